This is an optimization exercise on Yosys and OpenROAD, whose aim is small area, not a production implementation.
At most, simulation tests tie the RTL to the original design; equivalence was not proved.
Runs are listed by start time; runs that overlapped did not see each other's results, and the first one shown may already differ from the original design.
Not every run is shown, and edits may drop behaviour that the tests do not exercise.
Only the layout flow was run in runs 4 and 5; the RTL was not checked for function there.
Power and IR drop assume default switching activity. The flow treats the clock pin as an ideal source, which a real chip does not have.

**run.sh**
```bash
#!/bin/bash
# synth_recipe.tcl (not shown) runs the flow's synth.tcl, then flattens the netlist and writes it again
# the make line also repeats each setting of config.mk as NAME=value (left out here)
make -C /OpenROAD-flow-scripts/flow DESIGN_CONFIG=/design/flow/config.mk WORK_HOME=/design/flow/orfs CLKGATE_MAP_FILE= SYNTH_SCRIPT=/design/flow/synth_recipe.tcl finish
```
**config.mk**
```make
export PLATFORM = sky130hd
export DESIGN_NAME = dotProduct
export DESIGN_NICKNAME = dotProduct
export VERILOG_FILES = /design/flow/design.v
export SDC_FILE = /design/flow/constraint.sdc
export NUM_CORES = 4
export LEC_CHECK = 0
export CAP_MARGIN = 20
export CORE_MARGIN = 2
export CORE_UTILIZATION = 40
export PLACE_DENSITY = 0.6
export SLEW_MARGIN = 20
```
**constraint.sdc**
```tcl
create_clock -name core_clock -period 10.0 [get_ports {clk}]
set_input_delay 2.0000 -clock core_clock [delete_from_list [all_inputs] [get_ports {clk}]]
set_output_delay 2.0000 -clock core_clock [all_outputs]
set_load 0.01 [all_outputs]
```
**design.v**
```verilog
module multiplier
		#(parameter Data_Width = 8)
		(in_data0, in_data1, out_data);
		input [Data_Width-1:0] in_data0, in_data1;
		output [Data_Width*2-1:0] out_data;
		assign out_data = in_data0 * in_data1;
endmodule
module PEGroup
			#(
			parameter Data_Width = 8,
			parameter Para_Deg = 4)
			(clk, reset, load_old_output, data0, data1, result, old_output);
			input clk, reset, load_old_output;
			input [Para_Deg * Data_Width - 1:0] data0, data1;
			input [Para_Deg * Data_Width * 2 - 1:0] old_output;
			output [Para_Deg * Data_Width * 2 - 1:0] result;
			wire [Data_Width * 2 - 1:0] mul_result [0:Para_Deg-1];
			reg [Data_Width * 2 - 1:0] tmp_result [0:Para_Deg-1];
			genvar PE_index;
			generate
				for(PE_index = 0; PE_index < Para_Deg; PE_index = PE_index + 1) begin: PEs
					multiplier #(.Data_Width(Data_Width)) mul(.in_data0(data0[Data_Width * (PE_index+1) - 1:Data_Width * PE_index]), 
					.in_data1(data1[Data_Width * (PE_index+1) - 1:Data_Width * PE_index]), .out_data(mul_result[PE_index]));
				end
			endgenerate
			integer acc_index;
			always@(posedge clk) begin
				if(reset) begin
					for(acc_index = 0; acc_index < Para_Deg; acc_index = acc_index + 1) begin: clearRegs
						tmp_result[acc_index] <= 0;
					end					
				end
				else if(load_old_output)begin
					for(acc_index = 0; acc_index < Para_Deg; acc_index = acc_index + 1) begin: accumulateWithOutput
						tmp_result[acc_index] <= old_output[2 * Data_Width * acc_index +:2 * Data_Width] + mul_result[acc_index];
					end
				end
				else begin	
					for(acc_index = 0; acc_index < Para_Deg; acc_index = acc_index + 1) begin: accumulate
						tmp_result[acc_index] <= mul_result[acc_index];
					end
				end
			end
			genvar out_index;
				generate
				for(out_index = 0; out_index < Para_Deg; out_index = out_index + 1) begin: output_connection
					assign result[Data_Width * 2 * out_index +:2 * Data_Width] = tmp_result[out_index];
				end
			endgenerate
endmodule
module Dual_SRAM
		#(
		parameter Data_Width = 8,
		parameter Addr_Width = 4,
		parameter Ram_Depth = 1 << Addr_Width,
		parameter Para_Deg = 2)
		(clk, Mem_Clear, Chip_Select, En_Write, En_Read, Addr_Write, Addr_Read, Write_Data, Read_Data);
			input clk, Mem_Clear, Chip_Select, En_Write, En_Read;
			input [Addr_Width-1:0] Addr_Write, Addr_Read;
			input [Para_Deg * Data_Width-1:0] Write_Data;
			output [Para_Deg * Data_Width-1:0] Read_Data;
			reg [Para_Deg * Data_Width-1:0] Read_Data;
			reg [Data_Width-1:0] Mem_Data [0:Ram_Depth-1];
			integer Mem_Index;
			integer Write_Index;
			always@(posedge clk) begin
				if(Mem_Clear) begin
					for(Mem_Index = 0; Mem_Index < Ram_Depth;Mem_Index = Mem_Index + 1) begin: ClearMemory
						Mem_Data[Mem_Index] <= 0;
					end
				end
				else if(Chip_Select && En_Write) begin
					for(Write_Index = 0; Write_Index < Para_Deg; Write_Index = Write_Index + 1) begin: WriteParallel
						Mem_Data[Addr_Write + Write_Index] <= Write_Data[Write_Index * Data_Width +: Data_Width];
					end
				end
				else begin
					for(Mem_Index = 0; Mem_Index < Ram_Depth;Mem_Index = Mem_Index + 1) begin: MemoryNoWrite
						Mem_Data[Mem_Index] <= Mem_Data[Mem_Index];
					end					
				end
			end
			integer Read_Index;
			always@(posedge clk) begin
				if(!Mem_Clear && Chip_Select && En_Read) begin
					for(Read_Index = 0; Read_Index < Para_Deg; Read_Index = Read_Index + 1) begin: ReadParallel
						Read_Data[Read_Index * Data_Width +: Data_Width] <= Mem_Data[Addr_Read + Read_Index];
					end
				end
				else begin
					Read_Data <= 0;
				end
			end
endmodule
module MEMController
		#(	
			parameter Addr_Width = 4,
			parameter Ram_Depth = 1 << Addr_Width,
			parameter Nums_SRAM_In = 2,
			parameter Nums_SRAM_Out = 1,
			parameter Nums_SRAM = Nums_SRAM_In + Nums_SRAM_Out,
			parameter Nums_Data_in_bits = 4,
			parameter Nums_Data = 1 << Nums_Data_in_bits,
			parameter Nums_Pipeline_Stages = 4,
			parameter Pipeline_Tail = Nums_Pipeline_Stages - 1,
			parameter Total_Computation_Steps = Nums_Data + Pipeline_Tail,
			parameter Para_Deg = 1
		)
		(clk, Mem_reset, Comp_reset, Mem_Index_reset, load_from_file, Computing, write_to_file, loading_signal, computing_signal, write_to_file_signal,
		Mem_Clear, En_Chip_Select, En_Write, En_Read, Addr_Read, Addr_Write, 
		test, mem_index_test);
		input clk, Mem_reset, Comp_reset, Mem_Index_reset, load_from_file, Computing, write_to_file;
		output reg [Nums_SRAM - 1:0] Mem_Clear, En_Chip_Select, En_Write, En_Read;
		output reg [Nums_SRAM * Addr_Width - 1:0] Addr_Read , Addr_Write;
		reg [Nums_Data_in_bits:0] computation_step_counter;
		output reg loading_signal, computing_signal, write_to_file_signal;
		output [Nums_Data_in_bits:0] test;
		reg [Addr_Width:0] mem_index_counter;  
		output [Addr_Width:0] mem_index_test;
		assign mem_index_test = mem_index_counter;
		assign test = computation_step_counter;
		integer Ram_Index;
		integer Addr_Index;
		always@(posedge clk) begin
			for(Ram_Index = 0; Ram_Index < Nums_SRAM; Ram_Index = Ram_Index + 1) begin: MemReset
				Mem_Clear[Ram_Index] <= Mem_reset;
			end
		end
		always@(posedge clk) begin
			if(load_from_file) begin
				loading_signal <= 1;
			end
			else if (loading_signal)  begin
				if (mem_index_counter < Ram_Depth) begin
					loading_signal <= loading_signal;
				end
				else begin
					loading_signal <= 0;
				end
			end
			else begin
				loading_signal <= 0;
			end
			if(Computing) begin
				computing_signal <= 1;
			end
			else if (computing_signal) begin
				if (computation_step_counter < Total_Computation_Steps) begin
					computing_signal <= computing_signal;
				end
				else begin
					computing_signal <= 0;
				end
			end
			else begin
				computing_signal <= computing_signal;
			end
			if (write_to_file) begin
				write_to_file_signal <= 1;	
			end
			else if (write_to_file_signal) begin
				if(mem_index_counter < Ram_Depth + 1) begin
					write_to_file_signal <= write_to_file_signal;
				end
				else begin
					write_to_file_signal <= 0;
				end
			end
			else begin
				write_to_file_signal <= write_to_file_signal;
			end
		end
		always@(posedge clk) begin
			if(Mem_Index_reset) begin
				mem_index_counter <= 0;
			end
			else if(loading_signal) begin
				if (mem_index_counter < Ram_Depth) begin
					mem_index_counter <= mem_index_counter + Para_Deg; 
				end
				else begin
					mem_index_counter <= mem_index_counter;
				end
			end
			else if(write_to_file_signal) begin
				if (mem_index_counter < Ram_Depth + 1) begin
					mem_index_counter <= mem_index_counter + Para_Deg;
				end
				else begin
					mem_index_counter <= mem_index_counter;
				end
			end
			else begin
				mem_index_counter <= mem_index_counter;
			end			
		end
		always@(posedge clk) begin
			if(Comp_reset) begin
				computation_step_counter <= 0;
			end
			else if(computing_signal) begin
				if (computation_step_counter < Total_Computation_Steps) begin
					computation_step_counter <= computation_step_counter + Para_Deg;
				end
				else begin
					computation_step_counter <= computation_step_counter;
				end
			end
		end
		always @(posedge clk) begin
			if(loading_signal) begin
				if (mem_index_counter < Ram_Depth) begin
					for(Ram_Index = 0; Ram_Index < Nums_SRAM; Ram_Index = Ram_Index + 1) begin: MemSetLoadingSignals
						En_Chip_Select[Ram_Index] <= 1;
						En_Read[Ram_Index] <= 1;
						En_Write[Ram_Index] <= 1;
						Addr_Write[Ram_Index * Addr_Width +: Addr_Width] <= mem_index_counter;
						Addr_Read[Ram_Index * Addr_Width +: Addr_Width] <= mem_index_counter - 2;
					end
				end
				else begin
					for(Ram_Index = 0; Ram_Index < Nums_SRAM; Ram_Index = Ram_Index + 1) begin: MemSetNotLoadingSignals
						En_Chip_Select[Ram_Index] <= 0;
						En_Read[Ram_Index] <= 0;
						En_Write[Ram_Index] <= 0;
						Addr_Write[Ram_Index * Addr_Width +: Addr_Width] <= 0;
						Addr_Read[Ram_Index * Addr_Width +: Addr_Width] <= 0;
					end
				end				
			end
			else if(write_to_file_signal) begin
				if (mem_index_counter < Ram_Depth + 1) begin
					for(Ram_Index = Nums_SRAM_In; Ram_Index < Nums_SRAM; Ram_Index = Ram_Index + 1) begin: MemSetWritingSignals
						En_Chip_Select[Ram_Index] <= 1;
						En_Read[Ram_Index] <= 1;
						En_Write[Ram_Index] <= 0;
						Addr_Write[Ram_Index * Addr_Width +: Addr_Width] <= 0;
						Addr_Read[Ram_Index * Addr_Width +: Addr_Width] <= mem_index_counter;
					end
				end
				else begin
					for(Ram_Index = Nums_SRAM_In; Ram_Index < Nums_SRAM; Ram_Index = Ram_Index + 1) begin: MemSetNotWritingSignals
						En_Chip_Select[Ram_Index] <= 0;
						En_Read[Ram_Index] <= 0;
						En_Write[Ram_Index] <= 0;
						Addr_Write[Ram_Index * Addr_Width +: Addr_Width] <= 0;
						Addr_Read[Ram_Index * Addr_Width +: Addr_Width] <= 0;
					end
				end				
			end
			else if(computing_signal) begin
				if(computation_step_counter < Total_Computation_Steps) begin
					for(Ram_Index = 0; Ram_Index < Nums_SRAM; Ram_Index = Ram_Index + 1) begin: MemSetComputingSignalsAllSRAM
						En_Chip_Select[Ram_Index] <= 1;
						if(computation_step_counter < Total_Computation_Steps - Pipeline_Tail) begin
							En_Read[Ram_Index] <= 1;
							Addr_Read[Ram_Index * Addr_Width +: Addr_Width] <= computation_step_counter;
						end
						else begin
							En_Read <= 0;
							Addr_Read <= 0;
						end
					end
					for(Ram_Index = 0; Ram_Index < Nums_SRAM_In; Ram_Index = Ram_Index + 1) begin: MemSetComputingSignalsInputSRAM
						En_Write[Ram_Index] <= 0;
						Addr_Write[Ram_Index * Addr_Width +: Addr_Width] <= 0;
					end
					for(Ram_Index = Nums_SRAM_In; Ram_Index < Nums_SRAM; Ram_Index = Ram_Index + 1) begin: MemSetComputingSignalsOutputSRAM
						if(computation_step_counter > 1 && computation_step_counter < Total_Computation_Steps - 1) begin
							En_Write[Ram_Index] <= 1;
							Addr_Write[Ram_Index * Addr_Width +: Addr_Width] <= computation_step_counter - 2;
						end
						else begin
							En_Write[Ram_Index] <= 0;
							Addr_Write[Ram_Index * Addr_Width +: Addr_Width] <= 0;						
						end
					end				
				end
				else begin
					En_Chip_Select <= 0;
					En_Read <= 0;
					En_Write <= 0;
					Addr_Read <= 0;
					Addr_Write <= 0;
				end
			end
			else begin
				En_Chip_Select <= 0;
				En_Read <= 0;
				En_Write <= 0;
				Addr_Read <= 0;
				Addr_Write <= 0;
			end
		end
endmodule
module dotProduct
		#(
			parameter Addr_Width = 5,
			parameter Ram_Depth = 1 << Addr_Width,
			parameter Nums_SRAM_In = 2,
			parameter Nums_SRAM_Out = 1,
			parameter Nums_SRAM = Nums_SRAM_In + Nums_SRAM_Out,
			parameter Nums_Data_in_bits = 5,
			parameter Nums_Data = 1 << Nums_Data_in_bits,
			parameter Nums_Pipeline_Stages = 4,
			parameter Pipeline_Tail = Nums_Pipeline_Stages - 1,
			parameter Total_Computation_Steps = Nums_Data + Pipeline_Tail,
			parameter Para_Deg = 1,
			parameter Data_Width_In = 8,
			parameter Data_Width_Out = 16
		)
		(clk, Mem_reset, Comp_reset, Mem_Index_reset, Computing,
		PE_reset, load_old_output, load_from_file, write_to_file,
		input_data_from_file, output_data_from_file, output_data_to_file,
		result, state);
		input clk, Mem_reset, Comp_reset, Mem_Index_reset, Computing;
		input PE_reset, load_old_output, load_from_file, write_to_file;
		input [Nums_SRAM_In * Para_Deg * Data_Width_In - 1:0] input_data_from_file;
		input [Nums_SRAM_Out * Para_Deg * Data_Width_Out - 1:0] output_data_from_file;
		output [Nums_SRAM_Out * Para_Deg * Data_Width_Out - 1:0] output_data_to_file;
		output [Para_Deg * Data_Width_Out - 1:0] result;
		output [Nums_Data_in_bits:0] state;
		wire [Nums_SRAM - 1:0] memclear, cs, en_w, en_r;
		wire [Nums_SRAM * Addr_Width - 1:0] read_addr, write_addr;
		wire [Para_Deg * Data_Width_In - 1:0] data_in [0:Nums_SRAM_In-1];
		wire [Para_Deg * Data_Width_Out - 1:0] old_output;
		wire [Para_Deg * Data_Width_Out - 1:0] data_out [0:Nums_SRAM_Out-1];
		wire [Para_Deg * Data_Width_In - 1:0] write_in_data [0:Nums_SRAM_In-1];
		wire [Para_Deg * Data_Width_Out - 1:0] write_out_data [0:Nums_SRAM_Out-1];
		wire loading_signal, computing_signal, write_to_file_signal;
		MEMController #(.Addr_Width(Addr_Width), .Ram_Depth(Ram_Depth), .Nums_SRAM_In(Nums_SRAM_In), .Nums_SRAM_Out(Nums_SRAM_Out), .Nums_SRAM(Nums_SRAM),
		.Nums_Data_in_bits(Nums_Data_in_bits), .Nums_Data(Nums_Data), .Nums_Pipeline_Stages(Nums_Pipeline_Stages), .Pipeline_Tail(Pipeline_Tail),
		.Total_Computation_Steps(Total_Computation_Steps), .Para_Deg(Para_Deg))
		memcontroller (.clk(clk), .Mem_reset(Mem_reset), .Comp_reset(Comp_reset), .Mem_Index_reset(Mem_Index_reset), 
		.load_from_file(load_from_file), .Computing(Computing), .write_to_file(write_to_file), 
		.loading_signal(loading_signal), .computing_signal(computing_signal), .write_to_file_signal(write_to_file_signal),
		.Mem_Clear(memclear), .En_Chip_Select(cs), .En_Write(en_w), .En_Read(en_r), .Addr_Read(read_addr), .Addr_Write(write_addr),
		 .test(state), .mem_index_test());
		genvar SRAM_Index;
		genvar offset_Index;
		generate
			for(SRAM_Index = 0; SRAM_Index < Nums_SRAM_In; SRAM_Index = SRAM_Index + 1) begin: SRAMsINs
				Dual_SRAM #(.Data_Width(Data_Width_In), .Addr_Width(Addr_Width), .Ram_Depth(Ram_Depth), .Para_Deg(Para_Deg))
				srams_inputs (.clk(clk), .Mem_Clear(memclear[SRAM_Index]), .Chip_Select(cs[SRAM_Index]), .En_Write(en_w[SRAM_Index]),
				.En_Read(en_r[SRAM_Index]), .Addr_Write(write_addr[Addr_Width * SRAM_Index +: Addr_Width]), 
				.Addr_Read(read_addr[Addr_Width * SRAM_Index +: Addr_Width]), .Write_Data(write_in_data[SRAM_Index]), .Read_Data(data_in[SRAM_Index]));
				assign write_in_data[SRAM_Index] = loading_signal ? input_data_from_file[SRAM_Index * Para_Deg * Data_Width_In +: Para_Deg * Data_Width_In] : 0;
			end
			for(SRAM_Index = Nums_SRAM_In; SRAM_Index < Nums_SRAM; SRAM_Index = SRAM_Index + 1) begin: SRAMsOuts
				Dual_SRAM #(.Data_Width(Data_Width_Out), .Addr_Width(Addr_Width), .Ram_Depth(Ram_Depth), .Para_Deg(Para_Deg))
				srams_outputs (.clk(clk), .Mem_Clear(memclear[SRAM_Index]), .Chip_Select(cs[SRAM_Index]), .En_Write(en_w[SRAM_Index]), 
				.En_Read(en_r[SRAM_Index]), .Addr_Write(write_addr[Addr_Width * SRAM_Index +: Addr_Width]), 
				.Addr_Read(read_addr[Addr_Width * SRAM_Index +: Addr_Width]), .Write_Data(write_out_data[SRAM_Index-Nums_SRAM_In]), .Read_Data(old_output));
				assign write_out_data[SRAM_Index-Nums_SRAM_In] = loading_signal ? 
						output_data_from_file[(SRAM_Index-Nums_SRAM_In) * Para_Deg * Data_Width_Out +: Para_Deg * Data_Width_Out] : data_out[SRAM_Index-Nums_SRAM_In];
			end
		endgenerate
		assign output_data_to_file = old_output;
		PEGroup #(.Data_Width(Data_Width_In), .Para_Deg(Para_Deg))
		pegroups (.clk(clk), .reset(PE_reset), .load_old_output(load_old_output), .data0(data_in[0]), .data1(data_in[1]), .result(data_out[0]), .old_output(old_output));
		genvar result_index;
		generate
			for(SRAM_Index = 0; SRAM_Index < Nums_SRAM_Out; SRAM_Index = SRAM_Index + 1) begin : resultOutParallel
				for(result_index = 0; result_index < Para_Deg; result_index = result_index + 1) begin: resultParallel
					assign result[result_index * Data_Width_Out +: Data_Width_Out] = data_out[SRAM_Index][result_index * Data_Width_Out +: Data_Width_Out];
				end
			end	
		endgenerate
endmodule
```
==> impl_metrics.py, run 1 <==
metrics = {
    "run_status": {
        "status": "timing/DRC/antenna clean",
    },
    "critical_path": {
        "cp-endpoint": "pegroups.tmp_result[0][15]",
        "r2r_cells": 20,
        "reg2reg_slack_ps": 3870,
        "critPathKind": "reg -> reg",
        "crit_start": "SRAMsINs[0].srams_inputs.Read_Data[2]",
        "r2r-end": "pegroups.tmp_result[0][15]",
        "critPathArrivalTime_ps": 6720,
        "cp_max_fo": 8,
        "start_kind": "flip-flop",
        "r2r-start": "SRAMsINs[0].srams_inputs.Read_Data[2]",
        "critical_path_required_ps": 10590,
        "cp-end-kind": "flip-flop",
    },
    "yosys": {
        "synth.mux.area_fraction_pct": 15.6,
        "synth_top_family_by_area": "multiplexers",
        "synth-compound-area-share_pct": 1.37,
        "synth_fa_ha_area_share_pct": 3.00,
        "synth_top_cell_by_area": "edfxtp_1",
        "synthesis.nets": 3607,
        "yosysSeqAreaShare_pct": 65.2,
        "yosysMostFrequentCell": "nor2_1",
        "avgSynthCellArea_um2": 14.5,
        "synth_xor_area_share_pct": 0.524,
        "ys_ff_latch": 1114,
        "yosys-top-cells-area": "edfxtp_1 62%, mux4_2 14%, nor2_1 8.2%",
        "synthFlopType": "edfxtp_1",
        "synth_enable_flop_cells": 1037,
        "yosys.area_share.simple_pct": 11.7,
        "synth_cells": 3468,
        "async_reset_ff_share_pct": 0,
        "yosysWarningCount": 7,
        "yosysUniqueCellTypes": 66,
        "yosys.area.top_type_share_pct": 62.1,
        "syn_area_um2": 50200,
        "yosys-top-cells-count": "1098 x nor2_1, 1037 x edfxtp_1, 320 x mux4_2",
    },
    "clock_tree": {
        "worstSkewPairLatency_ps": 730,
        "cts_tree": "done",
        "cts_buffers": 115,
        "cts_sinks": 1114,
        "clk_pin_slew_ps": 60,
        "h-tree-depth": 3,
        "cts-root-buf": "clkbuf_16",
        "ctsLongestPathBuffers": 3,
        "holdBufCountCts": 0,
        "post_cts_buffers": 0,
        "postCtsResizedCells": 0,
    },
    "run": {
        "drv_cap": 0,
    },
    "timing": {
        "finalSetupTns_ps": 0,
        "max_freq_ghz": 0.163,
        "tightest_slew_ps": 1170,
        "setup_viol": 0,
        "relSlewSlack_pct": 22.0,
        "min_period_over_period_pct": 61.3,
        "skew_ps": 53.8,
        "hold_viol": 0,
        "final_max_slew_viol_count": 0,
        "finalCriticalPeriod_ps": 6130,
        "rsz0062_at_grt": "false",
    },
    "floorplanning": {
        "initial_core_util_pct": 40.4,
        "coreArea_um2": 124000,
        "ios": 79,
        "dieHeight_um": 358,
        "rows": 129,
        "die_w_um": 358,
        "dieArea_um2": 128000,
    },
    "routing": {
        "drc": 0,
        "via_count": 28837,
        "first_pass_iters": 5,
        "drtIter0Drc": 2828,
        "wl_per_cell_um": 25.9,
        "wl_mm": 134,
        "vias_per_cell": 5.56,
        "ant_nets": 0,
    },
    "global_routing": {
        "grt_usage_pct": 20.9,
        "grt_pass1_wl_mm": 196,
        "antenna_found_initial": 6,
        "grt_max_degree": 129,
        "grt_overflow": 0,
        "grt_pass1_vias": 28488,
    },
    "cells_and_area": {
        "final_cell_area_um2": 56100,
        "nNetsFinal": 3589,
        "stdcell_count": 5184,
        "syn_to_final_growth_pct": 11.9,
        "diodes": 0,
        "final_core_utilization_pct": 45.2,
        "layout-drive-gt1-share_pct": 16.2,
    },
    "power": {
        "leakage_nw": 20.3,
        "p_per_area_nw_per_um2": 195,
        "vdd_drop_max_mv": 0.140,
    },
    "placement": {
        "place_congestion": 0.811,
        "dpl_cell_area_um2": 52500,
        "dpl.hpwl_mm": 82.0,
        "io_buffers": 78,
        "dp_cells": 4970,
    },
    "min_path": {
        "hp-class": "reg -> reg",
    },
}
-- through the flow --
step | hold slack (ps) | setup WS (ps) | power, mW
final | 574 | 3870 | 11.0
after detailed placement | 563 | 3910 | 6.97
after floorplan | 496 | 4380 | 6.39
after global routing | 638 | 3560 | 11.3
after CTS | 573 | 3890 | 11.0
after global placement | 562 | 3960 | 6.96
-- worst min-delay path by stage --
stage | start | to | cells after the start
2_1_floorplan | memcontroller.mem_index_counter[1] | memcontroller.mem_index_counter[1] | 2
3_3_place_gp | memcontroller.mem_index_counter[1] | memcontroller.mem_index_counter[1] | 2
3_5_place_dp | memcontroller.mem_index_counter[0] | memcontroller.mem_index_counter[5] | 2
4_1_cts | memcontroller.mem_index_counter[0] | memcontroller.mem_index_counter[5] | 2
5_1_grt | memcontroller.mem_index_counter[0] | memcontroller.mem_index_counter[5] | 2
6_report | memcontroller.mem_index_counter[0] | memcontroller.mem_index_counter[5] | 2
-- per-layer routing --
| metal | global-route usage, % | vias up | routed length [µm] |
|---|---|---|---|
| met3 | 3.00 | 170 | 9800 |
| met1 | 30.0 | 14985 | 56400 |
| met4 | 5.62 | 4 | 3480 |
| met2 | 33.6 | 1115 | 64400 |
| li1 | - | 12563 | - |
| met5 | 0 | - | 33 |
-- sequential cells by signal, summed over array words and instances (netlist names), 6 cells and up --
signal                                  flops
SRAMsOuts.srams_outputs.Read_Data          16
memcontroller.Addr_Read                    10
SRAMsINs.srams_inputs.Read_Data            16
memcontroller.computation_step_counter      6
memcontroller.mem_index_counter             6
memcontroller.Addr_Write                   10
pegroups.tmp_result                        16
SRAMsINs.srams_inputs.Mem_Data            512
SRAMsOuts.srams_outputs.Mem_Data          512
-- layout by cell type (no fill, tap or decap), types with 4 or more instances in the layout --
master           count
a21oi_1             21
fa_1                37
clkbuf_1            30
clkinv_1            27
o211ai_1             5
a21o_1              13
xor2_1              10
mux2i_1             42
buf_4               50
mux4_2             320
nand2_1            113
bufinv_16            4
edfxtp_1          1037
and2_1              59
nand2b_1            73
clkbuf_8             5
xnor2_1             20
nor3_1              16
dfxtp_1             71
nor3b_1              8
nand2_2              8
and3_1               4
clkdlybuf4s50_1     78
nor2_1            1098
nand3_1              8
o21ai_0             20
mux2i_4             16
o21bai_1             5
clkinv_2            24
clkbuf_16          115
a211oi_1             7
nor2b_1              4
inv_1               60
ha_1                61
-- critical path, stage by stage (launching register included) --
cell	delay, ps
dfxtp_1	480
and2_1	200
fa_1	460
fa_1	530
fa_1	540
inv_1	50
fa_1	530
inv_1	40
ha_1	330
o21a_1	220
o21a_1	170
a21oi_1	330
o21ba_2	220
xor2_1	190
inv_1	90
ha_1	340
nand4_1	140
o211ai_1	350
mux2i_1	120
or4_1	540
mux2i_1	130
-- report_power, final --
part	internal [mW]	switching, mW
registers	5.31	0.152
clock network	2.26	1.83
logic	0.583	0.814
-- cell type report --
type                            instances  area (µm²)
Multi-Input combinational cell       2027       16300
Clock buffer                          150        3060
Tap cell                             1637        2050
Sequential cell                      1114       32700
Inverter                               61         229
Fill cell                           10843       68000
Clock inverter                         64         497
Timing Repair Buffer                  131        1220
-- cells by family (layout without fill, tap and decap cells) --
group           count (synthesis)  in the layout
buf+inv                       327            406
mux                           379            379
xor+xnor                       30             30
flops                        1114           1114
simple gates                 1420           1420
fa+ha+maj                      98             98
compound gates                100            100
==> run 2, diff against run 1 <==
==> design.v (replaced) <==
module multiplier
		#(parameter Data_Width = 8)
		(in_data0, in_data1, out_data);
		input [Data_Width-1:0] in_data0, in_data1;
		output [Data_Width*2-1:0] out_data;
		assign out_data = in_data0 * in_data1;
endmodule
module dotProduct
		(clk, Mem_reset, Comp_reset, Mem_Index_reset, Computing,
		PE_reset, load_old_output, load_from_file, write_to_file,
		input_data_from_file, output_data_from_file, output_data_to_file,
		result, state);
		input clk, Mem_reset, Comp_reset, Mem_Index_reset, Computing;
		input PE_reset, load_old_output, load_from_file, write_to_file;
		input [15:0] input_data_from_file;
		input [15:0] output_data_from_file;
		output [15:0] output_data_to_file;
		output [15:0] result;
		output [5:0] state;
		reg clr, ls, cs, ws;
		reg [5:0] mic, csc;
		wire mic_lt32 = ~mic[5];
		wire mic_lt33 = ~mic[5] | (mic[4:0] == 5'd0);
		wire csc_lt32 = ~csc[5];
		wire csc_lt35 = ~csc[5] | (csc[4:0] < 5'd3);
		always @(posedge clk) begin
			clr <= Mem_reset;
			ls <= load_from_file | (ls & mic_lt32);
			cs <= Computing | (cs & csc_lt35);
			ws <= write_to_file | (ws & mic_lt33);
			if (Mem_Index_reset)
				mic <= 6'd0;
			else if (ls ? mic_lt32 : (ws & mic_lt33))
				mic <= mic + 6'd1;
			if (Comp_reset)
				csc <= 6'd0;
			else if (cs & csc_lt35)
				csc <= csc + 6'd1;
		end
		assign state = csc;
		reg en_r_ab, en_w_ab, en_r_o, en_w_o;
		reg [4:0] ar_ab, ar_o, aw_o;
		always @(posedge clk) begin
			if (ls) begin
				en_r_ab <= mic_lt32;
				en_w_ab <= mic_lt32;
				ar_ab <= mic[4:0] - 5'd2;
				en_r_o <= mic_lt32;
				en_w_o <= mic_lt32;
				ar_o <= mic[4:0] - 5'd2;
				aw_o <= mic[4:0];
			end else if (ws) begin
				en_r_o <= mic_lt33;
				en_w_o <= 1'b0;
				ar_o <= mic[4:0];
			end else if (cs) begin
				en_r_ab <= csc_lt32 & csc_lt35;
				en_w_ab <= 1'b0;
				ar_ab <= csc[4:0];
				en_r_o <= csc_lt32 & csc_lt35;
				en_w_o <= csc_lt35 & (csc[5:1] != 5'd0) & (csc != 6'd34);
				ar_o <= csc[4:0];
				aw_o <= csc[4:0] - 5'd2;
			end else begin
				en_r_ab <= 1'b0;
				en_w_ab <= 1'b0;
				en_r_o <= 1'b0;
				en_w_o <= 1'b0;
			end
		end
		reg rd_ab, rd_o;
		reg [4:0] ard_ab, ard_o;
		always @(posedge clk) begin
			rd_ab <= en_r_ab;
			rd_o <= en_r_o;
			ard_ab <= ar_ab;
			ard_o <= ar_o;
		end
		wire [4:0] aw_ab = ar_ab + 5'd2;
		wire [15:0] wd_ab = clr ? 16'd0 : input_data_from_file;
		wire [15:0] wd_o = clr ? 16'd0 : (ls ? output_data_from_file : result);
		reg [15:0] mem_ab [0:31];
		reg [15:0] mem_o [0:31];
		genvar i;
		generate
			for (i = 0; i < 32; i = i + 1) begin : row
				always @(posedge clk) begin
					if (clr | (en_w_ab & (aw_ab == i)))
						mem_ab[i] <= wd_ab;
					if (clr | (en_w_o & (aw_o == i)))
						mem_o[i] <= wd_o;
				end
			end
		endgenerate
		reg [15:0] q_ab, q_o;
		integer k;
		always @* begin
			q_ab = 16'd0;
			q_o = 16'd0;
			for (k = 0; k < 32; k = k + 1) begin
				q_ab = q_ab | (mem_ab[k] & {16{rd_ab & (ard_ab == k)}});
				q_o = q_o | (mem_o[k] & {16{rd_o & (ard_o == k)}});
			end
		end
		assign output_data_to_file = q_o;
		wire [15:0] prod;
		multiplier #(.Data_Width(8)) mul (.in_data0(q_ab[7:0]), .in_data1(q_ab[15:8]), .out_data(prod));
		reg [15:0] acc;
		always @(posedge clk) begin
			if (PE_reset)
				acc <= 16'd0;
			else if (load_old_output)
				acc <= q_o + prod;
			else
				acc <= prod;
		end
		assign result = acc;
endmodule
==> impl_metrics.py, run 2 <==
metrics = {
    "timing": {
        "min_period_over_period_pct": 79.7,
        "max_freq_ghz": 0.125,
        "relSlewSlack_pct": 17.5,
        "setup_ws_ps": 2030,
        "hold_viol": 0,
        "setup_viol": 0,
        "finalSetupTns_ps": 0,
        "tightest_slew_ps": 1230,
        "finalCriticalPeriod_ps": 7970,
        "rsz0062_at_grt": "false",
        "final_max_slew_viol_count": 0,
        "skew_ps": 38.2,
    },
    "yosys": {
        "avgSynthCellArea_um2": 16.1,
        "async_reset_ff_share_pct": 0,
        "yosysMostFrequentCell": "edfxtp_1",
        "synth_top_cell_by_area": "edfxtp_1",
        "yosys-top-cells-area": "edfxtp_1 73%, a22oi_1 7.1%, dfxtp_1 2.1%",
        "synth_enable_flop_cells": 1040,
        "yosysUniqueCellTypes": 63,
        "ys_ff_latch": 1086,
        "synthesis.nets": 2808,
        "syn_area_um2": 43000,
        "synthFlopType": "edfxtp_1",
        "synth_cells": 2668,
        "yosysSeqAreaShare_pct": 74.8,
        "yosys-top-cells-count": "1040 x edfxtp_1, 408 x a22oi_1, 143 x nor2_1",
        "yosysWarningCount": 3,
        "yosys.area.top_type_share_pct": 72.6,
    },
    "clock_tree": {
        "cts_buffers": 106,
        "post_cts_buffers": 0,
        "cts-root-buf": "clkbuf_16",
        "postCtsResizedCells": 0,
        "h-tree-depth": 3,
        "holdBufCountCts": 0,
        "clk_pin_slew_ps": 60,
        "ctsLongestPathBuffers": 3,
        "worstSkewPairLatency_ps": 700,
        "cts_sinks": 1086,
        "cts_tree": "done",
    },
    "global_routing": {
        "grt_usage_pct": 24.9,
        "grt_pass1_wl_mm": 195,
        "grt_pass1_vias": 26315,
        "grt_max_degree": 83,
        "antenna_found_initial": 1,
        "grt_overflow": 0,
    },
    "floorplanning": {
        "coreArea_um2": 107000,
        "dieArea_um2": 110000,
        "rows": 120,
        "initial_core_util_pct": 40.2,
        "die_w_um": 332,
        "ios": 79,
        "dieHeight_um": 332,
    },
    "cells_and_area": {
        "stdcell_count": 4342,
        "nNetsFinal": 2997,
        "seqCellArea_um2": 32200,
        "layout-drive-gt1-share_pct": 11.6,
        "final_common_cell": "edfxtp_1",
        "final_cell_mix": "1040 x edfxtp_1, 408 x a22oi_1, 112 x nor2_1, 110 x buf_4, 108 x clkbuf_16",
        "syn_to_final_growth_pct": 15.5,
        "final_core_utilization_pct": 46.5,
        "num-fill-cells": 9098,
        "final_cell_area_um2": 49700,
        "multiInputGateArea_um2": 10600,
        "largest_registers": "mem_ab (512), mem_o (512), acc (16)",
        "diodes": 0,
    },
    "critical_path": {
        "start_kind": "flip-flop",
        "cp-end-kind": "flip-flop",
        "cp_max_fo": 8,
        "critPathArrivalTime_ps": 8560,
        "critical_path_required_ps": 10590,
        "critPathKind": "reg -> reg",
        "crit_top_cell": "fa_1",
        "cpMaxStageDelayCell": "nor2_1",
        "slowest_delay_ps": 790,
    },
    "power": {
        "p_switching_mw": 4.01,
        "vdd_drop_max_mv": 0.235,
        "p_per_area_nw_per_um2": 259,
        "combPwrFrac_pct": 27.2,
        "seq_power_share_pct": 43.2,
        "p_clk_share_pct": 29.6,
        "p_sw_share_pct": 31.1,
        "p_int_mw": 8.85,
        "leakage_nw": 17.8,
    },
    "placement": {
        "dpl_cell_area_um2": 46300,
        "dpl.hpwl_mm": 83.3,
        "place_congestion": 0.875,
        "pre_cts_ws_ps": 2050,
        "io_buffers": 78,
        "dp_cells": 4152,
    },
    "routing": {
        "drtIter0Drc": 4093,
        "wl_mm": 139,
        "ant_nets": 0,
        "via_count": 26939,
        "first_pass_iters": 6,
        "drc": 0,
        "wl_per_cell_um": 32.1,
        "vias_per_cell": 6.20,
    },
    "run": {
        "drv_cap": 0,
    },
    "run_status": {
        "status": "timing/DRC/antenna clean",
    },
    "min_path": {
        "hp-class": "reg -> reg",
    },
}
[run 2: cell types whose count changed in the layout (fill, tap and decap cells not counted), moves of 60 or more]
| cell | before | now |
|---|---|---|
| nand4_1 | 3 | 97 |
| a22oi_1 | 0 | 408 |
| nor2_1 | 1098 | 112 |
| nand3_1 | 8 | 71 |
| buf_4 | 50 | 110 |
| mux4_2 | 320 | 0 |
[run 2: cell families after synthesis]
group	count (synthesis)	share of synthesized area, %
muxes	27	0.632
AOI/OAI and AO/OA	642	11.4
and+or+nand+nor	605	7.40
xor gates and xnor gates	35	0.713
adders and majority gates	99	3.53
buffers and inverters	174	1.57
DFF	1086	74.8
[run 2: worst paths after layout]
| check | startpoint | endpoint | slack [ps] | cells past startpoint |
|---|---|---|---|---|
| worst max-delay path | ard_ab[3] | acc[15] | 2030 | 27 |
| worst min-delay path | en_r_o | rd_o | 330 | 0 |
| worst max register to register | ard_ab[3] | acc[15] | 2030 | 27 |
| worst min register to register | en_r_o | rd_o | 330 | 0 |
[run 2: power by group through the flow]
stage                     clock network (mW)  logic (mW)  registers, mW
after floorplan                            0        2.33           5.60
after global placement                     0        3.44           5.64
after detailed placement                   0        3.45           5.65
after CTS                               3.83        3.49           5.56
after global routing                    4.00        3.86           5.59
final                                   3.81        3.49           5.56
[run 2: critical path, delay by kind of cell, from the launching register on]
family                   cells  cell delay (ps)
AO/OA/AOI/OAI                6             1110
XOR/XNOR                     1              200
adder cells (fa/ha/maj)      6             2600
buffers and inverters        4              540
flip-flops                   1              370
multiplexers                 2              620
AND/OR/NAND/NOR              8             2400
[run 2: layer usage]
metal,wire length (µm),global-route usage (%),up-vias
met2,65200,40.1,1745
met4,5340,8.79,0
li1,-,-,11123
met1,52200,33.1,13732
met5,0,0,-
met3,16700,5.93,339
[run 2: cell type report]
cell class	instances	area share, %
Inverter	64	0.484
Timing Repair Buffer	191	3.31
Clock inverter	53	0.882
Multi-Input combinational cell	1408	21.4
Clock buffer	137	5.66
Tap cell	1403	3.53
Sequential cell	1086	64.8
[run 2: through the flow]
step	hold WS (ps)	total power, mW
2_1_floorplan	310	7.93
3_5_place_dp	323	9.10
3_3_place_gp	326	9.08
5_1_grt	361	13.4
4_1_cts	333	12.9
6_report	332	12.9
==> run 3, diff against run 2 <==
--- a/config.mk
+++ b/config.mk
@@ -7,6 +7,7 @@
 export LEC_CHECK = 0
 export CAP_MARGIN = 20
 export CORE_MARGIN = 2
-export CORE_UTILIZATION = 40
-export PLACE_DENSITY = 0.6
+export CORE_UTILIZATION = 55
+export CTS_BUF_LIST = sky130_fd_sc_hd__clkbuf_4 sky130_fd_sc_hd__clkbuf_8
+export PLACE_DENSITY = 0.7
 export SLEW_MARGIN = 20
==> impl_metrics.py, run 3 <==
metrics = {
    "run_status": {
        "status": "timing/DRC/antenna clean",
    },
    "yosys": {
        "yosysWarningCount": 3,
        "synth_xor_area_share_pct": 0.713,
        "synth_fa_ha_area_share_pct": 3.53,
        "synthFlopType": "edfxtp_1",
        "synthesis.nets": 2808,
        "yosysUniqueCellTypes": 63,
        "yosysSeqAreaShare_pct": 74.8,
        "syn_area_um2": 43000,
        "yosys-top-cells-count": "1040 x edfxtp_1, 408 x a22oi_1, 143 x nor2_1",
        "ys_ff_latch": 1086,
        "yosys.area_share.simple_pct": 7.40,
        "async_reset_ff_share_pct": 0,
        "synth_enable_flop_cells": 1040,
        "avgSynthCellArea_um2": 16.1,
        "synth-compound-area-share_pct": 11.4,
        "synth_top_cell_by_area": "edfxtp_1",
        "synth_top_family_by_area": "compound AO/OA/AOI/OAI gates",
        "yosysMostFrequentCell": "edfxtp_1",
        "synth.mux.area_fraction_pct": 0.632,
        "yosys.area.top_type_share_pct": 72.6,
        "yosys-top-cells-area": "edfxtp_1 73%, a22oi_1 7.1%, dfxtp_1 2.1%",
        "synth_cells": 2668,
    },
    "clock_tree": {
        "cts_buffers": 168,
        "cts_sinks": 1086,
        "clk_pin_slew_ps": 70,
        "holdBufCountCts": 0,
        "ctsLongestPathBuffers": 3,
        "cts_tree": "done",
        "h-tree-depth": 4,
        "worstSkewPairLatency_ps": 850,
        "post_cts_buffers": 0,
        "cts-root-buf": "clkbuf_8",
        "postCtsResizedCells": 0,
    },
    "critical_path": {
        "r2r-end": "acc[15]",
        "cpMaxStageDelayCell": "nor2_1",
        "cp-endpoint": "acc[15]",
        "r2r-start": "ard_ab[1]",
        "slowest_delay_ps": 810,
        "cp_max_fo": 10,
        "cp_num_buf_inv": 3,
        "r2r_cells": 26,
        "start_kind": "flip-flop",
        "crit_start": "ard_ab[1]",
        "critical_path_required_ps": 10700,
        "cp.depth": 26,
        "reg2reg_slack_ps": 1940,
        "critPathArrivalTime_ps": 8760,
        "crit_top_cell": "fa_1",
        "cp-end-kind": "flip-flop",
        "critPathKind": "reg -> reg",
        "path_delay_family": "adder cells",
    },
    "global_routing": {
        "grt_max_degree": 63,
        "grt_overflow": 0,
        "grt_pass1_wl_mm": 192,
        "grt_usage_pct": 33.6,
        "antenna_found_initial": 4,
        "grt_pass1_vias": 27183,
    },
    "cells_and_area": {
        "final_cell_mix": "1040 x edfxtp_1, 408 x a22oi_1, 170 x clkbuf_8, 126 x nor2_1, 116 x buf_4",
        "nNetsFinal": 3064,
        "syn_to_final_growth_pct": 14.9,
        "final_common_cell": "edfxtp_1",
        "largest_registers": "mem_ab (512), mem_o (512), acc (16)",
        "layout-drive-gt1-share_pct": 15.3,
    },
    "timing": {
        "finalSetupTns_ps": 0,
        "relSlewSlack_pct": 21.9,
        "setup_viol": 0,
        "final_max_slew_viol_count": 0,
        "rsz0062_at_grt": "false",
        "finalCriticalPeriod_ps": 8060,
        "max_freq_ghz": 0.124,
        "setup_ws_ps": 1940,
        "min_period_over_period_pct": 80.6,
        "hold_viol": 0,
        "tightest_slew_ps": 1170,
        "skew_ps": 61.7,
    },
    "floorplanning": {
        "dieHeight_um": 284,
        "initial_core_util_pct": 55.5,
        "ios": 79,
        "rows": 102,
        "die_w_um": 284,
        "coreArea_um2": 77500,
        "dieArea_um2": 80400,
    },
    "power": {
        "leakage_nw": 18.1,
        "vdd_drop_max_mv": 0.240,
        "p_per_area_nw_per_um2": 259,
    },
    "routing": {
        "first_pass_iters": 8,
        "wl_per_cell_um": 33.0,
        "drtIter0Drc": 4766,
        "drc": 0,
        "via_count": 27746,
        "wl_mm": 136,
        "ant_nets": 0,
        "vias_per_cell": 6.76,
    },
    "placement": {
        "place_congestion": 0.924,
        "pre_cts_ws_ps": 2130,
        "dpl.hpwl_mm": 79.8,
        "io_buffers": 78,
    },
    "run": {
        "drv_cap": 0,
    },
    "min_path": {
        "hp-class": "reg -> reg",
        "holdPathStages": 0,
    },
}
==> run 3: cell counts after synthesis <==
No cell type changed its count.
==> run 3: final cells by class <==
type                            instances  area [µm²]
Antenna cell                            1        2.50
Clock buffer                          224        2750
Clock inverter                         84         701
Fill cell                            5434       28100
Inverter                               64         240
Multi-Input combinational cell       1408       10600
Sequential cell                      1086       32200
Tap cell                             1040        1300
Timing Repair Buffer                  196        1680
==> run 3: how the worst min path moves through the flow <==
stage,from,end
detailed placement,en_r_o,rd_o
global route,en_r_o,rd_o
CTS,en_r_o,rd_o
floorplan,en_r_o,rd_o
finish,en_r_o,rd_o
global placement,en_r_o,rd_o
==> run 3: report_power, final <==
part           total, mW  leakage [nW]  switching (mW)  internal [mW]
clock               3.81          1.81            1.80           2.01
sequential          5.56          11.0           0.142           5.42
combinational       3.43          5.24            2.12           1.30
==> run 3: cells by family (layout without fill, tap and decap cells) <==
| group | after synthesis | after routing |
|---|---|---|
| AOI/OAI and AO/OA | 642 | 642 |
| xor gates and xnor gates | 35 | 35 |
| adders and majority gates | 99 | 99 |
| buffers and inverters | 174 | 568 |
| DFF | 1086 | 1086 |
| muxes | 27 | 27 |
| other | 0 | 1 |
| and+or+nand+nor | 605 | 605 |
==> run 3: through the flow <==
step | std cells | utilization (%) | hold slack [ps] | total power [mW] | instance area, µm²
CTS | 4101 | 63.6 | 336 | 12.8 | 49300
global route | 4103 | 63.8 | 344 | 13.4 | 49400
finish | 4103 | 63.8 | 336 | 12.8 | 49400
floorplan | 2668 | - | 310 | 7.93 | 43000
detailed placement | 3793 | 59.2 | 321 | 9.02 | 45800
global placement | 3792 | 59.1 | 319 | 8.94 | 45800
==> run 3: layer usage <==
layer / wire, µm / share of wire, % / track usage, %
met5: 24 / 0.018 / 0
met3: 20200 / 15 / 9.44
met4: 5570 / 4.1 / 13.2
met2: 62000 / 46 / 52.2
met1: 47800 / 35 / 45.2
==> run 4, diff against run 3 <==
--- a/design.v
+++ b/design.v
@@ -76,7 +76,6 @@
 			ard_ab <= ar_ab;
 			ard_o <= ar_o;
 		end
-		wire [4:0] aw_ab = ar_ab + 5'd2;
 		wire [15:0] wd_ab = clr ? 16'd0 : input_data_from_file;
 		wire [15:0] wd_o = clr ? 16'd0 : (ls ? output_data_from_file : result);
 		reg [15:0] mem_ab [0:31];
@@ -85,7 +84,7 @@
 		generate
 			for (i = 0; i < 32; i = i + 1) begin : row
 				always @(posedge clk) begin
-					if (clr | (en_w_ab & (aw_ab == i)))
+					if (clr | (en_w_ab & (aw_o == i)))
 						mem_ab[i] <= wd_ab;
 					if (clr | (en_w_o & (aw_o == i)))
 						mem_o[i] <= wd_o;
@@ -109,10 +108,8 @@
 		always @(posedge clk) begin
 			if (PE_reset)
 				acc <= 16'd0;
-			else if (load_old_output)
-				acc <= q_o + prod;
 			else
-				acc <= prod;
+				acc <= prod + (q_o & {16{load_old_output}});
 		end
 		assign result = acc;
 endmodule
==> config.mk (replaced) <==
export PLATFORM = sky130hd
export DESIGN_NAME = dotProduct
export DESIGN_NICKNAME = dotProduct
export VERILOG_FILES = /design/flow/design.v
export SDC_FILE = /design/flow/constraint.sdc
export NUM_CORES = 4
export LEC_CHECK = 0
export CAP_MARGIN = 0
export CORE_MARGIN = 2
export CORE_UTILIZATION = 40
export CTS_CLUSTER_DIAMETER = 150
export CTS_CLUSTER_SIZE = 30
export GPL_TIMING_DRIVEN = 0
export PLACE_DENSITY = 0.6
export SLEW_MARGIN = 0
==> impl_metrics.py, run 4 <==
metrics = {
    "run_status": {
        "status": "timing/DRC/antenna clean",
    },
    "yosys": {
        "synthesis.nets": 2691,
        "yosys-top-cells-count": "1040 x edfxtp_1, 494 x a22oi_1, 149 x nor2_1",
        "syn_area_um2": 42200,
        "synthFlopType": "edfxtp_1",
        "yosys-top-cells-area": "edfxtp_1 74%, a22oi_1 8.8%, fa_1 2.4%",
        "ys_ff_latch": 1086,
        "yosysSeqAreaShare_pct": 76.1,
        "yosys.area.top_type_share_pct": 73.9,
        "synth.mux.area_fraction_pct": 0.456,
        "avgSynthCellArea_um2": 16.5,
        "synth_xor_area_share_pct": 0.435,
        "yosysWarningCount": 3,
        "async_reset_ff_share_pct": 0,
        "yosysMostFrequentCell": "edfxtp_1",
        "yosysUniqueCellTypes": 59,
        "synth_enable_flop_cells": 1040,
        "synth_cells": 2555,
        "synth_fa_ha_area_share_pct": 3.70,
        "synth_top_cell_by_area": "edfxtp_1",
        "synth-compound-area-share_pct": 11.1,
        "synth_top_family_by_area": "compound AO/OA/AOI/OAI gates",
        "yosys.area_share.simple_pct": 6.51,
    },
    "timing": {
        "finalCriticalPeriod_ps": 7910,
        "hold_viol": 0,
        "rsz0062_at_grt": "false",
        "skew_ps": 41.7,
        "finalSetupTns_ps": 0,
        "max_freq_ghz": 0.126,
        "relSlewSlack_pct": 2.06,
        "final_max_slew_viol_count": 0,
        "min_period_over_period_pct": 79.1,
        "setup_viol": 0,
        "tightest_slew_ps": 1470,
    },
    "critical_path": {
        "reg2reg_slack_ps": 2090,
        "start_kind": "flip-flop",
        "cp-end-kind": "flip-flop",
        "r2r_cells": 23,
        "critPathArrivalTime_ps": 8470,
        "cp-endpoint": "acc[14]",
        "crit_start": "rd_ab",
        "r2r-end": "acc[14]",
        "r2r-start": "rd_ab",
        "critPathKind": "reg -> reg",
        "cp_max_fo": 10,
        "critical_path_required_ps": 10560,
    },
    "floorplanning": {
        "ios": 79,
        "rows": 119,
        "initial_core_util_pct": 40.2,
        "die_w_um": 329,
        "dieHeight_um": 329,
        "coreArea_um2": 105000,
        "dieArea_um2": 108000,
    },
    "cells_and_area": {
        "layout-drive-gt1-share_pct": 5.61,
        "nNetsFinal": 2838,
        "final_common_cell": "edfxtp_1",
        "largest_registers": "mem_ab (512), mem_o (512), acc (16)",
        "final_cell_area_um2": 46700,
        "syn_to_final_growth_pct": 10.6,
        "num-fill-cells": 9102,
        "final_cell_mix": "1040 x edfxtp_1, 494 x a22oi_1, 133 x nor2_1, 119 x nand4_1, 112 x clkbuf_1",
    },
    "clock_tree": {
        "ctsLongestPathBuffers": 3,
        "cts_tree": "done",
        "holdBufCountCts": 0,
        "cts_buffers": 42,
        "clk_pin_slew_ps": 120,
        "cts_sinks": 1086,
        "post_cts_buffers": 0,
        "postCtsResizedCells": 0,
        "worstSkewPairLatency_ps": 670,
        "cts-root-buf": "clkbuf_16",
        "h-tree-depth": 2,
    },
    "routing": {
        "ant_nets": 0,
        "drc": 0,
        "first_pass_iters": 6,
        "wl_per_cell_um": 33.3,
        "via_count": 26127,
        "vias_per_cell": 6.34,
        "wl_mm": 137,
        "drtIter0Drc": 4917,
    },
    "global_routing": {
        "grt_overflow": 0,
        "met2_usage_pct": 39.0,
        "antenna_found_initial": 2,
        "grt_pass1_wl_mm": 189,
        "grtUsageMet3_pct": 5.42,
        "grt_max_degree": 33,
        "busiest_layer": "met2",
        "grt_usage_pct": 24.8,
        "grtUsageMet1_pct": 34.8,
        "grt_pass1_vias": 24800,
    },
    "placement": {
        "io_buffers": 77,
        "dpl.hpwl_mm": 83.0,
        "place_congestion": 0.869,
        "dpl_cell_area_um2": 45500,
    },
    "power": {
        "p_total_mw": 9.90,
        "vdd_drop_max_mv": 0.205,
        "p_per_area_nw_per_um2": 212,
        "leakage_nw": 16.0,
    },
    "run": {
        "drv_cap": 0,
    },
    "min_path": {
        "hp-class": "reg -> reg",
    },
}
[run 4: cell types whose count changed after synthesis, sizes merged, moves of 21 or more]
cell and delta:
nand4 +22, a221oi -36, a22o -40, nand3 -63, a22oi +86, inv +21
[run 4: power by group]
group | switching (mW) | leakage, nW | internal (mW) | total, mW
Sequential | 0.108 | 11.0 | 5.35 | 5.46
Clock | 1.36 | 0.573 | 0.811 | 2.17
Combinational | 1.44 | 4.45 | 0.826 | 2.27
[run 4: final cells by class]
cell class | instances | area, µm² | area share, %
clock buffer | 65 | 1140 | 2.43
antenna | 1 | 2.50 | 0.00536
sequential | 1086 | 32200 | 68.8
tap | 1391 | 1740 | 3.72
inverter | 85 | 319 | 0.683
timing repair buffer | 103 | 1250 | 2.68
buffer | 103 | 400 | 0.857
multi-input combinational | 1281 | 9660 | 20.7
clock inverter | 5 | 58.8 | 0.126
[run 4: worst min-delay path by stage]
stage / from / to / depth (start not counted)
floorplan: en_r_o / rd_o / 0
global placement: en_r_o / rd_o / 0
detailed placement: ar_ab[2] / ard_ab[2] / 0
CTS: en_r_o / rd_o / 0
global route: en_r_o / rd_o / 0
finish: en_r_o / rd_o / 0
[run 4: cells by family (layout without fill, tap and decap cells)]
kind of cell               count (synthesis)  in the layout
adders and majority gates                 95             95
other                                      0              1
buffers and inverters                    188            361
muxes                                     19             19
xor gates and xnor gates                  21             21
AOI/OAI and AO/OA                        627            627
DFF                                     1086           1086
and+or+nand+nor                          519            519
[run 4: worst max-delay path: stages (launching register included)]
cell and delay (ps):
dfxtp_1 490, nand4bb_1 230, nor2_1 960, clkbuf_1 1070
a22oi_1 190, nand4_1 170, nor2_1 60, nand3_1 470
nand2_1 160, fa_1 450, fa_1 540, inv_1 40
ha_1 260, inv_1 50, fa_1 540, inv_1 60
ha_1 260, a21o_1 150, a21o_1 200, a2111oi_0 410
nor3_1 160, a2111o_1 390, o311ai_0 120, mux2_2 390
[run 4: stage by stage]
step | hold WS (ps) | setup slack [ps] | cells | utilization (%)
floorplan | 310 | 3760 | 2555 | -
detailed placement | 329 | 2260 | 4047 | 43.3
global route | 357 | 1760 | 4119 | 44.5
CTS | 354 | 2240 | 4117 | 44.5
finish | 351 | 2090 | 4120 | 44.5
global placement | 317 | 2320 | 4023 | 42.6
[run 4: routing by layer]
metal	vias up	routed length, µm
met5	-	9
met4	2	4610
met3	270	16900
met2	1890	62600
met1	13471	53000
li1	10494	-
==> run 5, diff against run 4 <==
--- a/config.mk
+++ b/config.mk
@@ -7,9 +7,8 @@
 export LEC_CHECK = 0
 export CAP_MARGIN = 0
 export CORE_MARGIN = 2
-export CORE_UTILIZATION = 40
+export CORE_UTILIZATION = 60
 export CTS_CLUSTER_DIAMETER = 150
 export CTS_CLUSTER_SIZE = 30
-export GPL_TIMING_DRIVEN = 0
-export PLACE_DENSITY = 0.6
+export PLACE_DENSITY = 0.75
 export SLEW_MARGIN = 0
==> impl_metrics.py, run 5 <==
metrics = {
    "run_status": {
        "status": "timing/DRC/antenna clean",
    },
    "clock_tree": {
        "ctsLongestPathBuffers": 3,
        "cts_sinks": 1086,
        "holdBufCountCts": 0,
        "h-tree-depth": 2,
        "cts_tree": "done",
        "cts-root-buf": "clkbuf_16",
        "worstSkewPairLatency_ps": 650,
        "clk_pin_slew_ps": 120,
        "postCtsResizedCells": 0,
        "post_cts_buffers": 0,
        "cts_buffers": 42,
    },
    "yosys": {
        "avgSynthCellArea_um2": 16.5,
        "synth-compound-area-share_pct": 11.1,
        "yosys.area.top_type_share_pct": 73.9,
        "yosys-top-cells-count": "1040 x edfxtp_1, 494 x a22oi_1, 149 x nor2_1",
        "async_reset_ff_share_pct": 0,
        "synth_top_cell_by_area": "edfxtp_1",
        "yosysUniqueCellTypes": 59,
        "synthesis.nets": 2691,
        "yosysWarningCount": 3,
        "yosys.area_share.simple_pct": 6.51,
        "yosys-top-cells-area": "edfxtp_1 74%, a22oi_1 8.8%, fa_1 2.4%",
        "ys_ff_latch": 1086,
        "syn_area_um2": 42200,
        "synth_top_family_by_area": "compound AO/OA/AOI/OAI gates",
        "yosysMostFrequentCell": "edfxtp_1",
        "yosysSeqAreaShare_pct": 76.1,
        "synth.mux.area_fraction_pct": 0.456,
        "synth_enable_flop_cells": 1040,
        "synth_fa_ha_area_share_pct": 3.70,
        "synth_cells": 2555,
        "synthFlopType": "edfxtp_1",
        "synth_xor_area_share_pct": 0.435,
    },
    "global_routing": {
        "grt_overflow": 0,
        "grt_pass1_vias": 25526,
        "antenna_found_initial": 4,
        "grt_pass1_wl_mm": 182,
        "grt_max_degree": 83,
        "grt_usage_pct": 35.6,
    },
    "min_path": {
        "hp-class": "reg -> reg",
        "holdPathStages": 0,
        "hold_start": "ar_o[2]",
        "holdPathEnd": "ard_o[2]",
    },
    "power": {
        "leakage_nw": 16.3,
        "p_total_mw": 9.88,
        "vdd_drop_max_mv": 0.242,
        "p_per_area_nw_per_um2": 214,
    },
    "placement": {
        "io_buffers": 78,
        "dpl_cell_area_um2": 45000,
        "place_congestion": 0.969,
        "dpl.hpwl_mm": 76.9,
    },
    "timing": {
        "finalCriticalPeriod_ps": 7110,
        "finalSetupTns_ps": 0,
        "hold_viol": 0,
        "setup_viol": 0,
        "fin_hold_ws_ps": 353,
        "relSlewSlack_pct": 11.7,
        "rsz0062_at_grt": "false",
        "final_max_slew_viol_count": 0,
        "tightest_slew_ps": 1320,
        "max_freq_ghz": 0.141,
        "skew_ps": 48.8,
        "min_period_over_period_pct": 71.1,
    },
    "cells_and_area": {
        "multiInputGateArea_um2": 9560,
        "nNetsFinal": 2842,
        "layout-drive-gt1-share_pct": 8.60,
        "syn_to_final_growth_pct": 9.40,
        "seqCellArea_um2": 32200,
        "final_common_cell": "edfxtp_1",
        "largest_registers": "mem_ab (512), mem_o (512), acc (16)",
        "final_cell_mix": "1040 x edfxtp_1, 494 x a22oi_1, 134 x nor2_1, 132 x buf_4, 119 x nand4_1",
        "final_cell_area_um2": 46200,
        "num-fill-cells": 4668,
    },
    "routing": {
        "vias_per_cell": 7.18,
        "first_pass_iters": 6,
        "wl_mm": 130,
        "via_count": 26400,
        "wl_per_cell_um": 35.4,
        "drc": 0,
        "ant_nets": 0,
        "drtIter0Drc": 4870,
    },
    "floorplanning": {
        "rows": 97,
        "die_w_um": 269,
        "dieHeight_um": 269,
        "coreArea_um2": 69900,
        "dieArea_um2": 72600,
        "initial_core_util_pct": 60.4,
        "ios": 79,
    },
    "critical_path": {
        "crit_chain": "nand4bb_1 -> nor2_1 -> buf_4 -> a22oi_1 -> nand4_1 -> nor2_1 -> nand3_1 -> nand2_1 -> fa_1 -> fa_1 -> inv_1 -> ha_1 -> inv_1 -> fa_1 -> inv_1 -> ha_1 -> a21o_1 -> a21o_1 -> a2111oi_0 -> nor3_1 -> a2111o_1 -> o311ai_0 -> mux2_2",
        "cpMaxStageDelayCell": "nor2_1",
        "reg2reg_slack_ps": 2890,
        "r2r-start": "rd_ab",
        "r2r-end": "acc[14]",
        "critical_path_required_ps": 10540,
        "cp_max_fo": 10,
        "r2r_cells": 23,
        "cp-end-kind": "flip-flop",
        "slowest_delay_ps": 870,
        "critPathArrivalTime_ps": 7650,
        "start_kind": "flip-flop",
        "critPathKind": "reg -> reg",
    },
    "run": {
        "drv_cap": 0,
    },
}
[run 5: layout make-up]
type,instances,area share (%)
Tap cell,940,2.54
Inverter,85,0.690
Timing Repair Buffer,210,3.83
Clock buffer,66,2.51
Antenna cell,4,0.0217
Sequential cell,1086,69.6
Multi-Input combinational cell,1281,20.7
Clock inverter,3,0.135
[run 5: worst max-delay path, delay by kind of cell, from the launching register on]
family          cells  cell delay (ps)
compound gates      6             1420
simple gates        7             2160
flops               1              470
mux                 1              380
fa+ha+maj           5             2060
buf+inv             4              500
[run 5: worst max-delay path by stage]
stage / startpoint / end / slack, ps / cells past startpoint
2_1_floorplan: load_old_output / acc[14] / 3760 / 17
3_3_place_gp: load_old_output / acc[14] / 2860 / 15
3_5_place_dp: load_old_output / acc[14] / 2700 / 15
4_1_cts: rd_ab / acc[14] / 3020 / 23
5_1_grt: rd_ab / acc[14] / 2590 / 23
6_report: rd_ab / acc[14] / 2890 / 23
[run 5: report_power, final]
group | switching (mW) | internal [mW] | total, mW
clock network | 1.31 | 0.825 | 2.13
registers | 0.116 | 5.35 | 5.47
logic | 1.45 | 0.832 | 2.28
[run 5: layer usage]
metal,part of all wire [%],global-route usage [%],vias to the layer above
met2,44,53.2,2494
li1,-,-,10477
met1,33,48.3,12948
met3,17,11.4,479
met5,0.0085,0,-
met4,5.6,16.0,2
[run 5: per-stage QoR]
step                utilization, %  instances  setup slack, ps
detailed placement            64.3       3602             2700
global placement              64.3       3602             2860
finish                        66.1       3675             2890
global route                  66.1       3671             2590
CTS                           66.1       3671             3020
floorplan                        -       2555             3760
[run 5: cell families (layout without fill, tap and decap cells)]
family          after synthesis  count (layout)
flops                      1086            1086
fa+ha+maj                    95              95
mux                          19              19
simple gates                519             519
xor+xnor                     21              21
buf+inv                     188             364
compound gates              627             627
other cells                   0               4
==> run 6, diff against run 5 <==
--- a/design.v
+++ b/design.v
@@ -1,9 +1,199 @@
-module multiplier
-		#(parameter Data_Width = 8)
-		(in_data0, in_data1, out_data);
-		input [Data_Width-1:0] in_data0, in_data1;
-		output [Data_Width*2-1:0] out_data;
-		assign out_data = in_data0 * in_data1;
+module multiplier (pp_n, c_n, out_n);
+  input [63:0] pp_n;
+  input [15:0] c_n;
+  output [15:0] out_n;
+  wire t1, t2, t3, t4, t5, t6, t7, t8, t9, t10, t11, t12;
+  wire t13, t14, t15, t16, t17, t18, t19, t20, t21, t22, t23, t24;
+  wire t25, t26, t27, t28, t29, t30, t31, t32, t33, t34, t35, t36;
+  wire t37, t38, t39, t40, t41, t42, t43, t44, t45, t46, t47, t48;
+  wire t49, t50, t51, t52, t53, t54, t55, t56, t57, t58, t59, t60;
+  wire t61, t62, t63, t64, t65, t66, t67, t68, t69, t70, t71, t72;
+  wire t73, t74, t75, t76, t77, t78, t79, t80, t81, t82, t83, t84;
+  wire t85, t86, t87, t88, t89, t90, t91, t92, t93, t94, t95, t96;
+  wire t97, t98, t99, t100, t101, t102, t103, t104, t105, t106, t107, t108;
+  wire t109, t110, t111, t112, t113, t114, t115, t116, t117, t118, t119, t120;
+  wire t121, t122, t123, t124, t125, t126, t127, t128, t129, t130, t131, t132;
+  wire t133, t134, t135, t136, t137, t138, t139, t140, t141, t142, t143;
+  add_half_s hs2 (.a(pp_n[5]), .b(pp_n[12]), .s(t1));
+  add_half_c hc2 (.a(pp_n[5]), .b(pp_n[12]), .co(t2));
+  add_full fa4 (.a(pp_n[6]), .b(pp_n[13]), .c(pp_n[20]), .s(t3), .co(t4));
+  add_half_s hs6 (.a(pp_n[27]), .b(pp_n[34]), .s(t5));
+  add_half_c hc6 (.a(pp_n[27]), .b(pp_n[34]), .co(t6));
+  add_full fa8 (.a(pp_n[7]), .b(pp_n[14]), .c(pp_n[21]), .s(t7), .co(t8));
+  add_full fa10 (.a(pp_n[28]), .b(pp_n[35]), .c(pp_n[42]), .s(t9), .co(t10));
+  add_half_s hs12 (.a(pp_n[49]), .b(pp_n[56]), .s(t11));
+  add_half_c hc12 (.a(pp_n[49]), .b(pp_n[56]), .co(t12));
+  add_full fa14 (.a(pp_n[15]), .b(pp_n[22]), .c(pp_n[29]), .s(t13), .co(t14));
+  add_full fa16 (.a(pp_n[36]), .b(pp_n[43]), .c(pp_n[50]), .s(t15), .co(t16));
+  add_half_s hs18 (.a(pp_n[57]), .b(c_n[8]), .s(t17));
+  add_half_c hc18 (.a(pp_n[57]), .b(c_n[8]), .co(t18));
+  add_full fa20 (.a(pp_n[23]), .b(pp_n[30]), .c(pp_n[37]), .s(t19), .co(t20));
+  add_full fa22 (.a(pp_n[44]), .b(pp_n[51]), .c(pp_n[58]), .s(t21), .co(t22));
+  add_full fa24 (.a(pp_n[31]), .b(pp_n[38]), .c(pp_n[45]), .s(t23), .co(t24));
+  add_half_s hs26 (.a(pp_n[3]), .b(pp_n[10]), .s(t25));
+  add_half_c hc26 (.a(pp_n[3]), .b(pp_n[10]), .co(t26));
+  add_full fa28 (.a(pp_n[4]), .b(pp_n[11]), .c(pp_n[18]), .s(t27), .co(t28));
+  add_half_s hs30 (.a(pp_n[25]), .b(pp_n[32]), .s(t29));
+  add_half_c hc30 (.a(pp_n[25]), .b(pp_n[32]), .co(t30));
+  add_full fa32 (.a(pp_n[19]), .b(pp_n[26]), .c(pp_n[33]), .s(t31), .co(t32));
+  add_full fa34 (.a(pp_n[40]), .b(c_n[5]), .c(t1), .s(t33), .co(t34));
+  add_full fa36 (.a(pp_n[41]), .b(pp_n[48]), .c(c_n[6]), .s(t35), .co(t36));
+  add_full fa38 (.a(t3), .b(t5), .c(t2), .s(t37), .co(t38));
+  add_full fa40 (.a(c_n[7]), .b(t7), .c(t9), .s(t39), .co(t40));
+  add_full fa42 (.a(t11), .b(t4), .c(t6), .s(t41), .co(t42));
+  add_full fa44 (.a(t13), .b(t15), .c(t17), .s(t43), .co(t44));
+  add_full fa46 (.a(t8), .b(t10), .c(t12), .s(t45), .co(t46));
+  add_full fa48 (.a(c_n[9]), .b(t19), .c(t21), .s(t47), .co(t48));
+  add_full fa50 (.a(t14), .b(t16), .c(t18), .s(t49), .co(t50));
+  add_full fa52 (.a(pp_n[52]), .b(pp_n[59]), .c(c_n[10]), .s(t51), .co(t52));
+  add_full fa54 (.a(t23), .b(t20), .c(t22), .s(t53), .co(t54));
+  add_full fa56 (.a(pp_n[39]), .b(pp_n[46]), .c(pp_n[53]), .s(t55), .co(t56));
+  add_full fa58 (.a(pp_n[60]), .b(c_n[11]), .c(t24), .s(t57), .co(t58));
+  add_full fa60 (.a(pp_n[47]), .b(pp_n[54]), .c(pp_n[61]), .s(t59), .co(t60));
+  add_half_s hs62 (.a(pp_n[2]), .b(pp_n[9]), .s(t61));
+  add_half_c hc62 (.a(pp_n[2]), .b(pp_n[9]), .co(t62));
+  add_full fa64 (.a(pp_n[17]), .b(pp_n[24]), .c(c_n[3]), .s(t63), .co(t64));
+  add_full fa66 (.a(c_n[4]), .b(t27), .c(t29), .s(t65), .co(t66));
+  add_full fa68 (.a(t31), .b(t33), .c(t28), .s(t67), .co(t68));
+  add_full fa70 (.a(t35), .b(t37), .c(t32), .s(t69), .co(t70));
+  add_full fa72 (.a(t39), .b(t41), .c(t36), .s(t71), .co(t72));
+  add_full fa74 (.a(t43), .b(t45), .c(t40), .s(t73), .co(t74));
+  add_full fa76 (.a(t47), .b(t49), .c(t44), .s(t75), .co(t76));
+  add_full fa78 (.a(t51), .b(t53), .c(t48), .s(t77), .co(t78));
+  add_full fa80 (.a(t55), .b(t57), .c(t52), .s(t79), .co(t80));
+  add_full fa82 (.a(c_n[12]), .b(t59), .c(t56), .s(t81), .co(t82));
+  add_full fa84 (.a(pp_n[55]), .b(pp_n[62]), .c(c_n[13]), .s(t83), .co(t84));
+  add_half_s hs86 (.a(pp_n[1]), .b(pp_n[8]), .s(t85));
+  add_half_c hc86 (.a(pp_n[1]), .b(pp_n[8]), .co(t86));
+  add_full fa88 (.a(pp_n[16]), .b(c_n[2]), .c(t61), .s(t87), .co(t88));
+  add_full fa90 (.a(t25), .b(t63), .c(t62), .s(t89), .co(t90));
+  add_full fa92 (.a(t26), .b(t65), .c(t64), .s(t91), .co(t92));
+  add_full fa94 (.a(t30), .b(t67), .c(t66), .s(t93), .co(t94));
+  add_full fa96 (.a(t34), .b(t69), .c(t68), .s(t95), .co(t96));
+  add_full fa98 (.a(t38), .b(t71), .c(t70), .s(t97), .co(t98));
+  add_full fa100 (.a(t42), .b(t73), .c(t72), .s(t99), .co(t100));
+  add_full fa102 (.a(t46), .b(t75), .c(t74), .s(t101), .co(t102));
+  add_full fa104 (.a(t50), .b(t77), .c(t76), .s(t103), .co(t104));
+  add_full fa106 (.a(t54), .b(t79), .c(t78), .s(t105), .co(t106));
+  add_full fa108 (.a(t58), .b(t81), .c(t80), .s(t107), .co(t108));
+  add_full fa110 (.a(t60), .b(t83), .c(t82), .s(t109), .co(t110));
+  add_full fa112 (.a(pp_n[63]), .b(c_n[14]), .c(t84), .s(t111), .co(t112));
+  add_half_s hs114 (.a(pp_n[0]), .b(c_n[0]), .s(t113));
+  add_half_c hc114 (.a(pp_n[0]), .b(c_n[0]), .co(t114));
+  add_full fa116 (.a(c_n[1]), .b(t85), .c(t114), .s(t115), .co(t116));
+  add_full fa118 (.a(t87), .b(t86), .c(t116), .s(t117), .co(t118));
+  add_full fa120 (.a(t89), .b(t88), .c(t118), .s(t119), .co(t120));
+  add_full fa122 (.a(t91), .b(t90), .c(t120), .s(t121), .co(t122));
+  add_full fa124 (.a(t93), .b(t92), .c(t122), .s(t123), .co(t124));
+  add_full fa126 (.a(t95), .b(t94), .c(t124), .s(t125), .co(t126));
+  add_full fa128 (.a(t97), .b(t96), .c(t126), .s(t127), .co(t128));
+  add_full fa130 (.a(t99), .b(t98), .c(t128), .s(t129), .co(t130));
+  add_full fa132 (.a(t101), .b(t100), .c(t130), .s(t131), .co(t132));
+  add_full fa134 (.a(t103), .b(t102), .c(t132), .s(t133), .co(t134));
+  add_full fa136 (.a(t105), .b(t104), .c(t134), .s(t135), .co(t136));
+  add_full fa138 (.a(t107), .b(t106), .c(t136), .s(t137), .co(t138));
+  add_full fa140 (.a(t109), .b(t108), .c(t138), .s(t139), .co(t140));
+  add_full fa142 (.a(t111), .b(t110), .c(t140), .s(t141), .co(t142));
+  assign t143 = c_n[15] ^ t112 ^ t142;
+  assign out_n = {t143, t141, t139, t137, t135, t133, t131, t129, t127, t125, t123, t121, t119, t117, t115, t113};
+endmodule
+module add_full (a, b, c, s, co);
+  input a, b, c;
+  output s, co;
+  assign s = a ^ b ^ c;
+  assign co = (a & b) | (a & c) | (b & c);
+endmodule
+module add_half_s (a, b, s);
+  input a, b;
+  output s;
+  assign s = ~(a ^ b);
+endmodule
+module add_half_c (a, b, co);
+  input a, b;
+  output co;
+  assign co = a | b;
+endmodule
+module PEGroup (a, b, old_output, load_old_output, pp_n, c_n);
+		input [7:0] a, b;
+		input [15:0] old_output;
+		input load_old_output;
+		output [63:0] pp_n;
+		output [15:0] c_n;
+		genvar i, j;
+		generate
+			for (i = 0; i < 8; i = i + 1) begin : row
+				for (j = 0; j < 8; j = j + 1) begin : col
+					assign pp_n[8*i+j] = ~(a[i] & b[j]);
+				end
+			end
+		endgenerate
+		assign c_n = ~(old_output & {16{load_old_output}});
+endmodule
+module Dual_SRAM (sel, data, q);
+		input [31:0] sel;
+		input [32*16-1:0] data;
+		output [15:0] q;
+		genvar b, g;
+		generate
+			for (b = 0; b < 16; b = b + 1) begin : bits
+				wire [10:0] t;
+				for (g = 0; g < 10; g = g + 1) begin : grp
+					aoi222 u (.a1(data[(3*g)*16+b]), .a2(sel[3*g]), .b1(data[(3*g+1)*16+b]), .b2(sel[3*g+1]),
+						.c1(data[(3*g+2)*16+b]), .c2(sel[3*g+2]), .y(t[g]));
+				end
+				aoi22 u10 (.a1(data[30*16+b]), .a2(sel[30]), .b1(data[31*16+b]), .b2(sel[31]), .y(t[10]));
+				nand11 u11 (.t(t), .q(q[b]));
+			end
+		endgenerate
+endmodule
+module aoi222 (a1, a2, b1, b2, c1, c2, y);
+		input a1, a2, b1, b2, c1, c2;
+		output y;
+		assign y = ~((a1 & a2) | (b1 & b2) | (c1 & c2));
+endmodule
+module aoi22 (a1, a2, b1, b2, y);
+		input a1, a2, b1, b2;
+		output y;
+		assign y = ~((a1 & a2) | (b1 & b2));
+endmodule
+module nand11 (t, q);
+		input [10:0] t;
+		output q;
+		assign q = ~&t;
+endmodule
+module MEMController (aw, en_ab, en_o, clr, we_ab, we_o);
+		input [4:0] aw;
+		input en_ab, en_o, clr;
+		output [31:0] we_ab, we_o;
+		wire [3:0] hi_ab_n, hi_o_n;
+		wire [7:0] lo_n;
+		wire clr_n = ~clr;
+		genvar g, j;
+		generate
+			for (g = 0; g < 4; g = g + 1) begin : hi
+				assign hi_ab_n[g] = ~(en_ab & (aw[4:3] == g));
+				assign hi_o_n[g] = ~(en_o & (aw[4:3] == g));
+			end
+			for (j = 0; j < 8; j = j + 1) begin : lo
+				assign lo_n[j] = ~(aw[2:0] == j);
+			end
+			for (g = 0; g < 4; g = g + 1) begin : row_hi
+				for (j = 0; j < 8; j = j + 1) begin : row_lo
+					oai21 u_ab (.a1(hi_ab_n[g]), .a2(lo_n[j]), .b1(clr_n), .y(we_ab[8*g+j]));
+					oai21 u_o (.a1(hi_o_n[g]), .a2(lo_n[j]), .b1(clr_n), .y(we_o[8*g+j]));
+				end
+			end
+		endgenerate
+endmodule
+module oai21 (a1, a2, b1, y);
+		input a1, a2, b1;
+		output y;
+		assign y = ~((a1 | a2) & b1);
+endmodule
+module ao22 (a1, a2, b1, b2, y);
+		input a1, a2, b1, b2;
+		output y;
+		assign y = (a1 & a2) | (b1 & b2);
 endmodule
 module dotProduct
 		(clk, Mem_reset, Comp_reset, Mem_Index_reset, Computing,
@@ -76,40 +266,55 @@
 			ard_ab <= ar_ab;
 			ard_o <= ar_o;
 		end
+		reg [15:0] acc;
+		wire [31:0] we_ab, we_o;
+		MEMController wr_en (.aw(aw_o), .en_ab(en_w_ab), .en_o(en_w_o), .clr(clr), .we_ab(we_ab), .we_o(we_o));
 		wire [15:0] wd_ab = clr ? 16'd0 : input_data_from_file;
-		wire [15:0] wd_o = clr ? 16'd0 : (ls ? output_data_from_file : result);
+		wire [15:0] wd_o;
+		wire wd_file = ls & ~clr;
+		wire wd_acc = ~ls & ~clr;
+		genvar i;
+		generate
+			for (i = 0; i < 16; i = i + 1) begin : wdo
+				ao22 u (.a1(wd_file), .a2(output_data_from_file[i]), .b1(wd_acc), .b2(acc[i]), .y(wd_o[i]));
+			end
+		endgenerate
 		reg [15:0] mem_ab [0:31];
 		reg [15:0] mem_o [0:31];
-		genvar i;
 		generate
 			for (i = 0; i < 32; i = i + 1) begin : row
 				always @(posedge clk) begin
-					if (clr | (en_w_ab & (aw_o == i)))
+					if (we_ab[i])
 						mem_ab[i] <= wd_ab;
-					if (clr | (en_w_o & (aw_o == i)))
+					if (we_o[i])
 						mem_o[i] <= wd_o;
 				end
 			end
 		endgenerate
-		reg [15:0] q_ab, q_o;
-		integer k;
-		always @* begin
-			q_ab = 16'd0;
-			q_o = 16'd0;
-			for (k = 0; k < 32; k = k + 1) begin
-				q_ab = q_ab | (mem_ab[k] & {16{rd_ab & (ard_ab == k)}});
-				q_o = q_o | (mem_o[k] & {16{rd_o & (ard_o == k)}});
-			end
-		end
+		wire [15:0] q_ab, q_o;
+		wire [32*16-1:0] flat_ab, flat_o;
+		wire [31:0] sel_ab, sel_o;
+		generate
+			for (i = 0; i < 32; i = i + 1) begin : rsel
+				assign flat_ab[i*16 +: 16] = mem_ab[i];
+				assign flat_o[i*16 +: 16] = mem_o[i];
+				assign sel_ab[i] = rd_ab & (ard_ab == i);
+				assign sel_o[i] = rd_o & (ard_o == i);
+			end
+		endgenerate
+		Dual_SRAM rd_mux_ab (.sel(sel_ab), .data(flat_ab), .q(q_ab));
+		Dual_SRAM rd_mux_o (.sel(sel_o), .data(flat_o), .q(q_o));
 		assign output_data_to_file = q_o;
-		wire [15:0] prod;
-		multiplier #(.Data_Width(8)) mul (.in_data0(q_ab[7:0]), .in_data1(q_ab[15:8]), .out_data(prod));
-		reg [15:0] acc;
+		wire [63:0] pp_n;
+		wire [15:0] c_n, mac_n;
+		PEGroup pe (.a(q_ab[7:0]), .b(q_ab[15:8]), .old_output(q_o), .load_old_output(load_old_output),
+			.pp_n(pp_n), .c_n(c_n));
+		multiplier mul (.pp_n(pp_n), .c_n(c_n), .out_n(mac_n));
 		always @(posedge clk) begin
 			if (PE_reset)
 				acc <= 16'd0;
 			else
-				acc <= prod + (q_o & {16{load_old_output}});
+				acc <= ~mac_n;
 		end
 		assign result = acc;
 endmodule
==> flow/run.sh (new file) <==
#!/bin/bash
set -euo pipefail
bash standard.sh \
  "BUFFER_PORTS_ARGS=-buffer_cell sky130_fd_sc_hd__buf_1" \
  "CTS_ARGS=-sink_clustering_enable -repair_clock_nets -sink_clustering_size 25 -sink_clustering_max_diameter 80 -dont_use_dummy_load" \
  finish > standard_make.log 2>&1
==> standard.sh (new file) <==
#!/bin/bash
# synth_recipe.tcl (not shown) runs the flow's synth.tcl, then flattens the netlist and writes it again
# the make line also repeats each setting of config.mk as NAME=value (left out here)
make -C /OpenROAD-flow-scripts/flow DESIGN_CONFIG=/design/flow/config.mk WORK_HOME=/design/flow/orfs CLKGATE_MAP_FILE= SYNTH_SCRIPT=/design/flow/synth_recipe.tcl "${@:-finish}"
==> config.mk (replaced) <==
export PLATFORM = sky130hd
export DESIGN_NAME = dotProduct
export DESIGN_NICKNAME = dotProduct
export VERILOG_FILES = /design/flow/design.v
export SDC_FILE = /design/flow/constraint.sdc
export NUM_CORES = 4
export LEC_CHECK = 0
export CAP_MARGIN = 10
export CORE_MARGIN = 2
export CORE_UTILIZATION = 40
export CTS_CLUSTER_DIAMETER = 80
export CTS_CLUSTER_SIZE = 25
export GPL_TIMING_DRIVEN = 1
export PLACE_DENSITY = 0.75
export SLEW_MARGIN = 10
export SYNTH_HIERARCHICAL = 1
removed: run.sh
==> impl_metrics.py, run 6 <==
metrics = {
    "cells_and_area": {
        "final_cell_area_um2": 44700,
        "syn_to_final_growth_pct": 10.1,
        "final_common_cell": "edfxtp_1",
        "largest_registers": "mem_ab (512), mem_o (512), acc (16)",
        "diodes": 0,
        "layout-drive-gt1-share_pct": 11.3,
        "num-fill-cells": 8369,
        "final_cell_mix": "1040 x edfxtp_1, 320 x a222oi_1, 144 x buf_4, 96 x nand2_1, 81 x nor2_1",
        "nNetsFinal": 2466,
    },
    "yosys": {
        "synth_top_cell_by_area": "edfxtp_1",
        "yosysMostFrequentCell": "edfxtp_1",
        "synth_enable_flop_cells": 1040,
        "ys_ff_latch": 1086,
        "yosysSeqAreaShare_pct": 79.2,
        "synth_cells": 2137,
        "avgSynthCellArea_um2": 19.0,
        "yosys.area.top_type_share_pct": 76.9,
        "yosysUniqueCellTypes": 55,
        "yosys-top-cells-area": "edfxtp_1 77%, a222oi_1 7.9%, fa_1 3.1%",
        "yosys-top-cells-count": "1040 x edfxtp_1, 320 x a222oi_1, 96 x nand2_1",
        "syn_area_um2": 40600,
        "synthesis.nets": 2249,
        "synthFlopType": "edfxtp_1",
        "yosysWarningCount": 9,
        "async_reset_ff_share_pct": 0,
    },
    "routing": {
        "via_count": 23366,
        "vias_per_cell": 6.30,
        "drc": 0,
        "drtIter0Drc": 4570,
        "first_pass_iters": 14,
        "wl_mm": 105,
        "wl_per_cell_um": 28.4,
        "ant_nets": 0,
    },
    "run_status": {
        "status": "timing/DRC/antenna clean",
    },
    "placement": {
        "dpl.hpwl_mm": 68.5,
        "dpl_cell_area_um2": 43400,
        "io_buffers": 78,
        "place_congestion": 0.949,
        "pre_cts_ws_ps": 893,
    },
    "clock_tree": {
        "ctsLongestPathBuffers": 3,
        "postCtsResizedCells": 0,
        "worstSkewPairLatency_ps": 670,
        "post_cts_buffers": 0,
        "cts_sinks": 1086,
        "cts-root-buf": "clkbuf_16",
        "cts_tree": "done",
        "cts_buffers": 50,
        "h-tree-depth": 2,
        "holdBufCountCts": 0,
        "clk_pin_slew_ps": 100,
    },
    "global_routing": {
        "grt_pass1_vias": 22564,
        "grt_usage_pct": 19.8,
        "grt_overflow": 0,
        "grt_pass1_wl_mm": 151,
        "grt_max_degree": 34,
        "antenna_found_initial": 3,
    },
    "timing": {
        "setup_viol": 0,
        "rsz0062_at_grt": "false",
        "final_max_slew_viol_count": 0,
        "hold_viol": 0,
        "finalSetupTns_ps": 0,
        "min_period_over_period_pct": 91.9,
        "relSlewSlack_pct": 13.4,
        "tightest_slew_ps": 1300,
        "skew_ps": 68.1,
        "max_freq_ghz": 0.109,
        "setup_ws_ps": 814,
        "finalCriticalPeriod_ps": 9190,
    },
    "critical_path": {
        "crit_top_cell": "fa_1",
        "r2r-end": "acc[15]",
        "cpMaxStageDelayCell": "nor2_1",
        "start_kind": "flip-flop",
        "slowest_delay_ps": 890,
        "reg2reg_slack_ps": 810,
        "critPathArrivalTime_ps": 9700,
        "r2r_cells": 23,
        "critPathKind": "reg -> reg",
        "crit_chain": "nor2b_1 -> nand3_1 -> nor2_1 -> a222oi_1 -> nand4_1 -> or3_1 -> nand2_1 -> fa_1 -> fa_1 -> fa_1 -> fa_1 -> fa_1 -> fa_1 -> fa_1 -> fa_1 -> fa_1 -> fa_1 -> fa_1 -> fa_1 -> fa_1 -> fa_1 -> xor3_1 -> nor2_1",
        "cp_max_fo": 16,
        "r2r-start": "rd_ab",
        "cp-end-kind": "flip-flop",
        "critical_path_required_ps": 10510,
    },
    "floorplanning": {
        "ios": 79,
        "dieArea_um2": 104000,
        "die_w_um": 323,
        "rows": 116,
        "dieHeight_um": 323,
        "initial_core_util_pct": 40.5,
        "coreArea_um2": 100000,
    },
    "power": {
        "p_sw_share_pct": 27.8,
        "p_per_area_nw_per_um2": 215,
        "p_switching_mw": 2.67,
        "p_clk_share_pct": 22.6,
        "p_int_mw": 6.94,
        "vdd_drop_max_mv": 0.184,
        "combPwrFrac_pct": 20.1,
        "leakage_nw": 14.7,
        "seq_power_share_pct": 57.3,
    },
    "run": {
        "drv_cap": 0,
    },
    "min_path": {
        "hp-class": "reg -> reg",
        "hold_start": "en_r_o",
        "holdPathStages": 0,
        "holdPathEnd": "rd_o",
    },
}
## run 6: cell types whose count changed after synthesis, moves of 45 or more
| cell | previous run | this run |
|---|---|---|
| a22oi_1 | 494 | 0 |
| a222oi_1 | 0 | 320 |
| clkbuf_1 | 89 | 19 |
| inv_1 | 85 | 15 |
| nor2_1 | 149 | 84 |
| o21ai_1 | 0 | 64 |
| nand4_1 | 119 | 67 |
| a21o_1 | 49 | 1 |
| and2_1 | 45 | 0 |
## run 6: power by group through the flow
stage,Sequential [mW],Combinational [mW],Clock (mW)
finish,5.50,1.93,2.17
global route,5.53,2.10,2.33
CTS,5.50,1.91,2.20
detailed placement,5.61,1.91,0
global placement,5.58,1.87,0
floorplan,5.56,1.46,0
## run 6: kinds of logic (layout without fill, tap and decap cells)
| group | after synthesis | count (layout) | synth area share, % |
|---|---|---|---|
| DFF | 1086 | 1086 | 79.2 |
| AOI/OAI and AO/OA | 468 | 468 | 10.7 |
| and+or+nand+nor | 418 | 418 | 5.27 |
| muxes | 8 | 8 | 0.225 |
| adders and majority gates | 71 | 71 | 3.33 |
| xor gates and xnor gates | 14 | 14 | 0.339 |
| buffers and inverters | 72 | 287 | 0.934 |
## run 6: worst max-delay path by stage
stage                    startpoint       to  slack [ps]  cells after the start
finish                        rd_ab  acc[15]         810                     23
global route                  rd_ab  acc[15]         420                     23
floorplan                 ard_ab[1]  acc[15]        1540                     25
detailed placement            rd_ab  acc[15]         890                     24
global placement    load_old_output  acc[15]        1080                     19
CTS                           rd_ab  acc[15]         910                     24
## run 6: critical path: cells and delay by family (launching register included)
kind	cells	cell delay [ps]
AOI/OAI and AO/OA	1	290
adders and majority gates	14	6020
and+or+nand+nor	7	2150
xor gates and xnor gates	1	230
DFF	1	410
## run 6: layer usage
metal / vias up / wire length (µm) / global-route usage (%)
met3: 203 / 12800 / 3.99
met1: 11821 / 38800 / 26.5
met5: - / 0 / 0
met4: 0 / 3740 / 6.61
li1: 9652 / - / -
met2: 1690 / 50100 / 32.3
## run 6: metrics by stage
stage / hold slack [ps] / instances / util [%] / power [mW]
finish: 345 / 3709 / 44.5 / 9.61
global route: 357 / 3709 / 44.5 / 9.96
CTS: 350 / 3709 / 44.5 / 9.61
detailed placement: 328 / 3659 / 43.3 / 7.51
global placement: 320 / 3659 / 43.3 / 7.45
floorplan: 310 / 2137 / - / 7.02
## run 6: layout make-up
| cell class | instances | area, µm² | area share (%) |
|---|---|---|---|
| sequential | 1086 | 32200 | 72.0 |
| tap | 1357 | 1700 | 3.80 |
| multi-input combinational | 979 | 8150 | 18.2 |
| timing repair buffer | 222 | 1370 | 3.08 |
| inverter | 15 | 56.3 | 0.126 |
| clock buffer | 50 | 1250 | 2.80 |
## run 6: modules after synthesis (local to each module, per instance), a selection
module | area (µm²) | flops+latches | cells
dotProduct | 33700 | 1086 | 1365
PEGroup | 407 | 0 | 98
multiplier | 144 | 0 | 17
MEMController | 121 | 0 | 17
nand11 | 23.8 | 0 | 4
add_full | 20.0 | 0 | 1
aoi222 | 10.0 | 0 | 1
ao22 | 8.76 | 0 | 1
add_half_s | 8.76 | 0 | 1
add_half_c | 6.26 | 0 | 1
oai21 | 5.00 | 0 | 1
==> run 7, diff against run 6 <==
==> flow/run.sh (replaced) <==
#!/bin/bash
set -euo pipefail
bash standard.sh \
  "BUFFER_PORTS_ARGS=-buffer_cell sky130_fd_sc_hd__buf_1" \
  "CTS_ARGS=-sink_clustering_enable -repair_clock_nets -sink_clustering_size 30 -sink_clustering_max_diameter 80 -dont_use_dummy_load" \
  finish > standard_make.log 2>&1
--- a/config.mk
+++ b/config.mk
@@ -9,7 +9,7 @@
 export CORE_MARGIN = 2
 export CORE_UTILIZATION = 40
 export CTS_CLUSTER_DIAMETER = 80
-export CTS_CLUSTER_SIZE = 25
+export CTS_CLUSTER_SIZE = 30
 export GPL_TIMING_DRIVEN = 1
 export PLACE_DENSITY = 0.75
 export SLEW_MARGIN = 10
==> impl_metrics.py, run 7 <==
metrics = {
    "critical_path": {
        "start_kind": "flip-flop",
        "cp-end-kind": "flip-flop",
        "slowest_delay_ps": 920,
        "critical_path_required_ps": 10500,
        "reg2reg_slack_ps": 770,
        "path_delay_family": "adder cells",
        "crit_chain": "nor2b_1 -> nand3_1 -> nor2_1 -> a222oi_1 -> nand4_1 -> or3_1 -> nand2_1 -> xnor2_1 -> fa_1 -> fa_1 -> fa_1 -> fa_1 -> fa_1 -> fa_1 -> fa_1 -> fa_1 -> fa_1 -> fa_1 -> fa_1 -> fa_1 -> fa_1 -> fa_1 -> xor3_1 -> nor2_1",
        "cp_max_fo": 16,
        "critPathKind": "reg -> reg",
        "cpMaxStageDelayCell": "nor2_1",
        "crit_top_cell": "fa_1",
        "cp_num_buf_inv": 0,
        "critPathArrivalTime_ps": 9730,
    },
    "power": {
        "p_total_mw": 9.45,
        "vdd_drop_max_mv": 0.187,
        "p_per_area_nw_per_um2": 212,
        "leakage_nw": 14.6,
    },
    "floorplanning": {
        "ios": 79,
        "rows": 116,
        "coreArea_um2": 100000,
        "dieArea_um2": 104000,
        "die_w_um": 323,
        "initial_core_util_pct": 40.5,
        "dieHeight_um": 323,
    },
    "yosys": {
        "synthFlopType": "edfxtp_1",
        "yosysSeqAreaShare_pct": 79.2,
        "synthesis.nets": 2249,
        "synth_top_cell_by_area": "edfxtp_1",
        "ys_ff_latch": 1086,
        "yosys-top-cells-area": "edfxtp_1 77%, a222oi_1 7.9%, fa_1 3.1%",
        "synth_enable_flop_cells": 1040,
        "yosysMostFrequentCell": "edfxtp_1",
        "syn_area_um2": 40600,
        "async_reset_ff_share_pct": 0,
        "avgSynthCellArea_um2": 19.0,
        "yosysUniqueCellTypes": 55,
        "yosys.area.top_type_share_pct": 76.9,
        "yosysWarningCount": 9,
        "synth_cells": 2137,
        "yosys-top-cells-count": "1040 x edfxtp_1, 320 x a222oi_1, 96 x nand2_1",
    },
    "cells_and_area": {
        "final_cell_area_um2": 44500,
        "layout-drive-gt1-share_pct": 11.0,
        "seqCellArea_um2": 32200,
        "diodes": 0,
        "num-fill-cells": 8395,
        "final_cell_mix": "1040 x edfxtp_1, 320 x a222oi_1, 144 x buf_4, 96 x nand2_1, 81 x nor2_1",
        "largest_registers": "mem_ab (512), mem_o (512), acc (16)",
        "nNetsFinal": 2459,
        "final_common_cell": "edfxtp_1",
        "syn_to_final_growth_pct": 9.62,
        "multiInputGateArea_um2": 8150,
        "stdcell_count": 3702,
    },
    "clock_tree": {
        "cts_tree": "done",
        "postCtsResizedCells": 0,
        "cts_sinks": 1086,
        "clk_pin_slew_ps": 120,
        "cts-root-buf": "clkbuf_16",
        "post_cts_buffers": 0,
        "h-tree-depth": 2,
        "ctsLongestPathBuffers": 3,
        "worstSkewPairLatency_ps": 650,
        "holdBufCountCts": 0,
        "cts_buffers": 43,
    },
    "timing": {
        "finalSetupTns_ps": 0,
        "skew_ps": 76.3,
        "tightest_slew_ps": 1300,
        "finalCriticalPeriod_ps": 9230,
        "relSlewSlack_pct": 13.3,
        "final_max_slew_viol_count": 0,
        "hold_viol": 0,
        "min_period_over_period_pct": 92.3,
        "setup_viol": 0,
        "max_freq_ghz": 0.108,
        "rsz0062_at_grt": "false",
    },
    "routing": {
        "drtIter0Drc": 4704,
        "wl_per_cell_um": 28.4,
        "via_count": 23300,
        "ant_nets": 0,
        "first_pass_iters": 14,
        "vias_per_cell": 6.29,
        "drc": 0,
        "wl_mm": 105,
    },
    "min_path": {
        "hp-class": "reg -> reg",
    },
    "global_routing": {
        "grt_usage_pct": 19.7,
        "grt_pass1_vias": 22491,
        "grt_pass1_wl_mm": 151,
        "antenna_found_initial": 6,
        "grt_max_degree": 34,
        "grt_overflow": 0,
    },
    "placement": {
        "dpl_cell_area_um2": 43400,
        "place_congestion": 0.949,
        "io_buffers": 78,
        "dp_cells": 3659,
        "dpl.hpwl_mm": 68.5,
    },
    "run_status": {
        "status": "timing/DRC/antenna clean",
    },
    "run": {
        "drv_cap": 0,
    },
}
[run 7: cell counts after synthesis]
Identical to the previous run, type by type.
[run 7: where the power goes]
group | switching (mW) | total, mW | internal, mW | leakage, nW
clock network | 1.24 | 2.01 | 0.777 | 0.530
logic | 1.25 | 1.93 | 0.684 | 3.17
registers | 0.139 | 5.50 | 5.37 | 10.9
[run 7: path summary, 6_finish.rpt]
path              startpoint       to  cells past startpoint
setup reg to reg       rd_ab  acc[15]                     24
setup / recovery       rd_ab  acc[15]                     24
hold reg to reg       en_r_o     rd_o                      0
hold / removal        en_r_o     rd_o                      0
[run 7: worst register-to-register path: cells and delay by family (launching register included)]
family | cells | cell delay (ps)
AO/OA/AOI/OAI | 1 | 290
XOR/XNOR | 2 | 470
adder cells (fa/ha/maj) | 14 | 5760
flip-flops | 1 | 420
AND/OR/NAND/NOR | 7 | 2220
[run 7: cells by family (layout without fill, tap and decap cells)]
group / after synthesis / count (layout) / share of synthesized area [%]
fa+ha+maj: 71 / 71 / 3.33
compound gates: 468 / 468 / 10.7
xor+xnor: 14 / 14 / 0.339
simple gates: 418 / 418 / 5.27
buf+inv: 72 / 280 / 0.934
mux: 8 / 8 / 0.225
flops: 1086 / 1086 / 79.2
[run 7: Yosys stat by module (local to each module, per instance), excerpt]
module         flip-flops and latches  area, µm²
aoi222                              0       10.0
add_half_s                          0       8.76
dotProduct                       1086      33700
add_full                            0       20.0
nand11                              0       23.8
PEGroup                             0        407
MEMController                       0        121
ao22                                0       8.76
multiplier                          0        144
aoi22                               0       12.5
add_half_c                          0       6.26
oai21                               0       5.00
[run 7: final cells by class]
class                      count  share of cell area (%)
clock buffer                  43                    2.42
inverter                      15                   0.127
multi-input combinational    979                    18.3
sequential                  1086                    72.2
tap                         1357                    3.82
timing repair buffer         222                    3.09
[run 7: stage by stage]
step,hold WS [ps],setup WS [ps],util [%]
after global routing,356,390,44.4
after detailed placement,328,893,43.3
after global placement,320,1080,43.3
after CTS,349,886,44.4
after floorplan,310,1540,-
final,348,767,44.4
[run 7: layer usage]
layer  share of wire [%]  up-vias  global-route usage (%)  wire, µm
met3                  12      178                    3.52     12500
met5               0.026        -                       0        27
met1                  37    11792                    26.5     38600
met2                  48     1699                    32.4     50300
met4                 3.5        4                    6.55      3640
li1                    -     9627                       -         -
==> run 8, diff against run 7 <==
==> run.sh (new file) <==
#!/bin/bash
# synth_recipe.tcl (not shown) runs the flow's synth.tcl, then flattens the netlist and writes it again
# the make line also repeats each setting of config.mk as NAME=value (left out here)
make -C /OpenROAD-flow-scripts/flow DESIGN_CONFIG=/design/flow/config.mk WORK_HOME=/design/flow/orfs CLKGATE_MAP_FILE= SYNTH_SCRIPT=/design/flow/synth_recipe.tcl finish
--- a/config.mk
+++ b/config.mk
@@ -11,6 +11,6 @@
 export CTS_CLUSTER_DIAMETER = 80
 export CTS_CLUSTER_SIZE = 30
 export GPL_TIMING_DRIVEN = 1
-export PLACE_DENSITY = 0.75
+export PLACE_DENSITY = 0.7
 export SLEW_MARGIN = 10
 export SYNTH_HIERARCHICAL = 1
removed: flow/run.sh
removed: standard.sh
==> impl_metrics.py, run 8 <==
metrics = {
    "run_status": {
        "status": "timing/DRC/antenna clean",
    },
    "routing": {
        "drtIter0Drc": 4448,
        "vias_per_cell": 6.20,
        "ant_nets": 0,
        "drc": 0,
        "first_pass_iters": 14,
        "wl_mm": 105,
        "wl_per_cell_um": 28.2,
        "via_count": 23112,
    },
    "yosys": {
        "synthesis.nets": 2249,
        "synth_top_cell_by_area": "edfxtp_1",
        "async_reset_ff_share_pct": 0,
        "synthFlopType": "edfxtp_1",
        "avgSynthCellArea_um2": 19.0,
        "yosys-top-cells-count": "1040 x edfxtp_1, 320 x a222oi_1, 96 x nand2_1",
        "synth_cells": 2137,
        "syn_area_um2": 40600,
        "yosysWarningCount": 9,
        "yosysMostFrequentCell": "edfxtp_1",
        "yosys.area.top_type_share_pct": 76.9,
        "yosysUniqueCellTypes": 55,
        "yosysSeqAreaShare_pct": 79.2,
        "synth_enable_flop_cells": 1040,
        "yosys-top-cells-area": "edfxtp_1 77%, a222oi_1 7.9%, fa_1 3.1%",
        "ys_ff_latch": 1086,
    },
    "cells_and_area": {
        "final_core_utilization_pct": 45.1,
        "final_cell_mix": "1040 x edfxtp_1, 320 x a222oi_1, 138 x buf_4, 96 x nand2_1, 78 x clkdlybuf4s50_1",
        "num-fill-cells": 8368,
        "nNetsFinal": 2455,
        "diodes": 0,
        "layout-drive-gt1-share_pct": 11.2,
        "largest_registers": "mem_ab (512), mem_o (512), acc (16)",
        "final_common_cell": "edfxtp_1",
        "syn_to_final_growth_pct": 11.4,
    },
    "power": {
        "p_total_mw": 9.69,
        "p_per_area_nw_per_um2": 214,
        "vdd_drop_max_mv": 0.152,
        "leakage_nw": 14.9,
    },
    "floorplanning": {
        "die_w_um": 323,
        "dieArea_um2": 104000,
        "initial_core_util_pct": 40.5,
        "dieHeight_um": 323,
        "ios": 79,
        "rows": 116,
        "coreArea_um2": 100000,
    },
    "critical_path": {
        "cp-end-kind": "flip-flop",
        "critPathKind": "reg -> reg",
        "cp_num_buf_inv": 0,
        "cpMaxStageDelayCell": "nor2_1",
        "crit_top_cell": "fa_1",
        "cp_max_fo": 16,
        "start_kind": "flip-flop",
        "critical_path_required_ps": 10510,
        "path_delay_family": "adder cells",
        "critPathArrivalTime_ps": 9740,
        "slowest_delay_ps": 1010,
        "crit_chain": "nor2b_1 -> nand3b_1 -> nor2_1 -> a222oi_1 -> nand4_1 -> or3_1 -> nand2_1 -> fa_1 -> fa_1 -> fa_1 -> fa_1 -> fa_1 -> fa_1 -> fa_1 -> fa_1 -> fa_1 -> fa_1 -> fa_1 -> fa_1 -> fa_1 -> fa_1 -> xor3_1 -> nor2_1",
    },
    "timing": {
        "setup_ws_ps": 770,
        "tightest_slew_ps": 1280,
        "rsz0062_at_grt": "false",
        "finalCriticalPeriod_ps": 9230,
        "final_max_slew_viol_count": 0,
        "relSlewSlack_pct": 14.4,
        "finalSetupTns_ps": 0,
        "hold_viol": 0,
        "min_period_over_period_pct": 92.3,
        "setup_viol": 0,
        "fin_hold_ws_ps": 345,
        "max_freq_ghz": 0.108,
        "skew_ps": 34.4,
    },
    "global_routing": {
        "grt_usage_pct": 19.8,
        "antenna_found_initial": 5,
        "grt_overflow": 0,
        "grt_pass1_vias": 22696,
        "grt_pass1_wl_mm": 152,
        "grt_max_degree": 34,
    },
    "clock_tree": {
        "postCtsResizedCells": 0,
        "cts_buffers": 44,
        "cts-root-buf": "clkbuf_16",
        "cts_tree": "done",
        "worstSkewPairLatency_ps": 640,
        "post_cts_buffers": 0,
        "holdBufCountCts": 0,
        "ctsLongestPathBuffers": 3,
        "cts_sinks": 1086,
        "h-tree-depth": 2,
        "clk_pin_slew_ps": 110,
    },
    "placement": {
        "pre_cts_ws_ps": 755,
        "io_buffers": 78,
        "place_congestion": 0.931,
        "dpl.hpwl_mm": 67.5,
    },
    "run": {
        "drv_cap": 0,
    },
    "min_path": {
        "hp-class": "reg -> reg",
    },
}
[run 8: cell counts after synthesis]
Identical to the previous run, type by type.
[run 8: worst paths after layout]
check         start  endpoint  slack, ps  cells after the start
max           rd_ab   acc[15]        770                     23
min          en_r_o      rd_o        350                      0
max reg2reg   rd_ab   acc[15]        770                     23
min reg2reg  en_r_o      rd_o        350                      0
[run 8: metrics by stage]
step           std cells  area (µm²)
5_1_grt             3730       45200
3_3_place_gp        3653       43900
4_1_cts             3729       45200
6_report            3730       45200
2_1_floorplan       2137       40600
3_5_place_dp        3653       43900
[run 8: area by class of cell]
cell class / instances / area (µm²) / share of cell area, %
clock buffers: 64 / 1220 / 2.69
inverters: 15 / 56.3 / 0.124
repair buffers: 217 / 1830 / 4.04
multi-input cells: 979 / 8160 / 18.0
clock inverters: 12 / 121 / 0.268
flip-flops and latches: 1086 / 32200 / 71.1
well taps: 1357 / 1700 / 3.75
[run 8: cells by family (layout without fill, tap and decap cells)]
| logic type | count (synthesis) | count (layout) | share of synthesized area (%) |
|---|---|---|---|
| mux | 8 | 8 | 0.225 |
| fa+ha+maj | 71 | 71 | 3.33 |
| compound gates | 468 | 468 | 10.7 |
| flops | 1086 | 1086 | 79.2 |
| buf+inv | 72 | 308 | 0.934 |
| xor+xnor | 14 | 14 | 0.339 |
| simple gates | 418 | 418 | 5.27 |
[run 8: routing by layer]
layer | share of wire (%) | vias to the layer above | GRT usage [%]
met3 | 12 | 225 | 4.73
met5 | 0.012 | - | 0
met2 | 48 | 1516 | 32.5
met4 | 4.1 | 2 | 7.23
li1 | - | 9656 | -
met1 | 36 | 11713 | 25.8
[run 8: modules after synthesis (local to each module, per instance), excerpt]
| module | cell area [µm²] | cells inside | flops+latches | copies in the design |
|---|---|---|---|---|
| dotProduct | 33700 | 1365 | 1086 | 1 |
| PEGroup | 407 | 98 | 0 | 1 |
| multiplier | 144 | 17 | 0 | 1 |
| MEMController | 121 | 17 | 0 | 1 |
| nand11 | 23.8 | 4 | 0 | 32 |
| add_full | 20.0 | 1 | 0 | 62 |
| aoi22 | 12.5 | 1 | 0 | 32 |
| aoi222 | 10.0 | 1 | 0 | 320 |
| add_half_s | 8.76 | 1 | 0 | 9 |
| ao22 | 8.76 | 1 | 0 | 16 |
| add_half_c | 6.26 | 1 | 0 | 9 |
| oai21 | 5.00 | 1 | 0 | 64 |
[run 8: where the power goes]
part / internal [mW] / total, mW / switching (mW)
logic: 0.736 / 1.99 / 1.25
registers: 5.37 / 5.50 / 0.139
clock network: 0.883 / 2.20 / 1.32
[run 8: worst register-to-register path, stage by stage (launching register included)]
cell	delay, ps
dfxtp_1	420
nor2b_1	290
nand3b_1	210
nor2_1	1010
a222oi_1	260
nand4_1	300
or3_1	300
nand2_1	130
fa_1	520
fa_1	520
fa_1	470
fa_1	420
fa_1	400
fa_1	430
fa_1	410
fa_1	410
fa_1	400
fa_1	390
fa_1	390
fa_1	390
fa_1	400
fa_1	390
xor3_1	210
nor2_1	50
==> run 9, diff against run 8 <==
==> flow/run.sh (new file) <==
#!/bin/bash
set -euo pipefail
bash standard.sh \
  "BUFFER_PORTS_ARGS=-buffer_cell sky130_fd_sc_hd__buf_1" \
  "CTS_ARGS=-sink_clustering_enable -repair_clock_nets -sink_clustering_size 30 -sink_clustering_max_diameter 80 -dont_use_dummy_load" \
  finish > standard_make.log 2>&1
==> standard.sh (new file) <==
#!/bin/bash
# synth_recipe.tcl (not shown) runs the flow's synth.tcl, then flattens the netlist and writes it again
# the make line also repeats each setting of config.mk as NAME=value (left out here)
make -C /OpenROAD-flow-scripts/flow DESIGN_CONFIG=/design/flow/config.mk WORK_HOME=/design/flow/orfs CLKGATE_MAP_FILE= SYNTH_SCRIPT=/design/flow/synth_recipe.tcl "${@:-finish}"
--- a/config.mk
+++ b/config.mk
@@ -11,6 +11,6 @@
 export CTS_CLUSTER_DIAMETER = 80
 export CTS_CLUSTER_SIZE = 30
 export GPL_TIMING_DRIVEN = 1
-export PLACE_DENSITY = 0.7
+export PLACE_DENSITY = 0.8
 export SLEW_MARGIN = 10
 export SYNTH_HIERARCHICAL = 1
removed: run.sh
==> impl_metrics.py, run 9 <==
metrics = {
    "run_status": {
        "status": "timing/DRC/antenna clean",
    },
    "clock_tree": {
        "cts_tree": "done",
        "cts_buffers": 43,
        "clk_pin_slew_ps": 120,
        "worstSkewPairLatency_ps": 640,
        "postCtsResizedCells": 0,
        "holdBufCountCts": 0,
        "cts_sinks": 1086,
        "ctsLongestPathBuffers": 3,
        "post_cts_buffers": 0,
        "h-tree-depth": 2,
        "cts-root-buf": "clkbuf_16",
    },
    "min_path": {
        "hp-class": "reg -> reg",
        "hold_start": "en_r_o",
    },
    "floorplanning": {
        "die_w_um": 323,
        "rows": 116,
        "dieHeight_um": 323,
        "initial_core_util_pct": 40.5,
        "ios": 79,
        "dieArea_um2": 104000,
        "coreArea_um2": 100000,
    },
    "timing": {
        "final_max_slew_viol_count": 0,
        "max_freq_ghz": 0.108,
        "rsz0062_at_grt": "false",
        "hold_viol": 0,
        "setup_viol": 0,
        "relSlewSlack_pct": 13.6,
        "finalSetupTns_ps": 0,
        "finalCriticalPeriod_ps": 9250,
        "min_period_over_period_pct": 92.5,
        "skew_ps": 71.0,
        "fin_hold_ws_ps": 311,
        "tightest_slew_ps": 1300,
    },
    "critical_path": {
        "cp_max_fo": 16,
        "crit_chain": "nor2b_1 -> nand3b_1 -> nor2_1 -> a222oi_1 -> nand4_1 -> or3_1 -> nand2_1 -> fa_1 -> fa_1 -> fa_1 -> fa_1 -> fa_1 -> fa_1 -> fa_1 -> fa_1 -> fa_1 -> fa_1 -> fa_1 -> fa_1 -> fa_1 -> fa_1 -> xor3_1 -> nor2_1",
        "critPathKind": "reg -> reg",
        "critical_path_required_ps": 10490,
        "start_kind": "flip-flop",
        "r2r-start": "rd_ab",
        "cp-end-kind": "flip-flop",
        "critPathArrivalTime_ps": 9740,
        "crit_start": "rd_ab",
        "slowest_delay_ps": 990,
        "cpMaxStageDelayCell": "nor2_1",
        "crit_top_cell": "fa_1",
    },
    "routing": {
        "drc": 0,
        "wl_per_cell_um": 27.4,
        "via_count": 23107,
        "wl_mm": 101,
        "drtIter0Drc": 4802,
        "first_pass_iters": 13,
        "ant_nets": 0,
        "vias_per_cell": 6.26,
    },
    "yosys": {
        "yosys-top-cells-area": "edfxtp_1 77%, a222oi_1 7.9%, fa_1 3.1%",
        "async_reset_ff_share_pct": 0,
        "synthFlopType": "edfxtp_1",
        "synthesis.nets": 2249,
        "synth_cells": 2137,
        "yosys.area.top_type_share_pct": 76.9,
        "yosys-top-cells-count": "1040 x edfxtp_1, 320 x a222oi_1, 96 x nand2_1",
        "synth_top_cell_by_area": "edfxtp_1",
        "syn_area_um2": 40600,
        "yosysSeqAreaShare_pct": 79.2,
        "synth_enable_flop_cells": 1040,
        "yosysMostFrequentCell": "edfxtp_1",
        "ys_ff_latch": 1086,
        "avgSynthCellArea_um2": 19.0,
        "yosysUniqueCellTypes": 55,
        "yosysWarningCount": 9,
    },
    "power": {
        "p_clk_share_pct": 21.5,
        "p_per_area_nw_per_um2": 211,
        "leakage_nw": 14.5,
        "vdd_drop_max_mv": 0.172,
        "combPwrFrac_pct": 19.9,
        "seq_power_share_pct": 58.6,
        "p_int_mw": 6.77,
        "p_total_mw": 9.40,
        "p_sw_share_pct": 27.9,
        "p_switching_mw": 2.63,
    },
    "cells_and_area": {
        "final_cell_mix": "1040 x edfxtp_1, 320 x a222oi_1, 132 x buf_4, 96 x nand2_1, 81 x nor2_1",
        "nNetsFinal": 2448,
        "largest_registers": "mem_ab (512), mem_o (512), acc (16)",
        "syn_to_final_growth_pct": 9.56,
        "layout-drive-gt1-share_pct": 11.0,
        "final_common_cell": "edfxtp_1",
    },
    "global_routing": {
        "grt_pass1_wl_mm": 146,
        "antenna_found_initial": 4,
        "grt_overflow": 0,
        "grt_usage_pct": 19.0,
        "grt_max_degree": 65,
        "grt_pass1_vias": 22091,
    },
    "run": {
        "drv_cap": 0,
    },
    "placement": {
        "dpl.hpwl_mm": 66.8,
        "place_congestion": 0.958,
        "io_buffers": 78,
    },
}
==> run 9: cells by family (layout without fill, tap and decap cells) <==
kind of cell | Yosys count | after routing | synth area share, %
other | 0 | 1 | 0
buffers and inverters | 72 | 269 | 0.934
and+or+nand+nor | 418 | 418 | 5.27
xor gates and xnor gates | 14 | 14 | 0.339
muxes | 8 | 8 | 0.225
DFF | 1086 | 1086 | 79.2
AOI/OAI and AO/OA | 468 | 468 | 10.7
adders and majority gates | 71 | 71 | 3.33
==> run 9: metal layers <==
| layer | vias up | wire, µm | track usage (%) |
|---|---|---|---|
| li1 | 9609 | - | - |
| met1 | 11559 | 36100 | 25.6 |
| met2 | 1753 | 47200 | 30.3 |
| met3 | 184 | 14200 | 4.75 |
| met4 | 2 | 3510 | 6.47 |
| met5 | - | 8 | 0 |
==> run 9: power by group through the flow <==
stage | clock network (mW) | registers, mW | logic, mW
floorplan | 0 | 5.56 | 1.46
global placement | 0 | 5.59 | 1.80
detailed placement | 0 | 5.61 | 1.85
CTS | 2.03 | 5.51 | 1.85
global route | 2.17 | 5.54 | 2.05
finish | 2.02 | 5.51 | 1.87
==> run 9: critical path: cells and delay by family, from the launching register on <==
family | cells | cell delay (ps)
DFF | 1 | 410
adders and majority gates | 14 | 5960
AOI/OAI and AO/OA | 1 | 310
and+or+nand+nor | 7 | 2230
xor gates and xnor gates | 1 | 210
==> run 9: modules after synthesis, one instance, submodules excluded, a selection <==
module / cells / copies in the design
aoi22: 1 / 32
dotProduct: 1365 / 1
add_full: 1 / 62
add_half_s: 1 / 9
oai21: 1 / 64
nand11: 4 / 32
add_half_c: 1 / 9
aoi222: 1 / 320
MEMController: 17 / 1
multiplier: 17 / 1
ao22: 1 / 16
PEGroup: 98 / 1
==> run 9: area by class of cell <==
class | instances | area (µm²)
Antenna cell | 1 | 2.50
Clock buffer | 43 | 1080
Fill cell | 8390 | 55800
Inverter | 15 | 56.3
Multi-Input combinational cell | 979 | 8200
Sequential cell | 1086 | 32200
Tap cell | 1357 | 1700
Timing Repair Buffer | 211 | 1300
==> run 9: stage by stage <==
step | util, % | setup slack, ps | std cells | area (µm²)
3_3_place_gp | 43.2 | 1050 | 3647 | 43400
6_report | 44.3 | 747 | 3692 | 44500
2_1_floorplan | - | 1540 | 2137 | 40600
5_1_grt | 44.3 | 324 | 3692 | 44500
4_1_cts | 44.3 | 873 | 3690 | 44400
3_5_place_dp | 43.2 | 912 | 3647 | 43400
==> run 9: final timing paths <==
check	to	slack [ps]	cells past startpoint
max	acc[15]	750	23
min	rd_o	310	0
max reg2reg	acc[15]	750	23
min reg2reg	rd_o	310	0

re-timing with driven ports:
The results above use ideal ports. As a check the final layouts listed here were re-extracted and re-timed, cells and wires unchanged.
Step 1 sets driving cells, clkbuf_16 on the clock port and buf_2 on the other inputs (assumed; they add their load-dependent delay and slew).
Step 2 times the ports against the registers' clock, not the clock port: input delays grow and output delays shrink by t, the midpoint of the rising clock arrivals with the driver on.
a / b / c = ideal / step 1 / step 2; a / b = the first two.
run	t (ns)	slack for setup (ns)	worst setup path after step 2
run 1	0.774	3.867 / 3.867 / 3.867	register to register
run 2	0.748	2.026 / 2.026 / 2.026	register to register
run 3	0.889	1.936 / 1.936 / 1.936	register to register
run 4	0.715	2.091 / 2.091 / 2.091	register to register
run 5	0.696	2.889 / 2.889 / 2.712	input to register
run 6	0.696	0.814 / 0.813 / 0.813	register to register
run 7	0.677	0.767 / 0.767 / 0.767	register to register
run 8	0.696	0.770 / 0.770 / 0.770	register to register
run 9	0.670	0.747 / 0.746 / 0.746	register to register
After both steps setup and hold are still met in every run listed. For run 5, which loses most, drivers alone change the setup slack by 0.000 ns; drivers and shift together by -0.177 ns.
